This design comes from an exercise in tuning for small area and a short achievable clock period on the open sky130 flow, not from production work.
In this exercise RTL edits were held to simulation tests only and were not proved equivalent to the original.
The runs stand in the order in which they began. Some may have run side by side, so a run need not build on the results above it, and the first need not be the original design.
The series may have gaps, and a smaller design here may also do less where the tests do not look.
No activity file was given, so power comes from the tool's default toggle rates.

### flow/design.v
`timescale 1ns / 1ps
module alu_ctr(
    input[5:0]        alu_ctr,
    output reg        sub_ctr,
    output reg        sig_ctr,
    output reg [3:0]  op_ctr
    );
always @ (*) begin
    sub_ctr <= (~alu_ctr[3] & ~alu_ctr[2] & alu_ctr[1]) | alu_ctr[3] | alu_ctr[5];
    sig_ctr <= (alu_ctr[1] & ~alu_ctr[0]) |(~alu_ctr[3]&~alu_ctr[0]);
    op_ctr[0] <= (alu_ctr[2] & alu_ctr[1] & ~alu_ctr[0]) | (alu_ctr[2] & ~alu_ctr[1] & ~alu_ctr[0])
                |(~alu_ctr[2] & alu_ctr[1]);
    op_ctr[1] <= (alu_ctr[2] & alu_ctr[1] & alu_ctr[0]) | (~alu_ctr[3] & ~alu_ctr[2] & alu_ctr[1])
                |(alu_ctr[4] & alu_ctr[3] & ~alu_ctr[1]) | (alu_ctr[4] & alu_ctr[3] & alu_ctr[1]);
    op_ctr[2] <= alu_ctr[4];
    op_ctr[3] <= alu_ctr[5];
end
endmodule
`timescale 1ns / 1ps
module alu(
    input [31:0]         regA_i,
    input [31:0]         regB_i,
    input                sub_ctr_i,
    input                sig_ctr_i,
    input [3:0]          op_ctr_i,
    output   zf, 
    output   sf, 
    output   cf,  
    output   of, 
    output reg           cout,
    output reg [31:0]    result_o
    );
reg [31:0] result;
reg [31:0] regB_ii;
always @ (*) begin
    if (sub_ctr_i) begin    
        regB_ii = ~regB_i;
    end       
    else begin
        regB_ii = regB_i;
    end
    {cout, result} = regA_i + regB_ii + sub_ctr_i;
    result_o = result;
    case(op_ctr_i)
        4'b0000: begin
            result_o = result;
        end
        4'b0011: begin
            if (sig_ctr_i) begin     
                result_o = {31'b0, (of ^ sf)};     
            end
            else begin
                if(regA_i < regB_i)
                    result_o = 32'b1;
                else
                    result_o = 32'b0;
            end
        end
        4'b1100: begin
              result_o = {31'b0, ~(of ^ sf)};     
        end
        4'b1110: begin
            if(regA_i >=  regB_i)
                result_o = 32'b1;
            else
                result_o = 32'b0;
        end  
        4'b0001: begin       
            result_o = regA_i | regB_i;
        end
        4'b0101: begin       
            result_o = regA_i & regB_i;
        end
        4'b0100: begin       
            result_o = (~regA_i & regB_i)|(regA_i & ~regB_i);
        end
        4'b0010: begin       
            result_o = regB_i;
        end
        4'b0110: begin       
            result_o = regA_i << regB_i[4:0];
        end
        4'b0111: begin       
            result_o = regA_i >> regB_i[4:0];
        end
        4'b1000: begin       
            result_o = ({32{regA_i[31]}}<<(6'd32-{1'b0,regB_i[4:0]}))|regA_i>>regB_i[4:0];
        end
    endcase
end
assign zf = (result == 32'b0 ? 1'b1 : 1'b0); 
assign sf = result[31];   
assign cf = (sub_ctr_i ? ~cout : cout);  
assign of = ((regA_i[31] == regB_ii[31]) && (regA_i[31] != result[31]) ? 1'b1 : 1'b0 ); 
endmodule
`timescale 1ns / 1ps
module alu_top(
    input[31:0] regA_i,
    input[31:0] regB_i,
    input[5:0]  alu_ctr,
    output[31:0]    res_o,
    output          zero
    );
    wire        sub_ctr;
    wire        sig_ctr;
    wire [3:0]  op_ctr;
    wire   zf; 
    wire   sf; 
    wire   cf;  
    wire   of; 
    wire    cout;
    alu_ctr alu_ctr0(
        .alu_ctr(alu_ctr), 
        .sub_ctr(sub_ctr), 
        .sig_ctr(sig_ctr), 
        .op_ctr(op_ctr)
        );
    alu alu0(
        .regA_i(regA_i), 
        .regB_i(regB_i), 
        .sub_ctr_i(sub_ctr), 
        .sig_ctr_i(sig_ctr), 
        .op_ctr_i(op_ctr), 
        .zf(zf), 
        .sf(sf), 
        .cf(cf), 
        .of(of), 
        .cout(cout), 
        .result_o(res_o)
        );
    assign zero = zf;   
endmodule
`timescale 1ns / 1ps
module id(
    input             rst_n,
    input [31:0]      inst_i,
    output reg [4:0]  reg1_addr_o,
    output reg [4:0]  reg2_addr_o,
    output reg [4:0]  wd_o,
    output reg [1:0]  branch_o,        
    output reg  jump_o,          
    output reg [2:0] memto_reg_o,    
    output reg  reg_wr_o,        
    output reg  mem_wr_o,        
    output reg  alu_asrc_o,      
    output reg muxpc_busa_o,    
    output reg [1:0]  alu_bsrc_o,    
    output reg [2:0]  ext_op_o,      
    output reg [5:0]  alu_ctr_o,      
    output reg [1:0]  mux_store_o   
    );
    wire [6:0] op  = inst_i[6:0];            
    wire [2:0] f3 = inst_i[14:12];          
    wire [6:0] f7 = inst_i[31:25];
    always @ (*) begin
        if(~rst_n) begin    
            wd_o <= 0;
            reg1_addr_o <= 0;
            reg2_addr_o <= 0;
        end
        else begin      
            wd_o <= inst_i[11:7];                     
            reg1_addr_o <= inst_i[19:15];              
            reg2_addr_o <= inst_i[24:20];              
        end
            branch_o[1]<=(op[6]& op[5] & ~op[4] & ~op[3] & ~op[2] & op[1] & op[0] & f3[2])
                          | (op[6] & op[5] & ~op[4] & ~op[3] & ~op[2] & op[1] & op[0] & f3[0]);
            branch_o[0]<=(op[6] & op[5] & ~op[4] & ~op[3] & ~op[2] & op[1] & op[0] & f3[2])
                          | (op[6] & op[5] & ~op[4] & ~op[3] & ~op[2] & op[1] & op[0] & ~f3[0]);     
            jump_o<=(op[6] & op[5] & ~op[4] & op[3] & op[2] & op[1] & op[0])
                     | (op[6] & op[5] & ~op[4] & ~op[3] & op[2] & op[1] & op[0]);             
            memto_reg_o[2]<= ~op[6] & ~op[5] & ~op[4] & ~op[3] & ~op[2] & op[1] & op[0] & f3[2];
            memto_reg_o[1]<= ~op[6] & ~op[5] & ~op[4] & ~op[3] & ~op[2] & op[1] & op[0] & ~f3[2] & ~f3[1];
            memto_reg_o[0]<= (~op[6] & ~op[5] & ~op[4] & ~op[3] & ~op[2] & op[1] & op[0] & f3[1])
                              | (~op[6] & ~op[5] & ~op[4] & ~op[3] & ~op[2] & op[1] & op[0] & f3[0]);     
            reg_wr_o<= (~op[6] & op[5] & op[4] & ~op[3] & ~op[2] & op[1] & op[0])            
                         | (~op[6] & ~op[5] & op[4] & ~op[3] & ~op[2] & op[1] & op[0])       
                         | (~op[6] & op[5] & op[4] & ~op[3] & op[2] & op[1] & op[0])         
                         | (~op[6] & ~op[5] & op[4] & ~op[3] & op[2] & op[1] & op[0])
                         | (~op[6] & ~op[5] & ~op[4] & ~op[3] & ~op[2] & op[1] & op[0])      
                         | (op[6] & op[5] & ~op[4] & op[3] & op[2] & op[1] & op[0]);         
            mem_wr_o<= ~op[6] & op[5] & ~op[4] & ~op[3] & ~op[2] & op[1] & op[0];   
            alu_asrc_o<= (op[6] & op[5] & ~op[4] & op[3] & op[2] & op[1] & op[0])
                          | (~op[6] & ~op[5] & op[4] & ~op[3] & op[2] & op[1] & op[0])
                          | (op[6] & op[5] & ~op[4] & ~op[3] & op[2] & op[1] & op[0]);   
            muxpc_busa_o<= op[6] & op[5] & ~op[4] & ~op[3] & op[2] & op[1] & op[0];
            mux_store_o[1] = ~op[6]&op[5]&~op[4]&~op[3]&~op[2]&op[1]&op[0] & f3[0];
            mux_store_o[0] = ~op[6]&op[5]&~op[4]&~op[3]&~op[2]&op[1]&op[0] & ~f3[1];
            alu_bsrc_o[1]<= (~op[6] & ~op[5] & op[4]&~op[3] & ~op[2] & op[1] & op[0])    
                           | (~op[6]&op[5]&op[4]&~op[3]&op[2]&op[1]&op[0])               
                           | (~op[6]&~op[5]&op[4]&~op[3]&op[2]&op[1]&op[0])              
                           | (~op[6]&~op[5]&~op[4]&~op[3]&~op[2]&op[1]&op[0])            
                           | (~op[6]&op[5]&~op[4]&~op[3]&~op[2]&op[1]&op[0]);            
            alu_bsrc_o[0]<= (op[6] & op[5] & ~op[4] & op[3] & op[2] & op[1] & op[0])    
                           | (op[6] & op[5] & ~op[4] & ~op[3] & op[2] & op[1] & op[0]);  
            ext_op_o[2]<= op[6] & op[5] & ~op[4] & op[3] & op[2] & op[1] & op[0];    
            ext_op_o[1]<= (op[6] & op[5] & ~op[4] & ~op[3] & ~op[2] & op[1] & op[0])         
                           | (~op[6] & op[5] & ~op[4] & ~op[3] & ~op[2] & op[1] & op[0]);    
            ext_op_o[0]<= (~op[6] & op[5] & op[4] & ~op[3] & op[2] & op[1] & op[0])          
                           | (op[6] & op[5] & ~op[4] & ~op[3] & ~op[2] & op[1] & op[0])      
                           | (~op[6] & ~op[5] & op[4] & ~op[3] & op[2] & op[1] & op[0]);
           alu_ctr_o[5]<= (~op[6] & ~op[5] & op[4] & ~op[3] & ~op[2] & op[1] & op[0] & f3[2] & ~f3[1] & f3[0] & f7[5])
                       | (~op[6] & op[5] & op[4] & ~op[3] & ~op[2] & op[1] & op[0] & f3[2] & ~f3[1] & f3[0] & f7[5])
                       | (op[6] & op[5] & ~op[4] & ~op[3] & ~op[2] & op[1] & op[0] & f3[2] & f3[0]);
           alu_ctr_o[4]<= (~op[6] & ~op[5] & op[4] & ~op[3] & ~op[2] & op[1] & op[0] & f3[2] & ~f3[1] & f3[0] & ~f7[5])
                       | (~op[6] & ~op[5] & op[4] & ~op[3] & ~op[2] & op[1] & op[0] & f3[2] & f3[1] & f3[0])
                       | (~op[6] & ~op[5] & op[4] & ~op[3] & ~op[2] & op[1] & op[0] & ~f3[2] & ~f3[1] & f3[0])
                       | (~op[6] & ~op[5] & op[4] & ~op[3] & ~op[2] & op[1] & op[0] & f3[2] & ~f3[1] & ~f3[0])
                       | (op[6] & op[5] & ~op[4] & ~op[3] & ~op[2] & op[1] & op[0] & f3[2] & f3[0])
                       | (~op[6] & op[5] & op[4] & ~op[3] & ~op[2] & op[1] & op[0] & f3[2] & ~f3[1] & f3[0] & ~f7[5])
                       | (~op[6] & op[5] & op[4] & ~op[3] & ~op[2] & op[1] & op[0] & f3[2] & f3[1] & f3[0])
                       | (~op[6] & op[5] & op[4] & ~op[3] & ~op[2] & op[1] & op[0] & ~f3[2] & ~f3[1] & f3[0])
                       | (~op[6] & op[5] & op[4] & ~op[3] & ~op[2] & op[1] & op[0] & f3[2] & ~f3[1] & ~f3[0]);
           alu_ctr_o[3]<= (~op[6] & ~op[5] & op[4] & ~op[3] & ~op[2] & op[1] & op[0] & f3[2] & ~f3[1] & f3[0] & ~f7[5])
                       | (~op[6] & ~op[5] & op[4] & ~op[3] & ~op[2] & op[1] & op[0] & ~f3[2] & ~f3[1] & f3[0])
                       | (~op[6] & op[5] & op[4] & ~op[3] & ~op[2] & op[1] & op[0] & ~f3[2] & ~f3[1] & ~f3[0] & f7[5])
                       | (~op[6] & op[5] & op[4] & ~op[3] & ~op[2] & op[1] & op[0] & f3[2] & ~f3[1] & f3[0] & ~f7[5])
                       | (~op[6] & op[5] & op[4] & ~op[3] & ~op[2] & op[1] & op[0] & ~f3[2] & ~f3[1] & f3[0])
                       | (~op[6] & op[5] & op[4] & ~op[3] & op[2] & op[1] & op[0])
                       | (op[6] & op[5] & ~op[4] & ~op[3] & ~op[2] & op[1] & op[0] & ~f3[2])
                       | (op[6] & op[5] & ~op[4] & ~op[3] & ~op[2] & op[1] & op[0] & f3[1] & f3[0]);
           alu_ctr_o[2]<= (~op[6] & ~op[5] & op[4] & ~op[3] & ~op[2] & op[1] & op[0] & f3[2] & ~f3[1] & f3[0] & ~f7[5])
                       | (~op[6] & ~op[5] & op[4] & ~op[3] & ~op[2] & op[1] & op[0] & f3[2] & f3[1])
                       | (~op[6] & op[5] & op[4] & ~op[3] & ~op[2] & op[1] & op[0] & f3[2] & ~f3[1] & f3[0] & ~f7[5])
                       | (~op[6] & op[5] & op[4] & ~op[3] & ~op[2] & op[1] & op[0] & f3[2] & f3[1])
                       | (~op[6] & op[5] & op[4] & ~op[3] & op[2] & op[1] & op[0]);
           alu_ctr_o[1]<= (~op[6] & ~op[5] & op[4] & ~op[3] & ~op[2] & op[1] & op[0] & ~f3[2] & f3[1])
                       | (~op[6] & ~op[5] & op[4] & ~op[3] & ~op[2] & op[1] & op[0] & f3[2] & f3[1] & ~f3[0])
                       | (~op[6] & op[5] & op[4] & ~op[3] & ~op[2] & op[1] & op[0] & f3[2] & f3[1] & ~f3[0])
                       | (~op[6] & op[5] & op[4] & ~op[3] & ~op[2] & op[1] & op[0] & ~f3[2] & f3[1])
                       | (op[6] & op[5] & ~op[4] & ~op[3] & ~op[2] & op[1] & op[0] & f3[2] & ~f3[0])
                       | (~op[6] & op[5] & op[4] & ~op[3] & op[2] & op[1] & op[0]);
           alu_ctr_o[0]<= (~op[6] & ~op[5] & op[4] & ~op[3] & ~op[2] & op[1] & op[0] & ~f3[2] & f3[1] & f3[0])
                       | (~op[6] & op[5] & op[4] & ~op[3] & ~op[2] & op[1] & op[0] & ~f3[2] & f3[1] & f3[0])
                       | (op[6] & op[5] & ~op[4] & ~op[3] & ~op[2] & op[1] & op[0] & f3[2] & f3[1] & ~f3[0])
                       | (~op[6] & op[5] & op[4] & ~op[3] & op[2] & op[1] & op[0]);
    end
endmodule
`timescale 1ns / 1ps
module ie(
    input [31:0]             instr,
    input [2:0]              ext_op,
    output reg [31:0]        imm
    ); 
always @ (*) begin
    case(ext_op)
        3'b000: begin  
            imm <= {{20{instr[31]}} , instr[31:20]};
        end
        3'b001: begin  
            imm <= {instr[31:12], 12'b0};
        end
        3'b010: begin  
            imm <= {{20{instr[31]}}, instr[31:25], instr[11:7]};
        end
        3'b011: begin  
            imm <= {{20{instr[31]}}, instr[7], instr[30:25], instr[11:8], 1'b0};
        end
        3'b100: begin  
            imm <= {{12{instr[31]}}, instr[19:12], instr[20], instr[30:21], 1'b0};
        end
        default: begin
            imm <= 32'b0;
        end
    endcase
end
endmodule
`timescale 1ns / 1ps
module mux_PcOrBusA(
	input [31:0]	bus_a,
	input [31:0]    pc,
	input			mux_pcBusa,
	output reg[31:0]bus_a_o
    );
	always @ (*) begin
	    if(mux_pcBusa)begin        
            bus_a_o <= bus_a;
	    end
        else begin                   
            bus_a_o <= pc;
        end
	end
endmodule
`timescale 1ns / 1ps
module mux_alu_asrc(
    input           alu_asrc,
    input [31:0]    bus_a,
    input [31:0]    pc,
    output reg[31:0]    bus_ao
    );
    always @ (*) begin
        case(alu_asrc)
            1'b0 : begin    
                bus_ao <= bus_a;
            end
            1'b1 : begin    
                bus_ao <= pc;
            end
        endcase
    end
endmodule
`timescale 1ns / 1ps
module mux_alu_bsrc(
    input [1:0]     alu_bsrc,
    input [31:0]    bus_b,
    input [31:0]    imm,
    output reg[31:0]    bus_bo
    );
    always @ (*) begin
        case(alu_bsrc)
            2'b00 : begin    
                bus_bo <= bus_b;
            end
            2'b01 : begin    
                bus_bo <= 4'h4;
            end
            2'b10 : begin    
                bus_bo <= imm;
            end
            default : begin
                bus_bo <= bus_b;
            end
        endcase
    end
endmodule
`timescale 1ns / 1ps
module mux_memto_reg(
    input [31:0]	result,
	input [31:0]	mem_data,
	input [2:0]		memto_reg,
	input [31:0]       addr,      
	output reg[31:0]	bus_w_o
    );
	always @ (*) begin
		case(memto_reg)
			3'b000: begin   
				bus_w_o <= result;
			end
			3'b001: begin   
				bus_w_o <= mem_data;
			end
			3'b010: begin   
				if(addr[1:0] == 0)
					bus_w_o <= {{24{mem_data[7]}}, mem_data[7:0]};
				else if(addr[1:0] == 1)
					bus_w_o <= {{24{mem_data[15]}}, mem_data[15:8]};
				else  if(addr[1:0] == 2)
					bus_w_o <= {{24{mem_data[23]}}, mem_data[23:16]};
				else
					bus_w_o <= {{24{mem_data[31]}}, mem_data[31:24]};
			end
			3'b011: begin   
					if(addr[1:0] == 2'b10)
						bus_w_o <= {{16{mem_data[31]}}, mem_data[31:16]};
					else
						bus_w_o <= {{16{mem_data[15]}}, mem_data[15:0]};
			end
			3'b100: begin   
				begin
				if(addr[1:0] == 0)
					bus_w_o <= {24'b0, mem_data[7:0]};
				else if(addr[1:0] == 1)
					bus_w_o <= {24'b0, mem_data[15:8]};
				else  if(addr[1:0] == 2)
					bus_w_o <= {24'b0, mem_data[23:16]};
				else
					bus_w_o <= {24'b0, mem_data[31:24]};
				end
			end
			3'b101: begin   
				if(addr[1:0] == 2'b10)
					bus_w_o <= {16'b0, mem_data[31:16]};
				else
					bus_w_o <= {16'b0, mem_data[15:0]};
			end
			default: begin
				bus_w_o <= result;
			end
		endcase
	end
endmodule
`timescale 1ns / 1ps
module mux_store(
    input [31:0]	bus_b,
	input [1:0]		mux_store,
	output reg[31:0]	bus_b_o
    );
	always @ (*) begin
		case(mux_store)
			2'b00: begin  
				bus_b_o <= bus_b;
			end
			2'b01: begin   
				bus_b_o <= {{24{bus_b[7]}}, bus_b[7:0]};
			end
			2'b11: begin   
				bus_b_o <= {{16{bus_b[15]}}, bus_b[15:0]};
			end
			default: begin
				bus_b_o <= bus_b;
			end
		endcase
	end
endmodule
`timescale 1ns / 1ps
module next_pc(
    input           ce,
    input [31:0]    pcOrbusa,
    input [31:0]    imm,
    input [1:0]     branch,
    input           result_o,  
    input           zero,
    input           jump,
    output reg[31:0]    next_pc
    );
always @ (*) begin
    if(~ce)
        next_pc <= 0;
    else begin
        if(branch == 2'b01)  
            if(zero || jump)
                next_pc <= pcOrbusa + imm;
            else
                next_pc <= pcOrbusa + 4'h4;
        else if(branch == 2'b10)  
            if(~zero || jump)
                next_pc <= pcOrbusa + imm;
            else
                next_pc <= pcOrbusa + 4'h4;
        else if(branch == 2'b11)
            if(result_o == 1)
                next_pc <= pcOrbusa + imm;
            else
                next_pc <= pcOrbusa + 4'h4;
        else                        
            if(jump)
                next_pc <= pcOrbusa + imm;
            else
                next_pc <= pcOrbusa + 4'h4;
    end 
end
endmodule
`timescale 1ns / 1ps
module pc_reg(
    input              clk,
    input              rst_n,
    input [31:0]       next_pc,
    output reg [31:0]  cur_pc,
    output reg         ce
    );
    always @ (posedge clk or negedge rst_n) begin
        if(~rst_n)
            ce <= 1'b0;
        else
            ce <= 1'b1;      
    end
    always @ (posedge clk) begin
        if(~ce)
            cur_pc <= 32'b0;
        else
            cur_pc <= next_pc;
    end    
endmodule
`timescale 1ns / 1ps
module reg_file(
    input              rst_n,
    input              clk,
    input [4:0]        rw,      
    input [31:0]       bus_w,   
    input              reg_wr,  
    input [4:0]        ra,      
    output reg [31:0] bus_a,   
    input [4:0]        rb,      
    output reg [31:0] bus_b    
);
    reg [31:0] mem_r [0:31];
always @ (posedge clk) begin      
    if(rst_n) begin
        if((rw != 5'b0) && (reg_wr))
            mem_r[rw] <= bus_w;
    end
end
always @ (*) begin                                  
    if(~rst_n)
        bus_a <= 32'b0;
    else if(ra == 5'b0)
        bus_a <= 32'b0;
    else
        bus_a <= mem_r[ra];
    end
always @ (*) begin                                  
    if(~rst_n)
        bus_b <= 32'b0;
    else if(rb == 5'b0)
        bus_b <= 32'b0;
    else
        bus_b <= mem_r[rb];
    end
endmodule
module sc_cpu(
    input             clk,
    input             rst_n,
    output [31:0]     imem_addr,
    input  [31:0]     imem_rdata,
    output [31:0]     dmem_addr,
    output            dmem_re,
    output [3:0]      dmem_wstrb,
    output [31:0]     dmem_wdata,
    input  [31:0]     dmem_rdata
);
    wire [31:0]    inst;
    wire [31:0]    cur_pc;
    wire [31:0]    next_pc;
    wire [4:0]  rw_addr;
    wire [4:0]  ra_addr;
    wire [4:0]  rb_addr;
    wire [31:0]      imm;
    wire             zero;
    wire             ce;
    wire [31:0]      bus_w;
    wire [31:0]      bus_a;
    wire [31:0]      bus_b;
    wire [31:0]      bus_b_o;
    wire [31:0]      bus_a_o;
    wire [31:0]      bus_bi;
    wire [31:0]      bus_ai;
    wire [31:0]      bus_wo;
    wire  jump;
    wire  reg_wr;
    wire  mem_wr;
    wire  alu_asrc;
    wire  muxpc_busa;
    wire [1:0] alu_bsrc;
    wire [2:0] ext_op;
    wire [5:0] alu_ctr;
    wire [1:0] mux_store_o;
    wire [1:0] branch;
    wire [2:0] mem_to_reg;
    assign imem_addr = cur_pc;
    assign inst      = ce ? imem_rdata : 32'b0;
    reg_file reg_file0(
        .rst_n(rst_n),
        .clk(clk),
        .rw(rw_addr),
        .bus_w(bus_wo),
        .reg_wr(reg_wr),
        .ra(ra_addr),
        .bus_a(bus_a),
        .rb(rb_addr),
        .bus_b(bus_b)
        );
    alu_top alu_top0(
        .regA_i(bus_ai),
        .regB_i(bus_bi),
        .alu_ctr(alu_ctr),
        .res_o(bus_w),
        .zero(zero)
        );
    ie ie0(
        .instr(inst),
        .ext_op(ext_op),
        .imm(imm)
        );
    next_pc next_pc0(
        .ce(ce),
        .pcOrbusa(bus_a_o),
        .imm(imm),
        .branch(branch),
        .result_o(bus_w[0]),
        .zero(zero),
        .jump(jump),
        .next_pc(next_pc)
        );
    pc_reg pc_reg0(
        .clk(clk),
        .rst_n(rst_n),
        .next_pc(next_pc),
        .cur_pc(cur_pc),
        .ce(ce)
        );
    mux_alu_bsrc mux_alu_bsrc0(
        .alu_bsrc(alu_bsrc),
        .bus_b(bus_b),
        .imm(imm),
        .bus_bo(bus_bi)
        );
    mux_alu_asrc mux_alu_asrc0(
        .alu_asrc(alu_asrc),
        .bus_a(bus_a),
        .pc(cur_pc),
        .bus_ao(bus_ai)
        );
    id id0(
        .rst_n(rst_n),
        .inst_i(inst),
        .reg1_addr_o(ra_addr),
        .reg2_addr_o(rb_addr),
        .wd_o(rw_addr),
        .branch_o(branch),
        .jump_o(jump),
        .memto_reg_o(mem_to_reg),
        .reg_wr_o(reg_wr),
        .mem_wr_o(mem_wr),
        .alu_asrc_o(alu_asrc),
        .muxpc_busa_o(muxpc_busa),
        .alu_bsrc_o(alu_bsrc),
        .ext_op_o(ext_op),
        .alu_ctr_o(alu_ctr),
        .mux_store_o(mux_store_o)
        );
    mux_store mux_store0(
        .bus_b(bus_b),
        .mux_store(mux_store_o),
        .bus_b_o(bus_b_o)
        );
    mux_memto_reg mux_memto_reg0(
        .result(bus_w),
        .mem_data(dmem_rdata),
        .memto_reg(mem_to_reg),
        .addr(bus_w),
        .bus_w_o(bus_wo)
        );
    mux_PcOrBusA mux_PcOrBusA0(
        .bus_a(bus_a),
        .pc(cur_pc),
        .mux_pcBusa(muxpc_busa),
        .bus_a_o(bus_a_o)
        );
    reg [3:0]  wstrb;
    reg [31:0] wdata;
    always @ (*) begin
        if (mux_store_o == 2'b11) begin
            wdata = {bus_b_o[15:0], bus_b_o[15:0]};
            wstrb = (bus_w[1:0] == 2'b10) ? 4'b1100 : 4'b0011;
        end
        else if (mux_store_o == 2'b01) begin
            wdata = {4{bus_b_o[7:0]}};
            wstrb = 4'b0001 << bus_w[1:0];
        end
        else begin
            wdata = bus_b_o;
            wstrb = 4'b1111;
        end
    end
    assign dmem_addr  = bus_w;
    assign dmem_re    = |mem_to_reg;
    assign dmem_wstrb = (mem_wr && rst_n) ? wstrb : 4'b0000;
    assign dmem_wdata = wdata;
endmodule
### flow/run.sh
#!/bin/bash
# synth_recipe.tcl (not shown) runs the flow's synth.tcl, then flattens the netlist and writes it again
# the make line also repeats each setting of config.mk as NAME=value (left out here)
make -C /OpenROAD-flow-scripts/flow DESIGN_CONFIG=/design/flow/config.mk WORK_HOME=/design/flow/orfs CLKGATE_MAP_FILE= SYNTH_SCRIPT=/design/flow/synth_recipe.tcl finish
### flow/config.mk
export PLATFORM = sky130hd
export DESIGN_NAME = sc_cpu
export DESIGN_NICKNAME = sc_cpu
export VERILOG_FILES = /design/flow/design.v
export SDC_FILE = /design/flow/constraint.sdc
export NUM_CORES = 4
export LEC_CHECK = 0
export CAP_MARGIN = 40
export CORE_MARGIN = 2
export CORE_UTILIZATION = 40
export SLEW_MARGIN = 20
### flow/constraint.sdc
create_clock -name core_clock -period 18.0 [get_ports {clk}]
set_input_delay 3.6000 -clock core_clock [delete_from_list [all_inputs] [get_ports {clk}]]
set_output_delay 3.6000 -clock core_clock [all_outputs]
set_load 0.01 [all_outputs]
==> results of run 1 <==
==> through the flow <==
step / hold slack, ps / total power [mW] / util
global placement: 686 / 4.05 / 0.431
global route: 715 / 6.56 / 0.460
detailed placement: 674 / 4.07 / 0.437
floorplan: 665 / 3.50 / -
CTS: 685 / 6.39 / 0.459
finish: 700 / 6.44 / 0.460
==> worst min path at each step <==
stage / from / end / slack [ps] / cells past startpoint
6_report: pc_reg0.cur_pc[18] / pc_reg0.cur_pc[18] / 700 / 3
5_1_grt: pc_reg0.cur_pc[18] / pc_reg0.cur_pc[18] / 710 / 3
4_1_cts: pc_reg0.cur_pc[18] / pc_reg0.cur_pc[18] / 690 / 3
3_5_place_dp: pc_reg0.cur_pc[18] / pc_reg0.cur_pc[18] / 670 / 3
3_3_place_gp: pc_reg0.cur_pc[18] / pc_reg0.cur_pc[18] / 690 / 3
2_1_floorplan: pc_reg0.cur_pc[0] / pc_reg0.cur_pc[0] / 670 / 3
==> power groups by stage <==
| stage | sequential (mW) | clock (mW) | combinational [mW] |
|---|---|---|---|
| floorplan | 2.85 | 0 | 0.652 |
| global placement | 2.85 | 0 | 1.20 |
| detailed placement | 2.85 | 0 | 1.21 |
| CTS | 2.80 | 2.37 | 1.22 |
| global route | 2.80 | 2.46 | 1.30 |
| finish | 2.80 | 2.37 | 1.28 |
==> worst max-delay path: cells and delay by family <==
kind                       cells  cell delay [ps]
and+or+nand+nor                8             1650
adders and majority gates      1              380
AOI/OAI and AO/OA             12             3500
buffers and inverters          8             2820
==> sequential cells by signal, indices dropped and copies added, names as in the netlist <==
name	flops
pc_reg0.ce	1
pc_reg0.cur_pc	32
reg_file0.mem_r	1024
==> final cells by class <==
type / instances / area (sq um) / area share
inverter: 149 / 559 / 0.00727
sequential: 1057 / 31400 / 0.408
clock buffer: 147 / 3020 / 0.0392
multi-input combinational: 4886 / 33500 / 0.436
clock inverter: 75 / 682 / 0.00886
timing repair buffer: 526 / 4930 / 0.0640
antenna: 16 / 40.0 / 0.000520
tap: 2204 / 2760 / 0.0358
==> cells by family after synthesis <==
| group | count (synthesis) |
|---|---|
| AOI/OAI and AO/OA | 2089 |
| and+or+nand+nor | 1916 |
| DFF | 1057 |
| buffers and inverters | 692 |
| muxes | 572 |
| adders and majority gates | 164 |
| xor gates and xnor gates | 112 |
| other | 2 |
==> cells in the final DEF, fill, tap and decap left out, drive strengths merged, types with 27 or more instances in the layout <==
cell type	instances
o22ai	191
clkbuf	149
nand2	555
nor3	78
clkdlybuf4s50	160
nor2b	28
o221ai	67
nor2	513
mux4	28
inv	150
and2	27
buf	363
clkinv	63
nand3	236
o31ai	48
xnor2	90
edfxtp	1024
a22oi	87
o22a	32
a21o	55
ha	162
o21ai	450
or2	92
nand4	34
a31oi	73
dfxtp	32
nand2b	49
nand4b	87
o311ai	31
a221oi	142
mux2i	369
conb	33
mux2	175
and3	110
a21oi	456
a211oi	123
o21a	30
a311oi	51
o211ai	66
==> per-layer routing <==
metal / routed length [um] / part of all wire / global-route usage / vias up
met4: 28600 / 0.082 / 0.269 / 10
li1: - / - / - / 25800
met1: 126000 / 0.36 / 0.480 / 31500
met2: 150000 / 0.43 / 0.582 / 5200
met5: 75 / 0.00021 / 0 / -
met3: 44900 / 0.13 / 0.120 / 1218
==> impl_results.md, run 1 <==
- Status: timing/DRC/antenna clean
- Synth top cells by count: edfxtp_1 (1024), nand2_1 (553), nor2_1 (512)
- Synth Area in Simple Gates: 0.139
- Crit path DAT: 12210 ps
- Fin crit period: 15810 ps
- Initial antenna violation count: 17
- Post-synth EDFFs: 1024
- I/O Pins: 167
- Max cap viols: 0
- Most common cell in the netlist: edfxtp_1
- Mux cell area share after synthesis: 0.0934
- Post-synthesis sequential area ratio: 0.466
- DP Worst Slack: 2640 ps
- Final Cycle Share: 0.878
- First-pass GRT wire length: 475 mm
- Adder-Cell Fraction of Synth Area: 0.0307
- Worst rel slew slack: 0.277
- Post-Layout Cell Count: 9060
- Clock sink count: 1057
- CP most frequent cell: nand3_1
- Synth Warn #: 13
- Core box area: 0.167 sq mm
- Clock Power Share: 0.367
- Drt total wl: 349 mm
- CTS max path bufs: 3
- Ys flop type: edfxtp_1
- Combinational power share: 0.198
- Unique masters post-synth: 125
- Reg2Reg Depth: 30
- Clock skew: 96.3 ps
- CTS resizes: 0
- Synth top area share: 0.456
- Final Setup Violations: 0
- Fillers: 15500
- Final Max Slew Viols: 0
- Reg-to-reg slack, setup: 7510 ps
- Clk latency of the worst-skew pair: 810 ps
- CP required: 14400 ps
- Internal power: 4.45 mW
- DRC: 0
- CTS root buf: clkbuf_16
- Main combinational cell family by area after synthesis: compound AO/OA/AOI/OAI gates
- DR iter-0 viols: 10400
- Hold bufs inserted after CTS: 0
- Total GRT Usage: 0.390
- Flops & latches, synth: 1057
- Worst-path fanout max: 61
- Syn Inst Count: 6604
- Sequential power share: 0.435
- Via/cell ratio: 7.04
- Setup CP Type: in2out
- Largest net degree at the start of global routing: 146
- Placer Congestion: 1.06
- Final worst slack: 2190 ps
- Slew @ Worst Pin: 1080 ps
- DIE HEIGHT: 414 um
- Startpoint types: input pin
- Setup crit end: dmem_wstrb[3]
- Leading area contributor after synthesis: edfxtp_1
- # port buffers: 166
- H-Tree Depth: 3
- Critical R2R Capture: pc_reg0.cur_pc[22]
- Switching share of power: 0.309
- # Post-CTS Setup Buffers: 0
- Vias in the first global route: 59000
- Cell Pwr Density: 83.7 mW/mm^2
- Gr ovfl total: 0
- Synthesized cell area: 0.0674 sq mm
- Clk slew on worst S/H paths: 60 ps
- Post-Synth XOR/XNOR Area: 0.0147
- Design area: 0.0770 sq mm
- Worst Hold Class: reg2reg
- Final ANT Viol Nets: 0
- Max VDD drop: 101 uV
- Starting Density: 0.403
- Layout area overhead: 14.2%
- R2R Path Start: pc_reg0.ce
- Static leakage: 27.1 nW
- Beginning of the critical path: rst_n
- Avg WL per Cell: 38.5 um
- DP HPWL: 241 mm
- Number of buffers created by CTS: 116
- Avg Cell Area, Syn: 10.2 sq um
- Via count: 63800
- Layout cells sized above 1: 0.145
- Num rows: 150
- Hold Vio Cnt, Final: 0
- Die W: 414 um
- NetSw: 1.99 mW
- Die area: 0.172 sq mm
- RSZ-0062 raised after global routing: false
- Post-synthesis async set-or-reset flop share: 0.000946
- CTS tree: built
- CP endpoint kind: output pin
- Cell total after placement: 8805
- Slowest cell on the critical path: a22oi_1
- Crit-path max cell delay: 660 ps
- Maximum operating frequency: 63.3 MHz
- Setup TNS Final: 0 ps
- Fin nets: 6966
- DRT Pass-1 Iters: 7
- Placed inst area: 0.0730 sq mm
- Area contributors post-synth: edfxtp_1 (46%), mux2i_1 (5.5%), a21oi_1 (3.4%)
- Compound-Gate Fraction of Synth Area: 0.209
==> run 2, diff against run 1 <==
==> flow/design.v (replaced) <==
`timescale 1ns / 1ps
module sc_cpu(
    input             clk,
    input             rst_n,
    output [31:0]     imem_addr,
    input  [31:0]     imem_rdata,
    output [31:0]     dmem_addr,
    output            dmem_re,
    output [3:0]      dmem_wstrb,
    output [31:0]     dmem_wdata,
    input  [31:0]     dmem_rdata
);
    reg        ce;           
    reg [31:0] pc;
    always @(posedge clk or negedge rst_n) begin
        if (~rst_n)
            ce <= 1'b0;
        else
            ce <= 1'b1;
    end
    wire [31:0] inst = imem_rdata;
    wire [4:0]  op   = inst[6:2];        
    wire [2:0]  f3   = inst[14:12];
    wire [4:0]  rd   = inst[11:7];
    wire [4:0]  rs1  = inst[19:15];
    wire [4:0]  rs2  = inst[24:20];
    wire c_hi     = op[4];
    wire c_branch = op[4] & ~op[0];
    wire c_jalr   = op[4] & op[0] & ~op[1];
    wire c_jal    = op[4] & op[1];
    wire c_mem    = ~op[4] & ~op[2];
    wire c_load   = c_mem & ~op[3];
    wire c_store  = c_mem & op[3];
    wire c_upper  = ~op[4] & op[2] & op[0];      
    wire c_lui    = c_upper & op[3];
    wire c_alu    = ~op[4] & op[2] & ~op[0];     
    wire c_rr     = op[3];                       
    wire reg_wr   = ce & ((~c_hi & ~c_store) | c_jal);
    wire [31:0] imm_i = {{20{inst[31]}}, inst[31:20]};
    wire [31:0] imm_s = {{20{inst[31]}}, inst[31:25], inst[11:7]};
    wire [31:0] imm_b = {{20{inst[31]}}, inst[7], inst[30:25], inst[11:8], 1'b0};
    wire [31:0] imm_u = {inst[31:12], 12'b0};
    wire [31:0] imm_j = {{12{inst[31]}}, inst[19:12], inst[20], inst[30:21], 1'b0};
    wire [31:0] wb;
    wire [31:0] rf_q [0:31];
    wire [32*31-1:0] rf_flat;           
    assign rf_q[0] = 32'b0;
    genvar g;
    generate
        for (g = 1; g < 32; g = g + 1) begin : rf
            reg [31:0] q;
            always @(posedge clk) begin
                if (reg_wr && rd == g)
                    q <= wb;
            end
            assign rf_q[g] = q;
            assign rf_flat[32*g-1 -: 32] = q;
        end
    endgenerate
    wire [31:0] sel_a = 32'b1 << rs1;
    wire [31:0] sel_b = 32'b1 << rs2;
    wire [31:0] rs1_v, rs2_v;
    rf_read rd_a (.sel(sel_a[31:1]), .q(rf_flat), .y(rs1_v));
    rf_read rd_b (.sel(sel_b[31:1]), .q(rf_flat), .y(rs2_v));
    integer i;
    wire [31:0] imm_ls = c_store ? imm_s : imm_i;
    wire [31:0] agu    = rs1_v + imm_ls;
    wire [31:0] alu_b   = c_rr ? rs2_v : imm_i;
    wire        do_sub  = c_branch | (f3[1] & ~f3[2]) | (f3 == 3'b000 & c_rr & inst[30]);
    wire [32:0] sum     = {1'b0, rs1_v} + {1'b0, alu_b ^ {32{do_sub}}} + {32'b0, do_sub};
    wire        ltu     = ~sum[32];
    wire        lt      = (rs1_v[31] ^ alu_b[31]) ? rs1_v[31] : ltu;
    wire        eq      = (rs1_v == rs2_v);
    wire [4:0]  shamt   = c_rr ? rs2_v[4:0] : inst[24:20];
    wire        sh_left = ~f3[2];
    reg  [31:0] sh_in, sh_out;
    always @(*) begin
        for (i = 0; i < 32; i = i + 1)
            sh_in[i] = sh_left ? rs1_v[31 - i] : rs1_v[i];
    end
    wire        sh_fill = inst[30] & rs1_v[31] & ~sh_left;
    wire [31:0] sh_1    = shamt[0] ? {{1{sh_fill}},  sh_in[31:1]}  : sh_in;
    wire [31:0] sh_2    = shamt[1] ? {{2{sh_fill}},  sh_1[31:2]}   : sh_1;
    wire [31:0] sh_4    = shamt[2] ? {{4{sh_fill}},  sh_2[31:4]}   : sh_2;
    wire [31:0] sh_8    = shamt[3] ? {{8{sh_fill}},  sh_4[31:8]}   : sh_4;
    wire [31:0] sh_r    = shamt[4] ? {{16{sh_fill}}, sh_8[31:16]}  : sh_8;
    always @(*) begin
        for (i = 0; i < 32; i = i + 1)
            sh_out[i] = sh_r[31 - i];        
    end
    reg [31:0] alu_r;
    always @(*) begin
        case (f3)
            3'b000: alu_r = sum[31:0];
            3'b001: alu_r = sh_out;
            3'b010: alu_r = {31'b0, lt};
            3'b011: alu_r = {31'b0, ltu};
            3'b100: alu_r = rs1_v ^ alu_b;
            3'b101: alu_r = sh_r;
            3'b110: alu_r = rs1_v | alu_b;
            default: alu_r = rs1_v & alu_b;
        endcase
    end
    wire [31:0] pc4     = pc + 32'd4;
    wire [31:0] imm_pc  = c_hi ? (op[1] ? imm_j : imm_b) : imm_u;
    wire [31:0] pc_imm  = pc + imm_pc;
    reg taken;
    always @(*) begin
        case (f3)
            3'b000: taken = eq;
            3'b001: taken = ~eq;
            3'b100: taken = lt;
            3'b101: taken = ~lt;
            3'b110: taken = ltu;
            3'b111: taken = ~ltu;
            default: taken = 1'b0;
        endcase
    end
    wire [31:0] next_pc = ~ce      ? 32'b0 :
                          c_jalr   ? agu :
                          (c_jal | (c_branch & taken)) ? pc_imm : pc4;
    always @(posedge clk) begin
        pc <= next_pc;
    end
    wire [1:0]  la = agu[1:0];
    wire [7:0]  ld_byte = la == 2'd0 ? dmem_rdata[7:0] :
                          la == 2'd1 ? dmem_rdata[15:8] :
                          la == 2'd2 ? dmem_rdata[23:16] : dmem_rdata[31:24];
    wire [15:0] ld_half = (la == 2'd2) ? dmem_rdata[31:16] : dmem_rdata[15:0];
    wire        ld_sx   = ~f3[2];
    reg  [31:0] ld_v;
    always @(*) begin
        if (f3[1])
            ld_v = dmem_rdata;
        else if (f3[0])
            ld_v = {{16{ld_sx & ld_half[15]}}, ld_half};
        else
            ld_v = {{24{ld_sx & ld_byte[7]}}, ld_byte};
    end
    assign wb = c_load  ? ld_v :
                c_jal   ? pc4 :
                c_upper ? (c_lui ? imm_u : pc_imm) :
                alu_r;
    wire st_word = f3[1];
    wire st_half = f3[0] & ~f3[1];
    reg [3:0] wstrb;
    always @(*) begin
        if (st_word)
            wstrb = 4'b1111;
        else if (st_half)
            wstrb = (agu[1:0] == 2'b10) ? 4'b1100 : 4'b0011;
        else
            wstrb = 4'b0001 << agu[1:0];
    end
    assign imem_addr  = pc;
    assign dmem_addr  = agu;
    assign dmem_re    = ce & c_load;
    assign dmem_wstrb = (ce & c_store) ? wstrb : 4'b0000;
    assign dmem_wdata = {st_word ? rs2_v[31:24] : st_half ? rs2_v[15:8] : rs2_v[7:0],
                         st_word ? rs2_v[23:16] : rs2_v[7:0],
                         (st_word | st_half) ? rs2_v[15:8] : rs2_v[7:0],
                         rs2_v[7:0]};
endmodule
module rf_read(
    input  [30:0]     sel,       
    input  [32*31-1:0] q,
    output [31:0]     y
);
    genvar b, k;
    generate
        for (b = 0; b < 32; b = b + 1) begin : bt
            wire [30:0] d;
            for (k = 0; k < 31; k = k + 1) begin : word
                assign d[k] = q[32*k + b];
            end
            rf_read_bit rb (.sel(sel), .d(d), .y(y[b]));
        end
    endgenerate
endmodule
module rf_read_bit(
    input  [30:0] sel,
    input  [30:0] d,
    output        y
);
    wire [10:0] n;
    genvar k;
    generate
        for (k = 0; k < 10; k = k + 1) begin : grp
            rf_aoi222 g (.s(sel[3*k+2:3*k]), .d(d[3*k+2:3*k]), .y(n[k]));
        end
    endgenerate
    assign n[10] = ~(sel[30] & d[30]);
    assign y = ~&n;
endmodule
module rf_aoi222(
    input  [2:0] s,
    input  [2:0] d,
    output       y
);
    assign y = ~((s[0] & d[0]) | (s[1] & d[1]) | (s[2] & d[2]));
endmodule
==> flow/flow/run.sh (new file) <==
#!/bin/bash
# Layout flow: the standard ORFS flow (standard.sh), with
#  * plain buffers on the ports,
#  * gate sizing not limited to cells of the same footprint,
#  * a clock tree of clkbuf_8 with larger sink clusters and no dummy loads.
set -euo pipefail
bash standard.sh \
  SETUP_SLACK_MARGIN=8 \
  MATCH_CELL_FOOTPRINT=0 \
  "BUFFER_PORTS_ARGS=-buffer_cell sky130_fd_sc_hd__buf_2" \
  "CTS_ARGS=-sink_clustering_enable -repair_clock_nets -buf_list sky130_fd_sc_hd__clkbuf_8 -sink_clustering_size 16 -sink_clustering_max_diameter 60 -dont_use_dummy_load" \
  finish > standard_flow.log 2>&1
==> flow/standard.sh (new file) <==
#!/bin/bash
# synth_recipe.tcl (not shown) runs the flow's synth.tcl, then flattens the netlist and writes it again
# the make line also repeats each setting of config.mk as NAME=value (left out here)
make -C /OpenROAD-flow-scripts/flow DESIGN_CONFIG=/design/flow/config.mk WORK_HOME=/design/flow/orfs CLKGATE_MAP_FILE= SYNTH_SCRIPT=/design/flow/synth_recipe.tcl "${@:-finish}"
--- a/flow/config.mk
+++ b/flow/config.mk
@@ -7,3 +7,3 @@
 export LEC_CHECK = 0
-export CAP_MARGIN = 40
+export CAP_MARGIN = 20
 export CORE_MARGIN = 2
@@ -11 +11,2 @@
 export SLEW_MARGIN = 20
+export SYNTH_HIERARCHICAL = 1
removed: flow/run.sh
==> run 2 against run 1 <==
  * Register-to-register slack better by 3900 ps
  * Core utilization up 2.7 points
  * Wire length fell by 26%
  * Cell area down 17%
  * Non-clock buffer count is 80 higher
  * Critical path type unchanged
==> impl_results.md, run 2 <==
- Placer Congestion: 1.03 (-3.5%)
- DRC: 0 (unchanged)
- Cells along the critical path: buf_12 > nand2b_4 > buf_12 > nor2_4 > buf_12 > a222oi_1 > nand4_1 > a2111o_1 > buf_12 > ha_4 > nand4_1 > nor4_2 > nand4_1 > a31oi_4 > buf_4 > nor2_4 > o21ai_1 > xor2_1 > buf_2
- DIE HEIGHT: 369 um (-11%)
- Max VDD drop: 60.8 uV (-40%)
- Fin crit period: 11970 ps (-3840 ps)
- Flops & latches, synth: 1025 (-3.0%)
- # port buffers: 164 (-1.2%)
- Maximum operating frequency: 83.5 MHz (+32%)
- DR iter-0 viols: 11800 (+13%)
- Max reg flops: 992 (-3.1%)
- Via/cell ratio: 7.41 (+5.3%)
- Die area: 0.136 sq mm (-21%)
- Drt total wl: 258 mm (-26%)
- Crit-path leading delay family: simple AND/OR/NAND/NOR gates
- DRT Pass-1 Iters: 14 (+7)
- Clk slew on worst S/H paths: 70 ps (about the same)
- Fillers: 11500 (-26%)
- Post-synth EDFFs: 992 (-3.1%)
- Cell Pwr Density: 94.6 mW/mm^2 (+13%)
- Critical path buffers and inverters: 6 (-2)
- Post-synthesis async set-or-reset flop share: 0.000976 (+0.0000295)
- Syn Inst Count: 4163 (-37%)
- Worst Hold Class: reg2reg
- Number of buffers created by CTS: 87 (-25%)
- Area occupied by multi-input gates: 0.0241 sq mm (-28%)
- Core box area: 0.132 sq mm (-21%)
- Die W: 369 um (-11%)
- Top reg by flops: rf.q
- Mux cell area share after synthesis: 0.0353 (-0.0582)
- Commonest non-fill, non-tap cell in the layout: edfxtp_1
- Gr ovfl total: 0 (unchanged)
- Fin nets: 4945 (-29%)
- Synth top area share: 0.560 (+0.104)
- CP most frequent cell: buf_12
- Setup TNS Final: 0 ps (unchanged)
- H-Tree Depth: 3 (unchanged)
- Clock sink count: 1025 (-3.0%)
- Layout area overhead: 20.6%
- DP HPWL: 156 mm (-35%)
- Final Setup Violations: 0 (unchanged)
- Startpoint types: input pin
- Setup CP Type: in2out
- Unique masters post-synth: 90 (-28%)
- CTS root buf: clkbuf_8
- Adder-Cell Fraction of Synth Area: 0.0383 (+0.00763)
- Area contributors post-synth: edfxtp_1 (56%), a222oi_1 (12%), ha_1 (3.7%)
- Compound-Gate Fraction of Synth Area: 0.224 (+0.0158)
- Status: timing/DRC/antenna clean
- Synth Warn #: 7 (-6)
- Crit path DAT: 8370 ps (-3840 ps)
- Final Max Slew Viols: 0 (unchanged)
- Slew @ Worst Pin: 1230 ps (+147 ps)
- Avg Cell Area, Syn: 12.8 sq um (+25%)
- Crit-path max cell delay: 750 ps (+90 ps)
- Layout cells sized above 1: 0.227 (+0.0816)
- Final ANT Viol Nets: 0 (unchanged)
- First-pass GRT wire length: 343 mm (-28%)
- Main combinational cell family by area after synthesis: compound AO/OA/AOI/OAI gates
- CTS max path bufs: 3 (unchanged)
- Avg WL per Cell: 39.9 um (+3.4%)
- Synthesized cell area: 0.0532 sq mm (-21%)
- Final Cycle Share: 0.665 (-0.213)
- Max cap viols: 0 (unchanged)
- Post-Synth XOR/XNOR Area: 0.0287 (+0.0140)
- Util after Layout: 0.487 (+0.0269)
- Worst-path fanout max: 7 (-89%)
- Starting Density: 0.404 (+0.00107)
- Area occupied by registers: 0.0305 sq mm (-3.1%)
- Clock skew: 160 ps (+63.5 ps)
- CP required: 14400 ps (about the same)
- CTS tree: built
- CP endpoint kind: output pin
- Static leakage: 22.4 nW (-17%)
- Post-synthesis sequential area ratio: 0.573 (+0.106)
- Most common cell in the netlist: edfxtp_1
- Clk latency of the worst-skew pair: 870 ps (+60 ps)
- Leading area contributor after synthesis: edfxtp_1
- Slowest cell on the critical path: nand4_1
- Via count: 48000 (-25%)
- Num rows: 133 (-11%)
- Largest regs: rf.q: 992 flops, pc: 32 flops, ce: 1 flops
- Synth Area in Simple Gates: 0.0825 (-0.0560)
- Ys flop type: edfxtp_1
- Synth top cells by count: edfxtp_1 (992), a222oi_1 (641), nand2_1 (324)
- RSZ-0062 raised after global routing: true
- I/O Pins: 167 (unchanged)
- Initial antenna violation count: 14 (-3)
- Vias in the first global route: 44000 (-25%)
- Worst rel slew slack: 0.179 (-0.0983)
- Total GRT Usage: 0.358 (-0.0310)
- Commonest cells after routing, fill and taps aside: edfxtp_1 (992), a222oi_1 (641), nand2_1 (301)
- Hold Vio Cnt, Final: 0 (unchanged)
- Largest net degree at the start of global routing: 51 (-65%)
-- run 2: layer usage --
| layer | track usage | part of all wire |
|---|---|---|
| met1 | 0.457 | 0.34 |
| met2 | 0.524 | 0.42 |
| met3 | 0.106 | 0.16 |
| met4 | 0.245 | 0.083 |
| met5 | 0 | 0.00021 |
-- run 2: cells by family after synthesis --
kind of cell               after synthesis
xor gates and xnor gates               174
DFF                                   1025
other                                    1
adders and majority gates              161
and+or+nand+nor                        937
AOI/OAI and AO/OA                     1461
buffers and inverters                  244
muxes                                  160
-- run 2: final cells by class --
cell class	instances	area share
Tap cell	1755	0.0342
Clock buffer	87	0.0187
Multi-Input combinational cell	2895	0.376
Inverter	103	0.00636
Sequential cell	1025	0.475
Antenna cell	5	0.000195
Timing Repair Buffer	606	0.0898
-- run 2: path summary, 6_finish.rpt --
| path | endpoint | slack [ps] | depth (start not counted) | start |
|---|---|---|---|---|
| max reg2reg | rf[14].q[16] | 11400 | 22 | rf[22].q[3] |
| min reg2reg | pc[0] | 500 | 2 | pc[0] |
| min | pc[0] | 500 | 2 | pc[0] |
| max | dmem_addr[25] | 6030 | 19 | imem_rdata[18] |
| max in group asynchronous | ce | 15290 | 1 | rst_n |
| min in group asynchronous | ce | 2630 | 1 | rst_n |
-- run 2: repair_timing --
item                                    in CTS  in global routing
buffers inserted                           130                 90
cloned                                      18                 14
hold buffers                                 0                  0
pin swaps                                  167                156
gates resized for setup                    352                137
endpoints found under the setup margin     979                127
-- run 2: worst register-to-register path: stages (launching register included) --
cell and delay [ps]:
edfxtp_1 390, a222oi_1 440, nand4_1 400, a2111o_1 420, buf_4 220, mux2i_2 170, buf_4 350, clkinv_1 130
buf_4 250, xnor2_1 240, ha_1 310, a211oi_1 260, a211oi_1 100, buf_4 170, and2_1 190, o2111ai_1 240
nand3b_1 120, a21oi_1 390, xor2_1 140, o221ai_1 430, o2111ai_1 310, nand2_1 140, buf_4 380
-- run 2: per-module statistics from Yosys, one instance, submodules excluded, excerpt --
| module | flops+latches | cells inside |
|---|---|---|
| rf_aoi222 | 0 | 1 |
| rf_read_bit | 0 | 4 |
| sc_cpu | 1025 | 3267 |
-- run 2: power by group --
group | switching, mW | internal [mW]
combinational | 1.39 | 0.703
clock | 0.746 | 0.430
sequential | 0.0365 | 2.77
-- run 2: per-stage QoR --
step           cell area (sq um)  power (mW)  setup WS [ps]  hold slack [ps]  std cells
6_report                   64100        6.07           6030              497       6476
5_1_grt                    64100        6.21           6170              526       6473
4_1_cts                    62500        5.89           6460              494       6367
3_5_place_dp               58300        4.61           5110              486       6132
3_3_place_gp               58300        4.60           5120              475       6132
2_1_floorplan              53900        3.85           7430              493       4163
==> run 3, diff against run 2 <==
==> flow/run.sh (new file) <==
#!/bin/bash
# synth_recipe.tcl (not shown) runs the flow's synth.tcl, then flattens the netlist and writes it again
# the make line also repeats each setting of config.mk as NAME=value (left out here)
make -C /OpenROAD-flow-scripts/flow DESIGN_CONFIG=/design/flow/config.mk WORK_HOME=/design/flow/orfs CLKGATE_MAP_FILE= SYNTH_SCRIPT=/design/flow/synth_recipe.tcl finish
--- a/flow/config.mk
+++ b/flow/config.mk
@@ -10,2 +10,6 @@
 export CORE_UTILIZATION = 40
+export CTS_BUF_LIST = sky130_fd_sc_hd__clkbuf_8
+export CTS_CLUSTER_DIAMETER = 60
+export CTS_CLUSTER_SIZE = 16
+export SETUP_SLACK_MARGIN = 5
 export SLEW_MARGIN = 20
removed: flow/flow/run.sh
removed: flow/standard.sh
==> run 3 against run 2 <==
  * Synthesized cell count unchanged
  * Largest cell class unchanged
  * Non-clock buffer count is 220 lower
  * Hold slack improved by 58 ps
  * Critical path depth up 1
  * Flip-flop and latch count unchanged
  * Area after synthesis unchanged
  * Final cell count is 2.5% lower
  * Total power is 0.34% higher
  * Core utilization is 2.5 points lower
  * Die area is the same
  * Wire length shrank 4.9%
  * Count of clock-buffer cells in the layout is the same
==> impl_results.md, run 3 <==
- Fin nets: 4724 (-4.5%)
- Avg WL per Cell: 38.9 um (-2.4%)
- Die W: 369 um (unchanged)
- Die area: 0.136 sq mm (unchanged)
- Clock sink count: 1025 (unchanged)
- Synth top cells by count: edfxtp_1 (992), a222oi_1 (641), nand2_1 (324)
- Final ANT Viol Nets: 0 (unchanged)
- Cell Pwr Density: 100 mW/mm^2 (+5.7%)
- Gr ovfl total: 0 (unchanged)
- Crit-path leading delay family: compound AO/OA/AOI/OAI gates
- Layout cells sized above 1: 0.124 (-0.103)
- Largest regs: rf.q: 992 flops, pc: 32 flops, ce: 1 flops
- Hold Path Depth: 2 (unchanged)
- Setup CP Type: in2out
- Critical path buffers and inverters: 6 (unchanged)
- Initial antenna violation count: 21 (+7)
- Number of buffers created by CTS: 86 (-1.1%)
- Commonest cells after routing, fill and taps aside: edfxtp_1 (992), a222oi_1 (641), nand2_1 (322)
- Syn Inst Count: 4163 (unchanged)
- Util after Layout: 0.462 (-0.0247)
- Slowest cell on the critical path: clkdlybuf4s50_1
- Setup TNS Final: 0 ps (unchanged)
- Placer Congestion: 1.02 (-0.89%)
- Combinational power share: 0.312 (-0.032)
- Largest net degree at the start of global routing: 49 (-3.9%)
- Drt total wl: 246 mm (-4.9%)
- Total GRT Usage: 0.346 (-0.0121)
- Max cap viols: 0 (unchanged)
- Final Max Slew Viols: 0 (unchanged)
- NetSw: 2.18 mW (+0.52%)
- Startpoint types: input pin
- Worst rel slew slack: 0.241 (+0.0615)
- Synthesized cell area: 0.0532 sq mm (unchanged)
- First-pass GRT wire length: 333 mm (-2.9%)
- Via/cell ratio: 7.34 (-0.99%)
- Worst Hold Class: reg2reg
- Slew @ Worst Pin: 1140 ps (-95.7 ps)
- DR iter-0 viols: 11800 (-0.63%)
- Max reg flops: 992 (unchanged)
- CTS root buf: clkbuf_8
- DRC: 0 (unchanged)
- Ys flop type: edfxtp_1
- Fin crit period: 13000 ps (+1030 ps)
- Final Setup Violations: 0 (unchanged)
- Top reg by flops: rf.q
- # port buffers: 164 (unchanged)
- Clock skew: 122 ps (-37.9 ps)
- Avg Cell Area, Syn: 12.8 sq um (unchanged)
- H-Tree Depth: 3 (unchanged)
- I/O Pins: 167 (unchanged)
- Internal power: 3.91 mW (+0.24%)
- DP HPWL: 160 mm (+2.3%)
- Clk slew on worst S/H paths: 90 ps (+20 ps)
- Clock Power Share: 0.227 (+0.033)
- Worst path depth: 20 (+1)
- Switching share of power: 0.358 (+0.000637)
- Flops & latches, synth: 1025 (unchanged)
- Hold Vio Cnt, Final: 0 (unchanged)
- DIE HEIGHT: 369 um (unchanged)
- Num rows: 133 (unchanged)
- Post-synth EDFFs: 992 (unchanged)
- Clk latency of the worst-skew pair: 880 ps (about the same)
- Reg2Reg Depth: 20 (-9.1%)
- CP endpoint kind: output pin
- Final Power: 6.09 mW (+0.34%)
- Synth Warn #: 7 (unchanged)
- Status: timing/DRC/antenna clean
- Commonest non-fill, non-tap cell in the layout: edfxtp_1
- DRT Pass-1 Iters: 13 (-1)
- Max VDD drop: 64.6 uV (+6.2%)
- Worst-path fanout max: 32 (+25)
- Static leakage: 20.7 nW (-7.5%)
- Cells along the critical path: clkbuf_4 > nand2b_4 > buf_4 > buf_4 > nor2_4 > buf_4 > a222oi_1 > nand4_1 > a2111o_1 > buf_4 > ha_1 > nor3_1 > nor3_1 > a22oi_1 > a31oi_4 > o2111ai_2 > nand3b_1 > a41oi_1 > xnor2_2 > clkdlybuf4s50_1
- Most common cell in the netlist: edfxtp_1
- CTS tree: built
- Core box area: 0.132 sq mm (unchanged)
- Synth top area share: 0.560 (unchanged)
- Crit-path max cell delay: 580 ps (-170 ps)
- Post-synthesis async set-or-reset flop share: 0.000976 (unchanged)
- Via count: 46300 (-3.5%)
- Final Cycle Share: 0.722 (+0.0572)
- Vias in the first global route: 42300 (-3.8%)
- Leading area contributor after synthesis: edfxtp_1
- Layout area overhead: 14.5%
- CP required: 14400 ps (about the same)
- Unique masters post-synth: 90 (unchanged)
- RSZ-0062 raised after global routing: false
- CP most frequent cell: buf_4
- CTS max path bufs: 3 (unchanged)
- Sequential power share: 0.461 (about the same)
- Area contributors post-synth: edfxtp_1 (56%), a222oi_1 (12%), ha_1 (3.7%)
- Maximum operating frequency: 76.9 MHz (-7.9%)
- Crit path DAT: 9400 ps (+1030 ps)
- Post-synthesis sequential area ratio: 0.573 (unchanged)
- Starting Density: 0.404 (unchanged)
run 3: cell counts after synthesis:
No cell type changed its count.
run 3: per-layer routing:
metal | global-route usage | wire length, um | vias up
li1 | - | - | 18700
met3 | 0.0863 | 34500 | 666
met1 | 0.454 | 87800 | 23000
met4 | 0.217 | 18700 | 22
met5 | 0.00142 | 136 | -
met2 | 0.513 | 104000 | 3925
run 3: final timing paths:
check                                 to  slack [ps]            from
max reg2reg                 rf[19].q[31]       10420     rf[19].q[2]
max in group asynchronous             ce       14950           rst_n
max                        dmem_addr[29]        5000  imem_rdata[18]
min reg2reg                        pc[0]         560           pc[0]
min in group asynchronous             ce        2950           rst_n
min                                pc[0]         560           pc[0]
run 3: stage by stage:
| step | hold slack, ps | setup slack [ps] | cells | area, sq um |
|---|---|---|---|---|
| 2_1_floorplan | 493 | 6510 | 4163 | 53200 |
| 3_3_place_gp | 517 | 3430 | 6140 | 58800 |
| 3_5_place_dp | 535 | 3440 | 6140 | 58800 |
| 4_1_cts | 550 | 4980 | 6291 | 60700 |
| 5_1_grt | 616 | 5000 | 6303 | 60800 |
| 6_report | 555 | 5000 | 6312 | 60900 |
run 3: cell type report:
class	count	area [sq um]
inverter	103	387
fill	11900	70800
clock buffer	87	1200
clock inverter	49	472
antenna	12	30.0
timing repair buffer	386	3300
sequential	1025	30500
tap	1755	2200
multi-input combinational	2895	22800
run 3: modules after synthesis, one instance, submodules excluded, a selection:
module | cell area, sq um | flip-flops and latches
sc_cpu | 45000 | 1025
rf_read_bit | 27.5 | 0
rf_aoi222 | 10.0 | 0
run 3: power groups by stage:
stage	sequential (mW)	combinational, mW	clock (mW)
after detailed placement	2.86	1.80	0
final	2.81	1.90	1.38
after floorplan	2.85	0.952	0
after CTS	2.80	1.83	1.38
after global routing	2.81	1.96	1.47
after global placement	2.86	1.80	0
run 3: what timing repair did:
action / 4_1_cts / 5_1_grt
pin swaps: 9 / 10
setup buffers: 15 / 8
setup endpoints to repair: 28 / 18
cloned: 0 / 1
hold buffers: 0 / 0
gates resized for setup: 42 / 31
run 3: cells by family after synthesis:
group	count (synthesis)	share of synthesized area
AND/OR/NAND/NOR	937	0.0825
AO/OA/AOI/OAI	1461	0.224
flip-flops	1025	0.573
other	1	0.0000705
buffers and inverters	244	0.0179
multiplexers	160	0.0353
XOR/XNOR	174	0.0287
adder cells (fa/ha/maj)	161	0.0383
run 3: tightest hold or removal path: stages, from the launching register on:
cell	delay, ps
dfxtp_1	380
nand2_1	80
a21oi_1	60
==> run 4, diff against run 3 <==
==> flow/flow/run.sh (new file) <==
#!/bin/bash
# Layout flow: the standard ORFS flow (standard.sh), with
#  * plain buffers on the ports,
#  * gate sizing not limited to cells of the same footprint,
#  * a clock tree of clkbuf_8 with larger sink clusters and no dummy loads.
set -euo pipefail
bash standard.sh \
  SETUP_SLACK_MARGIN=10 \
  MATCH_CELL_FOOTPRINT=0 \
  "BUFFER_PORTS_ARGS=-buffer_cell sky130_fd_sc_hd__buf_2" \
  "CTS_ARGS=-sink_clustering_enable -repair_clock_nets -buf_list sky130_fd_sc_hd__clkbuf_8 -sink_clustering_size 16 -sink_clustering_max_diameter 60 -dont_use_dummy_load" \
  finish > standard_flow.log 2>&1
==> flow/standard.sh (new file) <==
#!/bin/bash
# synth_recipe.tcl (not shown) runs the flow's synth.tcl, then flattens the netlist and writes it again
# the make line also repeats each setting of config.mk as NAME=value (left out here)
make -C /OpenROAD-flow-scripts/flow DESIGN_CONFIG=/design/flow/config.mk WORK_HOME=/design/flow/orfs CLKGATE_MAP_FILE= SYNTH_SCRIPT=/design/flow/synth_recipe.tcl "${@:-finish}"
--- a/flow/config.mk
+++ b/flow/config.mk
@@ -10,7 +10,4 @@
 export CORE_UTILIZATION = 40
-export CTS_BUF_LIST = sky130_fd_sc_hd__clkbuf_8
-export CTS_CLUSTER_DIAMETER = 60
-export CTS_CLUSTER_SIZE = 16
-export SETUP_SLACK_MARGIN = 5
 export SLEW_MARGIN = 20
 export SYNTH_HIERARCHICAL = 1
+export TNS_END_PERCENT = 0
removed: flow/run.sh
==> run 4 against run 3 <==
  * Sequential share of layout area shrank 0.11 points
  * Sequential power is essentially flat
  * Global-route usage is essentially flat
  * Critical path depth shrank 2
  * Clock power shrank 16%
  * Still clean
  * Core utilization grew 0.11 points
  * Final cell count grew 0.19%
  * Synthesized cell count is the same
  * Largest cell class unchanged
  * Flip-flop and latch count is the same
  * Via count grew 1.4%
==> impl_results.md, run 4 <==
- DRC: 0 (unchanged)
- Unique masters post-synth: 90 (unchanged)
- Static leakage: 21.1 nW (+1.9%)
- Leading area contributor after synthesis: edfxtp_1
- Core box area: 0.132 sq mm (unchanged)
- Syn Inst Count: 4163 (unchanged)
- Clock Power Share: 0.197 (-0.030)
- Final ANT Viol Nets: 0 (unchanged)
- Reg-to-reg slack, setup: 10670 ps (+250 ps)
- Starting Density: 0.404 (unchanged)
- Largest regs: rf.q: 992 flops, pc: 32 flops, ce: 1 flops
- Reg2Reg Depth: 19 (-5.0%)
- Final Power: 5.88 mW (-3.5%)
- Cell Pwr Density: 96.3 mW/mm^2 (-3.7%)
- Slew @ Worst Pin: 1270 ps (+132 ps)
- Cell total after placement: 6126 (-0.23%)
- Die W: 369 um (unchanged)
- M1 GR Usage: 0.450 (-0.00396)
- WHS Endpoint: pc[0]
- Synth Warn #: 7 (unchanged)
- Final Max Slew Viols: 0 (unchanged)
- Die area: 0.136 sq mm (unchanged)
- Via count: 47000 (+1.4%)
- Final worst slack: 6120 ps (+1120 ps)
- Internal power: 3.77 mW (-3.6%)
- Via/cell ratio: 7.43 (+1.2%)
- Post-synthesis sequential area ratio: 0.573 (unchanged)
- Area occupied by registers: 0.0305 sq mm (unchanged)
- R2R Path Start: rf[28].q[1]
- Total GRT Usage: 0.346 (about the same)
- Max VDD drop: 66.4 uV (+2.7%)
- Area contributors post-synth: edfxtp_1 (56%), a222oi_1 (12%), ha_1 (3.7%)
- Maximum operating frequency: 84.2 MHz (+9.4%)
- DIE HEIGHT: 369 um (unchanged)
- Layout cells sized above 1: 0.176 (+0.0517)
- CTS root buf: clkbuf_8
- Clk latency of the worst-skew pair: 840 ps (-40 ps)
- CTS max path bufs: 3 (unchanged)
- Startpoint types: input pin
- Avg WL per Cell: 38.8 um (-0.36%)
- Hold wc startpoint: pc[0]
- Combinational power share: 0.326 (+0.014)
- I/O Pins: 167 (unchanged)
- Initial antenna violation count: 16 (-24%)
- Final Setup Violations: 0 (unchanged)
- Hold_ws: 578 ps (+22.7 ps)
- Crit path DAT: 8280 ps (-1120 ps)
- Final Cycle Share: 0.660 (-0.0623)
- Design area: 0.0610 sq mm (+0.23%)
- Sequential power share: 0.477 (+0.016)
- Clock sink count: 1025 (unchanged)
- M3 GR Usage: 0.0974 (+0.0111)
- # port buffers: 164 (unchanged)
- M2 GR Usage: 0.515 (+0.00112)
- Avg Cell Area, Syn: 12.8 sq um (unchanged)
- Gr ovfl total: 0 (unchanged)
- Status: timing/DRC/antenna clean
- Cells along the critical path: buf_12 > nand3b_1 > buf_4 > nor2_4 > buf_12 > a222oi_1 > nand4_1 > a2111o_1 > buf_6 > ha_4 > nand4_1 > buf_4 > nor2_1 > o2111ai_4 > nand2_1 > a31oi_1 > xnor2_1 > buf_2
- Post-synthesis async set-or-reset flop share: 0.000976 (unchanged)
- Clock skew: 119 ps (-2.82 ps)
- Synthesized cell area: 0.0532 sq mm (unchanged)
- Most common cell in the netlist: edfxtp_1
- CTS tree: built
- Post-Layout Cell Count: 6324 (+0.19%)
- Top reg by flops: rf.q
- Switching share of power: 0.359 (+0.000626)
- Drt total wl: 245 mm (-0.17%)
- Hold Vio Cnt, Final: 0 (unchanged)
- DR iter-0 viols: 11300 (-4.2%)
- RSZ-0062 raised after global routing: true
- Critical R2R Capture: pc[29]
- Worst rel slew slack: 0.153 (-0.0875)
- Worst Hold Class: reg2reg
- H-Tree Depth: 3 (unchanged)
- CP endpoint kind: output pin
- Synth top cells by count: edfxtp_1 (992), a222oi_1 (641), nand2_1 (324)
- Worst-path fanout max: 32 (unchanged)
- Slowest cell on the critical path: nand4_1
- Placer Congestion: 1.02 (-0.19%)
- Area occupied by multi-input gates: 0.0232 sq mm (+1.6%)
- Fin crit period: 11880 ps (-1120 ps)
- Number of buffers created by CTS: 83 (-3.5%)
- Placed inst area: 0.0580 sq mm (-1.3%)
- Max reg flops: 992 (unchanged)
- Clk slew on worst S/H paths: 70 ps (-20 ps)
- DRT Pass-1 Iters: 13 (unchanged)
- NetSw: 2.11 mW (-3.3%)
- First-pass GRT wire length: 333 mm (about the same)
- Synth top area share: 0.560 (unchanged)
- Fin nets: 4792 (+1.4%)
- Commonest cells after routing, fill and taps aside: edfxtp_1 (992), a222oi_1 (641), nand2_1 (320)
- Post-synth EDFFs: 992 (unchanged)
- CP required: 14400 ps (about the same)
- Num rows: 133 (unchanged)
- Ys flop type: edfxtp_1
- Fillers: 11900 (-0.13%)
- Crit-path max cell delay: 620 ps (+40 ps)
- Vias in the first global route: 42900 (+1.2%)
- DP Worst Slack: 4820 ps (+1380 ps)
- Commonest non-fill, non-tap cell in the layout: edfxtp_1
- Util after Layout: 0.464 (+0.00106)
- Max cap viols: 0 (unchanged)
- Hold Path Depth: 2 (unchanged)
- Setup TNS Final: 0 ps (unchanged)
- Layout area overhead: 14.7%
- Hold bufs inserted after CTS: 0 (unchanged)
- DP HPWL: 154 mm (-3.7%)
- Flops & latches, synth: 1025 (unchanged)
- Busiest grt layer: met2
- Largest net degree at the start of global routing: 62 (+27%)
- Setup CP Type: in2out
-- run 4: cell types whose count changed in the layout (fill, tap and decap cells not counted), sizes merged, moves of 5 or more --
| cell | before | now |
|---|---|---|
| buf | 227 | 447 |
| bufinv | 5 | 0 |
| clkdlybuf4s50 | 154 | 0 |
| clkinv | 25 | 3 |
| diode | 12 | 6 |
| inv | 117 | 99 |
-- run 4: power groups by stage --
| stage | logic (mW) | clock network, mW | registers [mW] |
|---|---|---|---|
| 4_1_cts | 1.82 | 1.16 | 2.80 |
| 3_5_place_dp | 1.73 | 0 | 2.85 |
| 5_1_grt | 1.97 | 1.25 | 2.80 |
| 6_report | 1.92 | 1.16 | 2.80 |
| 3_3_place_gp | 1.72 | 0 | 2.85 |
| 2_1_floorplan | 0.963 | 0 | 2.85 |
-- run 4: cell type report --
| type | count | share of cell area |
|---|---|---|
| sequential | 1025 | 0.499 |
| multi-input combinational | 2894 | 0.380 |
| timing repair buffer | 458 | 0.0594 |
| tap | 1755 | 0.0360 |
| clock buffer | 83 | 0.0187 |
| inverter | 103 | 0.00640 |
| antenna | 6 | 0.000246 |
-- run 4: Yosys stat by module, one instance, submodules excluded, a selection --
module | copies in the design | cells | flops+latches
rf_aoi222 | 640 | 1 | 0
rf_read_bit | 64 | 4 | 0
sc_cpu | 1 | 3267 | 1025
-- run 4: what timing repair did --
| action | CTS | global route |
|---|---|---|
| resized for setup | 168 | 13 |
| setup endpoints to repair | 1092 | 1092 |
| gates cloned | 11 | 0 |
| pin swaps | 85 | 28 |
| buffers inserted | 78 | 19 |
-- run 4: kinds of logic (layout without fill, tap and decap cells) --
group                    Yosys count  count (layout)  share of synthesized area
other                              1               7                  0.0000705
flip-flops                      1025            1025                      0.573
AO/OA/AOI/OAI                   1461            1461                      0.224
adder cells (fa/ha/maj)          161             161                     0.0383
buffers and inverters            244             644                     0.0179
multiplexers                     160             160                     0.0353
XOR/XNOR                         174             174                     0.0287
AND/OR/NAND/NOR                  937             937                     0.0825
-- run 4: worst max path at each step --
stage,start,to,cells past startpoint
finish,imem_rdata[15],dmem_addr[24],18
global placement,imem_rdata[19],dmem_addr[29],17
global route,imem_rdata[17],dmem_addr[28],19
CTS,imem_rdata[17],dmem_addr[28],20
detailed placement,imem_rdata[19],dmem_addr[29],17
floorplan,imem_rdata[16],dmem_addr[30],17
-- run 4: metal layers --
metal  routed length [um]  part of all wire
met5                  101           0.00041
met4                17200             0.070
met3                36800              0.15
met2               104000              0.43
met1                86600              0.35
-- run 4: critical path: cells and delay by family --
| family | cells | cell delay, ps |
|---|---|---|
| compound gates | 4 | 1430 |
| simple gates | 6 | 1350 |
| buf+inv | 6 | 1050 |
| xor+xnor | 1 | 520 |
| fa+ha+maj | 1 | 270 |
==> run 5, diff against run 4 <==
--- a/flow/config.mk
+++ b/flow/config.mk
@@ -7,6 +7,6 @@
 export LEC_CHECK = 0
-export CAP_MARGIN = 20
+export CAP_MARGIN = 5
 export CORE_MARGIN = 2
 export CORE_UTILIZATION = 40
-export SLEW_MARGIN = 20
+export SLEW_MARGIN = 5
 export SYNTH_HIERARCHICAL = 1
==> run 5 against run 4 <==
  * Hold slack improved by 2.8 ps
  * Wire length is essentially flat
  * Clock power about the same
==> impl_results.md, run 5 <==
- Status: timing/DRC/antenna clean
- Largest regs: rf.q: 992 flops, pc: 32 flops, ce: 1 flops
- DR iter-0 viols: 11500 (+2.4%)
- Via count: 46800 (-0.31%)
- Commonest non-fill, non-tap cell in the layout: edfxtp_1
- Vias in the first global route: 42600 (-0.53%)
- Max cap viols: 0 (unchanged)
- Design area: 0.0609 sq mm (-0.13%)
- Synth top area share: 0.560 (unchanged)
- CTS tree: built
- Starting Density: 0.404 (unchanged)
- Avg Cell Area, Syn: 12.8 sq um (unchanged)
- Cells along the critical path: buf_12 > nand3b_1 > buf_6 > nor2_4 > buf_12 > a222oi_1 > nand4_1 > a2111o_2 > ha_4 > a21oi_4 > o21ai_2 > a221o_1 > a41oi_2 > a21oi_2 > nand3b_1 > buf_4 > o211ai_1 > buf_2
- Crit-path max cell delay: 840 ps (+220 ps)
- Largest net degree at the start of global routing: 62 (unchanged)
- DRT Pass-1 Iters: 13 (unchanged)
- Gr ovfl total: 0 (unchanged)
- Leading area contributor after synthesis: edfxtp_1
- Hold bufs inserted after CTS: 0 (unchanged)
- Die area: 0.136 sq mm (unchanged)
- Layout area overhead: 14.6%
- Synthesized cell area: 0.0532 sq mm (unchanged)
- Static leakage: 21.1 nW (-0.13%)
- Crit-path leading delay family: compound AO/OA/AOI/OAI gates
- Placer Congestion: 1.02 (unchanged)
- Final ANT Viol Nets: 0 (unchanged)
- Synth Warn #: 7 (unchanged)
- Fin nets: 4787 (-0.10%)
- Unique masters post-synth: 90 (unchanged)
- Final Max Slew Viols: 0 (unchanged)
- I/O Pins: 167 (unchanged)
- Critical path buffers and inverters: 5 (-1)
- Die W: 369 um (unchanged)
- Number of buffers created by CTS: 83 (unchanged)
- Num rows: 133 (unchanged)
- Post-synth EDFFs: 992 (unchanged)
- CP required: 14400 ps (about the same)
- Clk slew on worst S/H paths: 70 ps (about the same)
- DIE HEIGHT: 369 um (unchanged)
- DP HPWL: 154 mm (about the same)
- Max VDD drop: 66.2 uV (-0.36%)
- Most common cell in the netlist: edfxtp_1
- Initial antenna violation count: 20 (+4)
- Cell Pwr Density: 96.0 mW/mm^2 (-0.32%)
- CTS root buf: clkbuf_8
- Synth top cells by count: edfxtp_1 (992), a222oi_1 (641), nand2_1 (324)
- Flops & latches, synth: 1025 (unchanged)
- Post-synthesis async set-or-reset flop share: 0.000976 (unchanged)
- RSZ-0062 raised after global routing: true
- Commonest cells after routing, fill and taps aside: edfxtp_1 (992), a222oi_1 (641), nand2_1 (321)
- Placed inst area: 0.0580 sq mm (about the same)
- Avg WL per Cell: 38.8 um (about the same)
- Clock sink count: 1025 (unchanged)
- Fin crit period: 12070 ps (+189 ps)
- Final Cycle Share: 0.671 (+0.0105)
- Maximum operating frequency: 82.9 MHz (-1.6%)
- Startpoint types: input pin
- Setup TNS Final: 0 ps (unchanged)
- Via/cell ratio: 7.41 (-0.23%)
- Area contributors post-synth: edfxtp_1 (56%), a222oi_1 (12%), ha_1 (3.7%)
- Post-synthesis sequential area ratio: 0.573 (unchanged)
- Ys flop type: edfxtp_1
- Clock skew: 106 ps (-13.5 ps)
- CP endpoint kind: output pin
- Worst rel slew slack: 0.0749 (-0.0781)
- DRC: 0 (unchanged)
- Clk latency of the worst-skew pair: 820 ps (-20 ps)
- CTS max path bufs: 3 (unchanged)
- Max reg flops: 992 (unchanged)
- H-Tree Depth: 3 (unchanged)
- Final Power: 5.85 mW (-0.44%)
- Worst Hold Class: reg2reg
- Worst-path fanout max: 16 (-50%)
- Layout cells sized above 1: 0.172 (-0.00332)
- # port buffers: 164 (unchanged)
- Top reg by flops: rf.q
- Crit path DAT: 8470 ps (+190 ps)
- Drt total wl: 245 mm (about the same)
- Syn Inst Count: 4163 (unchanged)
- Slew @ Worst Pin: 1380 ps (+117 ps)
- Final Setup Violations: 0 (unchanged)
- Slowest cell on the critical path: a2111o_2
- First-pass GRT wire length: 332 mm (-0.28%)
- Hold_ws: 581 ps (+2.75 ps)
- Total GRT Usage: 0.345 (-0.00139)
- Setup CP Type: in2out
- Core box area: 0.132 sq mm (unchanged)
- Hold Vio Cnt, Final: 0 (unchanged)
==> run 5: power breakdown <==
group / total (mW) / internal, mW / leakage [nW] / switching [mW]
Sequential: 2.80 / 2.77 / 9.27 / 0.0349
Clock: 1.16 / 0.412 / 0.597 / 0.743
Combinational: 1.89 / 0.576 / 11.2 / 1.32
Total: 5.85 / 3.76 / 21.1 / 2.09
==> run 5: routing by layer <==
layer / track usage / share of wire / routed length [um] / up-vias
li1: - / - / - / 18800
met1: 0.453 / 0.36 / 87100 / 23200
met2: 0.512 / 0.43 / 105000 / 4096
met3: 0.0909 / 0.14 / 35300 / 749
met4: 0.201 / 0.073 / 17800 / 18
met5: 0 / 0.00047 / 115 / -
==> run 5: final cells by class <==
cell class | instances | area, sq um
multi-input combinational | 2894 | 23100
inverter | 103 | 390
timing repair buffer | 453 | 3600
tap | 1755 | 2200
clock buffer | 83 | 1140
sequential | 1025 | 30500
fill | 11900 | 70700
antenna | 6 | 15.0
==> run 5: path summary, 6_finish.rpt <==
path / start / end / slack (ps) / cells past startpoint
min reg2reg: pc[0] / pc[0] / 580 / 2
min: pc[0] / pc[0] / 580 / 2
max: imem_rdata[16] / dmem_addr[28] / 5930 / 18
min in group asynchronous: rst_n / ce / 2610 / 1
max in group asynchronous: rst_n / ce / 15310 / 1
max reg2reg: rf[25].q[2] / rf[21].q[16] / 10540 / 19
==> run 5: kinds of logic after synthesis <==
logic type / count (synthesis) / share of synthesized area
compound gates: 1461 / 0.224
xor+xnor: 174 / 0.0287
fa+ha+maj: 161 / 0.0383
buf+inv: 244 / 0.0179
flops: 1025 / 0.573
mux: 160 / 0.0353
other cells: 1 / 0.0000705
simple gates: 937 / 0.0825
==> run 5: Yosys stat by module (local to each module, per instance), a selection <==
module	times used	flip-flops and latches	cells	cell area, sq um
rf_aoi222	640	0	1	10.0
rf_read_bit	64	0	4	27.5
sc_cpu	1	1025	3267	45000
==> run 5: stage by stage <==
step | worst slack [ps] | std cells | utilization
after floorplan | 7380 | 4163 | -
after global placement | 4860 | 6126 | 0.441
after detailed placement | 4820 | 6126 | 0.441
after CTS | 6450 | 6280 | 0.460
after global routing | 5910 | 6315 | 0.463
final | 5930 | 6319 | 0.463
==> run 5: what timing repair did <==
action	4_1_cts	5_1_grt
setup endpoints to repair	1092	1092
gates cloned	9	3
resized for setup	144	10
buffers inserted	62	30
pin swaps	67	15
==> run 5: worst register-to-register path: cells and delay by family, from the launching register on <==
kind            cells  cell delay, ps
compound gates      7            2740
xor+xnor            2             490
simple gates        5            1950
flops               1             410
mux                 1             190
buf+inv             3             840
fa+ha+maj           1             380
==> run 6, diff against run 5 <==
--- a/flow/design.v
+++ b/flow/design.v
@@ -61,5 +61,7 @@
     wire [31:0] sel_b = 32'b1 << rs2;
-    wire [31:0] rs1_v, rs2_v;
-    rf_read rd_a (.sel(sel_a[31:1]), .q(rf_flat), .y(rs1_v));
-    rf_read rd_b (.sel(sel_b[31:1]), .q(rf_flat), .y(rs2_v));
+    wire [31:0] rs1_v, rs2_v, rs1_n, rs2_n;
+    rf_read rd_a (.sel(sel_a[31:1]), .q(rf_flat), .y_n(rs1_n));
+    rf_read rd_b (.sel(sel_b[31:1]), .q(rf_flat), .y_n(rs2_n));
+    assign rs1_v = ~rs1_n;
+    assign rs2_v = ~rs2_n;
     integer i;
@@ -166,3 +168,3 @@
     input  [32*31-1:0] q,
-    output [31:0]     y
+    output [31:0]     y_n        
 );
@@ -175,3 +177,3 @@
             end
-            rf_read_bit rb (.sel(sel), .d(d), .y(y[b]));
+            rf_read_bit rb (.sel(sel), .d(d), .y_n(y_n[b]));
         end
@@ -182,5 +184,6 @@
     input  [30:0] d,
-    output        y
+    output        y_n
 );
     wire [10:0] n;
+    wire [2:0]  h;
     genvar k;
@@ -192,3 +195,12 @@
     assign n[10] = ~(sel[30] & d[30]);
-    assign y = ~&n;
+    rf_nand4 c0 (.a(n[3:0]), .y(h[0]));
+    rf_nand4 c1 (.a(n[7:4]), .y(h[1]));
+    rf_nand3 c2 (.a(n[10:8]), .y(h[2]));
+    assign y_n = ~|h;
+endmodule
+module rf_nand4(input [3:0] a, output y);
+    assign y = ~&a;
+endmodule
+module rf_nand3(input [2:0] a, output y);
+    assign y = ~&a;
 endmodule
--- a/flow/config.mk
+++ b/flow/config.mk
@@ -7,6 +7,6 @@
 export LEC_CHECK = 0
-export CAP_MARGIN = 5
+export CAP_MARGIN = 20
 export CORE_MARGIN = 2
 export CORE_UTILIZATION = 40
-export SLEW_MARGIN = 5
+export SLEW_MARGIN = 20
 export SYNTH_HIERARCHICAL = 1
==> run 6 against run 5 <==
  * Worst setup slack gained 82 ps
  * Hold slack worse by 90 ps
  * Synthesized cell count rose by 2.3%
  * Die area is 0.82% higher
  * Sequential share of layout area down 0.25 points
  * Clock skew increased by 48 ps
  * Critical path type unchanged
  * Register-to-register slack worse by 210 ps
  * First-iteration DRC count is 7.5% lower
==> impl_results.md, run 6 <==
- Status: timing/DRC/antenna clean
- Synth Area in Simple Gates: 0.103 (+0.0206)
- Most common cell in the netlist: edfxtp_1
- Adder-Cell Fraction of Synth Area: 0.0379 (-0.000362)
- Initial antenna violation count: 9 (-55%)
- Avg Cell Area, Syn: 12.6 sq um (-1.4%)
- Hold wc startpoint: pc[0]
- Clock skew: 154 ps (+48.0 ps)
- Worst rel slew slack: 0.207 (+0.132)
- M1 GR Usage: 0.439 (-0.0147)
- Hold bufs inserted after CTS: 0 (unchanged)
- Crit path DAT: 8390 ps (-80 ps)
- Final Cycle Share: 0.666 (-0.00454)
- Slowest cell on the critical path: nor3_2
- Die area: 0.137 sq mm (+0.82%)
- Area occupied by multi-input gates: 0.0233 sq mm (+0.58%)
- Busiest grt layer: met2
- Clock sink count: 1025 (unchanged)
- Number of buffers created by CTS: 87 (+4.8%)
- Critical R2R Capture: rf[28].q[29]
- Post-synthesis sequential area ratio: 0.568 (-0.00472)
- Startpoint types: input pin
- Core box area: 0.133 sq mm (+1.3%)
- Setup TNS Final: 0 ps (unchanged)
- CTS root buf: clkbuf_8
- Avg WL per Cell: 37.9 um (-2.3%)
- Ys flop type: edfxtp_1
- Via count: 46800 (-0.14%)
- CP most frequent cell: nand4_1
- Critical path buffers and inverters: 5 (unchanged)
- Reg-to-reg slack, setup: 10330 ps (-210 ps)
- RSZ-0062 raised after global routing: true
- Placed inst area: 0.0584 sq mm (+0.71%)
- Starting Density: 0.402 (-0.00172)
- Via/cell ratio: 7.30 (-1.6%)
- Max reg flops: 992 (unchanged)
- Max VDD drop: 66.1 uV (about the same)
- Placer Congestion: 1.03 (+1.4%)
- Design area: 0.0612 sq mm (+0.51%)
- Vias in the first global route: 43100 (+1.0%)
- # port buffers: 164 (unchanged)
- DRT Pass-1 Iters: 13 (unchanged)
- CTS tree: built
- Setup crit end: dmem_addr[31]
- Final worst slack: 6010 ps (+81.6 ps)
- Largest regs: rf.q: 992 flops, pc: 32 flops, ce: 1 flops
- Layout area overhead: 14.2%
- Num rows: 134 (+0.75%)
- DR iter-0 viols: 10700 (-7.5%)
- Mux cell area share after synthesis: 0.0326 (-0.00272)
- First-pass GRT wire length: 329 mm (-0.92%)
- Compound-Gate Fraction of Synth Area: 0.211 (-0.0134)
- Worst-path fanout max: 16 (unchanged)
- Drt total wl: 243 mm (-0.87%)
- Area occupied by registers: 0.0305 sq mm (unchanged)
- Fin crit period: 11990 ps (-81.6 ps)
- Crit-path leading delay family: simple AND/OR/NAND/NOR gates
- Post-Layout Cell Count: 6413 (+1.5%)
- DIE HEIGHT: 370 um (+0.41%)
- Synth Warn #: 7 (unchanged)
- Synthesized cell area: 0.0536 sq mm (+0.83%)
- Maximum operating frequency: 83.4 MHz (+0.68%)
- Unique masters post-synth: 86 (-4.4%)
- Fillers: 12100 (+2.0%)
- M3 GR Usage: 0.0945 (+0.00364)
- Leading area contributor after synthesis: edfxtp_1
- Gr ovfl total: 0 (unchanged)
- Post-synthesis async set-or-reset flop share: 0.000976 (unchanged)
- M2 GR Usage: 0.503 (-0.00938)
- Area contributors post-synth: edfxtp_1 (56%), a222oi_1 (12%), ha_1 (3.7%)
- I/O Pins: 167 (unchanged)
- Top reg by flops: rf.q
- Cell Pwr Density: 94.2 mW/mm^2 (-1.8%)
- Fin nets: 4868 (+1.7%)
- Final ANT Viol Nets: 0 (unchanged)
- Static leakage: 20.7 nW (-1.8%)
- Reg2Reg Depth: 21 (+2)
- Beginning of the critical path: imem_rdata[17]
- Setup CP Type: in2out
- R2R Path Start: rf[1].q[2]
- Post-Synth XOR/XNOR Area: 0.0276 (-0.00105)
- Flops & latches, synth: 1025 (unchanged)
- Worst path depth: 16 (-2)
- Crit-path max cell delay: 740 ps (-100 ps)
- Synth top cells by count: edfxtp_1 (992), a222oi_1 (642), nand2_1 (290)
- Layout cells sized above 1: 0.176 (+0.00364)
- Die W: 370 um (+0.41%)
- Largest net degree at the start of global routing: 56 (-9.7%)
- Worst Hold Class: reg2reg
- Final Max Slew Viols: 0 (unchanged)
- CTS max path bufs: 3 (unchanged)
- Final Setup Violations: 0 (unchanged)
- Cells along the critical path: buf_8 > or3b_4 > nor2_4 > buf_4 > clkbuf_16 > a222oi_1 > nand4_1 > nor3_2 > inv_1 > ha_1 > nand4_1 > or3_1 > a21oi_1 > o22ai_1 > xnor2_2 > buf_2
- DRC: 0 (unchanged)
- Clk slew on worst S/H paths: 60 ps (about the same)
- DP HPWL: 155 mm (+0.92%)
- Main combinational cell family by area after synthesis: compound AO/OA/AOI/OAI gates
- CP required: 14400 ps (about the same)
- Synth top area share: 0.556 (-0.00462)
- DP Worst Slack: 4390 ps (-431 ps)
- Commonest cells after routing, fill and taps aside: edfxtp_1 (992), a222oi_1 (642), nand2_1 (287)
- Slew @ Worst Pin: 1180 ps (-200 ps)
- Total GRT Usage: 0.339 (-0.00531)
- Post-synth EDFFs: 992 (unchanged)
- H-Tree Depth: 3 (unchanged)
- Max cap viols: 0 (unchanged)
- Hold Vio Cnt, Final: 0 (unchanged)
- Syn Inst Count: 4259 (+2.3%)
- Clk latency of the worst-skew pair: 850 ps (+30 ps)
- Cell total after placement: 6239 (+1.8%)
- Commonest non-fill, non-tap cell in the layout: edfxtp_1
- CP endpoint kind: output pin
==> run 6: area by class of cell <==
| class | count | share of cell area |
|---|---|---|
| well taps | 1768 | 0.0361 |
| inverters | 128 | 0.00795 |
| repair buffers | 438 | 0.0590 |
| diodes | 5 | 0.000204 |
| multi-input cells | 2962 | 0.380 |
| clock buffers | 87 | 0.0196 |
| flip-flops and latches | 1025 | 0.497 |
==> run 6: worst min path at each step <==
| stage | to | slack [ps] | depth (start not counted) |
|---|---|---|---|
| floorplan | pc[0] | 490 | 2 |
| global placement | pc[0] | 470 | 2 |
| detailed placement | pc[0] | 480 | 2 |
| CTS | pc[0] | 490 | 2 |
| global route | pc[0] | 540 | 2 |
| finish | pc[0] | 490 | 2 |
==> run 6: worst min-delay path: stages, from the launching register on <==
cell and delay [ps]:
dfxtp_1 330, nand2_1 60, a21oi_1 50
==> run 6: logic make-up (layout without fill, tap and decap cells) <==
| group | after synthesis | after routing |
|---|---|---|
| xor+xnor | 169 | 169 |
| buf+inv | 272 | 653 |
| simple gates | 1094 | 1094 |
| fa+ha+maj | 161 | 161 |
| mux | 142 | 142 |
| other cells | 1 | 6 |
| flops | 1025 | 1025 |
| compound gates | 1395 | 1395 |
==> run 6: through the flow <==
stage	power, mW	hold slack [ps]	util
4_1_cts	5.69	488	0.455
3_3_place_gp	4.50	472	0.438
5_1_grt	5.93	538	0.459
2_1_floorplan	3.79	489	-
6_report	5.77	491	0.459
3_5_place_dp	4.52	480	0.438
==> run 6: modules after synthesis (local to each module, per instance), excerpt <==
module	cells inside	flops+latches	cell area, sq um
rf_nand4	1	0	6.26
rf_nand3	1	0	5.00
rf_read_bit	2	0	13.8
rf_aoi222	1	0	10.0
sc_cpu	3299	1025	45200
==> run 6: timing repair <==
| item | in CTS | in global routing |
|---|---|---|
| resized for setup | 101 | 65 |
| endpoints found under the hold margin | 0 | 0 |
| cloned | 7 | 6 |
| setup buffers | 46 | 23 |
| endpoints found under the setup margin | 1092 | 1092 |
| pin swaps | 35 | 62 |
==> run 6: report_power, final <==
group / switching, mW / internal (mW) / total, mW / leakage (nW)
sequential: 0.0388 / 2.76 / 2.80 / 9.28
clock: 0.750 / 0.430 / 1.18 / 0.626
combinational: 1.24 / 0.554 / 1.79 / 10.8
total: 2.03 / 3.74 / 5.77 / 20.7
==> run 6: routing by layer <==
metal / wire (um) / vias up
met5: 41 / -
met1: 86400 / 23000
li1: - / 19000
met4: 18600 / 6
met3: 35400 / 680
met2: 102000 / 4047
==> run 7, diff against run 6 <==
--- a/flow/design.v
+++ b/flow/design.v
@@ -61,7 +61,5 @@
     wire [31:0] sel_b = 32'b1 << rs2;
-    wire [31:0] rs1_v, rs2_v, rs1_n, rs2_n;
-    rf_read rd_a (.sel(sel_a[31:1]), .q(rf_flat), .y_n(rs1_n));
-    rf_read rd_b (.sel(sel_b[31:1]), .q(rf_flat), .y_n(rs2_n));
-    assign rs1_v = ~rs1_n;
-    assign rs2_v = ~rs2_n;
+    wire [31:0] rs1_v, rs2_v;
+    rf_read rd_a (.sel(sel_a[31:1]), .q(rf_flat), .y(rs1_v));
+    rf_read rd_b (.sel(sel_b[31:1]), .q(rf_flat), .y(rs2_v));
     integer i;
@@ -168,3 +166,3 @@
     input  [32*31-1:0] q,
-    output [31:0]     y_n        
+    output [31:0]     y
 );
@@ -177,3 +175,3 @@
             end
-            rf_read_bit rb (.sel(sel), .d(d), .y_n(y_n[b]));
+            rf_read_bit rb (.sel(sel), .d(d), .y(y[b]));
         end
@@ -184,6 +182,5 @@
     input  [30:0] d,
-    output        y_n
+    output        y
 );
     wire [10:0] n;
-    wire [2:0]  h;
     genvar k;
@@ -195,12 +192,3 @@
     assign n[10] = ~(sel[30] & d[30]);
-    rf_nand4 c0 (.a(n[3:0]), .y(h[0]));
-    rf_nand4 c1 (.a(n[7:4]), .y(h[1]));
-    rf_nand3 c2 (.a(n[10:8]), .y(h[2]));
-    assign y_n = ~|h;
-endmodule
-module rf_nand4(input [3:0] a, output y);
-    assign y = ~&a;
-endmodule
-module rf_nand3(input [2:0] a, output y);
-    assign y = ~&a;
+    assign y = ~&n;
 endmodule
--- a/flow/config.mk
+++ b/flow/config.mk
@@ -9,3 +9,3 @@
 export CORE_MARGIN = 2
-export CORE_UTILIZATION = 40
+export CORE_UTILIZATION = 46
 export SLEW_MARGIN = 20
==> run 7 against run 6 <==
  * Still clean on timing, DRC and antenna
  * Total power grew 2.0%
  * First-iteration DRC count rose by 1.5%
  * Sequential power hardly changed
  * Via count decreased by 0.68%
  * Maximum frequency increased by 3.0%
  * Critical path depth grew 2
  * Area after synthesis decreased by 0.82%
  * Final cell count is 5.6% lower
  * Non-clock buffer count fell by 12
  * Synthesized cell count down 2.3%
==> impl_results.md, run 7 <==
- CTS root buf: clkbuf_8
- Startpoint types: input pin
- Starting Density: 0.464 (+0.0622)
- CP required: 14400 ps (about the same)
- CP endpoint kind: output pin
- DR iter-0 viols: 10800 (+1.5%)
- Mux cell area share after synthesis: 0.0353 (+0.00272)
- Avg WL per Cell: 39.9 um (+5.5%)
- DP HPWL: 154 mm (-0.92%)
- Final Setup Violations: 0 (unchanged)
- Post-synth EDFFs: 992 (unchanged)
- Setup CP Type: in2out
- Fin nets: 4765 (-2.1%)
- Leading area contributor after synthesis: edfxtp_1
- Commonest non-fill, non-tap cell in the layout: edfxtp_1
- Via count: 46500 (-0.68%)
- Synth Warn #: 7 (unchanged)
- Hold bufs inserted after CTS: 0 (unchanged)
- Design area: 0.0606 sq mm (-1.0%)
- DIE HEIGHT: 344 um (-7.1%)
- First-pass GRT wire length: 327 mm (-0.57%)
- Synth top area share: 0.560 (+0.00462)
- Crit-path max cell delay: 650 ps (-90 ps)
- Status: timing/DRC/antenna clean
- Clk slew on worst S/H paths: 60 ps (about the same)
- Worst rel slew slack: 0.170 (-0.0376)
- # port buffers: 164 (unchanged)
- Synthesized cell area: 0.0532 sq mm (-0.82%)
- Clock sink count: 1025 (unchanged)
- Synth top cells by count: edfxtp_1 (992), a222oi_1 (641), nand2_1 (324)
- Number of buffers created by CTS: 88 (+1.1%)
- Flops & latches, synth: 1025 (unchanged)
- Cells along the critical path: buf_12 > or3b_4 > nor2_4 > buf_12 > a222oi_1 > nand4_1 > a2111o_2 > ha_4 > nand4_1 > buf_6 > nor3_4 > a22oi_2 > a31oi_4 > o2111ai_4 > nand3b_1 > a41oi_2 > xnor2_2 > buf_2
- Core box area: 0.115 sq mm (-14%)
- Largest net degree at the start of global routing: 60 (+7.1%)
- Syn Inst Count: 4163 (-2.3%)
- Fin crit period: 11640 ps (-350 ps)
- Total GRT Usage: 0.394 (+0.0546)
- Via/cell ratio: 7.67 (+5.2%)
- Largest regs: rf.q: 992 flops, pc: 32 flops, ce: 1 flops
- Post-synthesis sequential area ratio: 0.573 (+0.00472)
- RSZ-0062 raised after global routing: true
- Die W: 344 um (-7.1%)
- Num rows: 124 (-7.5%)
- I/O Pins: 167 (unchanged)
- Slew @ Worst Pin: 1240 ps (+57.0 ps)
- Vias in the first global route: 42400 (-1.6%)
- Area contributors post-synth: edfxtp_1 (56%), a222oi_1 (12%), ha_1 (3.7%)
- Ys flop type: edfxtp_1
- H-Tree Depth: 3 (unchanged)
- Crit-path leading delay family: compound AO/OA/AOI/OAI gates
- Compound-Gate Fraction of Synth Area: 0.224 (+0.0134)
- Main combinational cell family by area after synthesis: compound AO/OA/AOI/OAI gates
- Max cap viols: 0 (unchanged)
- Gr ovfl total: 0 (unchanged)
- Worst Hold Class: reg2reg
- Die area: 0.118 sq mm (-14%)
- Adder-Cell Fraction of Synth Area: 0.0383 (+0.000362)
- Avg Cell Area, Syn: 12.8 sq um (+1.5%)
- Unique masters post-synth: 90 (+4.7%)
- Max reg flops: 992 (unchanged)
- Drt total wl: 242 mm (-0.39%)
- Crit path DAT: 8040 ps (-350 ps)
- Placer Congestion: 1.06 (+3.2%)
- Cell Pwr Density: 97.1 mW/mm^2 (+3.1%)
- Most common cell in the netlist: edfxtp_1
- Slowest cell on the critical path: a2111o_2
- Clock skew: 95.8 ps (-57.8 ps)
- CTS max path bufs: 3 (unchanged)
- Commonest cells after routing, fill and taps aside: edfxtp_1 (992), a222oi_1 (641), nand2_1 (321)
- Max VDD drop: 74.1 uV (+12%)
- Synth Area in Simple Gates: 0.0825 (-0.0206)
- Final Max Slew Viols: 0 (unchanged)
- Worst-path fanout max: 32 (+16)
- Top reg by flops: rf.q
- Setup TNS Final: 0 ps (unchanged)
- DRT Pass-1 Iters: 13 (unchanged)
- Critical path buffers and inverters: 4 (-1)
- Initial antenna violation count: 6 (-3)
- Placed inst area: 0.0576 sq mm (-1.3%)
- CTS tree: built
- Hold Vio Cnt, Final: 0 (unchanged)
- Final Cycle Share: 0.647 (-0.0194)
- Maximum operating frequency: 85.9 MHz (+3.0%)
- Post-synthesis async set-or-reset flop share: 0.000976 (unchanged)
- Post-Synth XOR/XNOR Area: 0.0287 (+0.00105)
- Clk latency of the worst-skew pair: 790 ps (-60 ps)
- Layout area overhead: 14.0%
- DRC: 0 (unchanged)
- Static leakage: 21.0 nW (+1.4%)
- Layout cells sized above 1: 0.173 (-0.00258)
- Final ANT Viol Nets: 0 (unchanged)
run 7: changes by cell type after synthesis, moves of 9 or more:
cell      previous run  this run
nand2_1            290       324
a2111o_1             2        64
xnor2_1             94        76
or3_1               18         9
inv_1              127        99
nor3_1              36        27
nor2_1             260       237
a21oi_1            181       230
xor2_1              75        98
mux2i_1             99       119
nor3_2              65         0
nand3_1            147        77
o21ai_0            197       177
a22oi_1             19        10
run 7: power breakdown:
group / internal (mW) / switching, mW / leakage (nW)
clock network: 0.436 / 0.732 / 0.633
registers: 2.77 / 0.0358 / 9.27
logic: 0.588 / 1.33 / 11.1
total: 3.79 / 2.10 / 21.0
run 7: cell type report:
class	instances	area, sq um
flip-flops and latches	1025	30500
multi-input cells	2894	23300
inverters	103	390
clock buffers	88	1210
fillers	9875	53900
repair buffers	426	3350
well taps	1512	1890
diodes	9	22.5
run 7: cells by family after synthesis:
family,after synthesis
AO/OA/AOI/OAI,1461
XOR/XNOR,174
adder cells (fa/ha/maj),161
buffers and inverters,244
flip-flops,1025
multiplexers,160
other,1
AND/OR/NAND/NOR,937
run 7: final timing paths:
| check | startpoint | end | slack (ps) | depth (start not counted) |
|---|---|---|---|---|
| setup / recovery | imem_rdata[16] | dmem_addr[29] | 6360 | 18 |
| hold / removal | pc[0] | pc[0] | 540 | 2 |
| setup reg to reg | rf[25].q[2] | pc[14] | 10510 | 19 |
| hold reg to reg | pc[0] | pc[0] | 540 | 2 |
| max in group asynchronous | rst_n | ce | 15290 | 1 |
| min in group asynchronous | rst_n | ce | 2630 | 1 |
run 7: per-module statistics from Yosys (local to each module, per instance), excerpt:
module       times used  flip-flops and latches  cell area (sq um)
rf_read_bit          64                       0               27.5
sc_cpu                1                    1025              45000
rf_aoi222           640                       0               10.0
run 7: timing repair:
item | CTS | global route
gates resized for setup | 168 | 40
gates cloned | 5 | 2
hold endpoints to repair | 0 | 0
setup buffers | 67 | 13
pin swaps | 96 | 65
endpoints found under the setup margin | 1092 | 1092
run 7: routing by layer:
metal,GRT usage,vias up,wire [um]
li1,-,18800,-
met1,0.521,22800,85800
met2,0.579,4150,102000
met3,0.0990,737,34700
met4,0.253,2,19100
met5,0,-,14
run 7: tightest hold or removal path, delay by kind of cell (launching register included):
| kind | cells | cell delay [ps] |
|---|---|---|
| simple gates | 1 | 80 |
| flops | 1 | 360 |
| compound gates | 1 | 60 |
run 7: through the flow:
stage / hold slack [ps] / total power [mW] / setup slack [ps] / utilization / cells
final: 542 / 5.89 / 6360 / 0.529 / 6057
after global routing: 568 / 6.03 / 6340 / 0.529 / 6050
after CTS: 534 / 5.78 / 6530 / 0.526 / 6031
after detailed placement: 523 / 4.58 / 4770 / 0.503 / 5871
after global placement: 520 / 4.57 / 4750 / 0.503 / 5871
after floorplan: 493 / 3.82 / 7380 / - / 4163
==> run 8, diff against run 7 <==
--- a/flow/config.mk
+++ b/flow/config.mk
@@ -9,3 +9,3 @@
 export CORE_MARGIN = 2
-export CORE_UTILIZATION = 46
+export CORE_UTILIZATION = 52
 export SLEW_MARGIN = 20
==> run 8 against run 7 <==
  * Area after synthesis unchanged
  * Total power down 0.27%
  * Worst setup slack got worse by 93 ps
  * First-iteration DRC count grew 7.5%
  * Core utilization grew 6.3 points
  * Via count grew 0.95%
  * Cell area down 0.79%
  * Maximum frequency decreased by 0.79%
  * Non-clock buffer count down 14
==> impl_results.md, run 8 <==
- Total GRT Usage: 0.451 (+0.0571)
- CP endpoint kind: output pin
- Combinational power share: 0.324 (-0.002)
- NetSw: 2.09 mW (-0.32%)
- Cell Pwr Density: 97.7 mW/mm^2 (+0.53%)
- Post-synthesis sequential area ratio: 0.573 (unchanged)
- Avg WL per Cell: 41.3 um (+3.3%)
- Switching share of power: 0.356 (about the same)
- Synth top area share: 0.560 (unchanged)
- Via/cell ratio: 7.96 (+3.7%)
- Status: timing/DRC/antenna clean
- Crit path DAT: 8130 ps (+90 ps)
- Setup CP Type: in2out
- Clk latency of the worst-skew pair: 790 ps (about the same)
- Maximum operating frequency: 85.2 MHz (-0.79%)
- Avg Cell Area, Syn: 12.8 sq um (unchanged)
- Hold Vio Cnt, Final: 0 (unchanged)
- H-Tree Depth: 3 (unchanged)
- Post-synthesis async set-or-reset flop share: 0.000976 (unchanged)
- Sequential power share: 0.477 (about the same)
- Most common cell in the netlist: edfxtp_1
- Static leakage: 20.8 nW (-0.67%)
- Leading area contributor after synthesis: edfxtp_1
- Commonest non-fill, non-tap cell in the layout: edfxtp_1
- Via count: 46900 (+0.95%)
- Internal power: 3.78 mW (-0.24%)
- Fin nets: 4750 (-0.31%)
- Initial antenna violation count: 13 (+7)
- CTS tree: built
- Max VDD drop: 78.9 uV (+6.5%)
- Clock sink count: 1025 (unchanged)
- Gr ovfl total: 0 (unchanged)
- Final Cycle Share: 0.652 (+0.00514)
- Worst rel slew slack: 0.122 (-0.0480)
- Fin crit period: 11730 ps (+92.6 ps)
- Synthesized cell area: 0.0532 sq mm (unchanged)
- DRT Pass-1 Iters: 13 (unchanged)
- Slew @ Worst Pin: 1320 ps (+75.9 ps)
- Drt total wl: 243 mm (+0.56%)
- DP HPWL: 157 mm (+2.1%)
- CP required: 14400 ps (about the same)
- Worst Hold Class: reg2reg
- Layout cells sized above 1: 0.169 (-0.00451)
- Clk slew on worst S/H paths: 60 ps (about the same)
- Synth Warn #: 7 (unchanged)
- CTS max path bufs: 3 (unchanged)
- Final ANT Viol Nets: 0 (unchanged)
- Syn Inst Count: 4163 (unchanged)
- Core box area: 0.102 sq mm (-11%)
- Die area: 0.105 sq mm (-11%)
- Commonest cells after routing, fill and taps aside: edfxtp_1 (992), a222oi_1 (641), nand2_1 (319)
- Clock skew: 99.0 ps (+3.23 ps)
- Worst-path fanout max: 16 (-50%)
- I/O Pins: 167 (unchanged)
- Ys flop type: edfxtp_1
- Placer Congestion: 1.05 (-0.95%)
- DRC: 0 (unchanged)
- DR iter-0 viols: 11600 (+7.5%)
- Num rows: 117 (-5.6%)
- Layout area overhead: 13.1%
- Largest regs: rf.q: 992 flops, pc: 32 flops, ce: 1 flops
- Max cap viols: 0 (unchanged)
- Number of buffers created by CTS: 87 (-1.1%)
- Area contributors post-synth: edfxtp_1 (56%), a222oi_1 (12%), ha_1 (3.7%)
- Die W: 324 um (-5.9%)
- Post-synth EDFFs: 992 (unchanged)
- Final Max Slew Viols: 0 (unchanged)
- # port buffers: 164 (unchanged)
- DIE HEIGHT: 324 um (-5.9%)
- Util after Layout: 0.592 (+0.0625)
- Max reg flops: 992 (unchanged)
- Flops & latches, synth: 1025 (unchanged)
- Top reg by flops: rf.q
- Final Setup Violations: 0 (unchanged)
- CTS root buf: clkbuf_8
- Largest net degree at the start of global routing: 54 (-10%)
- Startpoint types: input pin
- First-pass GRT wire length: 330 mm (+0.99%)
- Starting Density: 0.523 (+0.0590)
- Setup TNS Final: 0 ps (unchanged)
- RSZ-0062 raised after global routing: true
- Unique masters post-synth: 90 (unchanged)
- Vias in the first global route: 43200 (+1.9%)
- Clock Power Share: 0.199 (about the same)
- Synth top cells by count: edfxtp_1 (992), a222oi_1 (641), nand2_1 (324)
-- run 8: logic make-up after synthesis --
family / Yosys count / share of synthesized area
AOI/OAI and AO/OA: 1461 / 0.224
xor gates and xnor gates: 174 / 0.0287
adders and majority gates: 161 / 0.0383
buffers and inverters: 244 / 0.0179
DFF: 1025 / 0.573
muxes: 160 / 0.0353
other: 1 / 0.0000705
and+or+nand+nor: 937 / 0.0825
-- run 8: per-layer routing --
metal  global-route usage  share of wire  up-vias  wire [um]
li1                     -              -    18800          -
met1                0.570           0.34    23000      83400
met2                0.666           0.43     4275     104000
met3                0.147           0.15      910      36400
met4                0.292          0.081        6      19800
met5                    0        0.00023        -         55
-- run 8: path summary, 6_finish.rpt --
kind | from | end | slack (ps) | cells after the start
setup / recovery | imem_rdata[18] | dmem_addr[31] | 6270 | 21
hold / removal | pc[0] | pc[0] | 530 | 2
setup reg to reg | rf[1].q[1] | rf[30].q[31] | 10600 | 20
hold reg to reg | pc[0] | pc[0] | 530 | 2
max in group asynchronous | rst_n | ce | 15240 | 1
min in group asynchronous | rst_n | ce | 2670 | 1
-- run 8: repair_timing --
| action | in CTS | in global routing |
|---|---|---|
| buffers inserted | 43 | 18 |
| pin swaps | 69 | 57 |
| endpoints found under the setup margin | 1092 | 1092 |
| hold buffers | 0 | 0 |
| hold endpoints to repair | 0 | 0 |
| resized for setup | 145 | 40 |
| cloned | 0 | 3 |
-- run 8: final cells by class --
class	count	area [sq um]
diodes	6	15.0
repair buffers	412	3110
flip-flops and latches	1025	30500
fillers	8375	41500
inverters	103	389
multi-input cells	2894	23300
clock buffers	87	1200
well taps	1368	1710
-- run 8: per-module statistics from Yosys, one instance, submodules excluded, excerpt --
| module | cells | copies in the design | flops+latches |
|---|---|---|---|
| sc_cpu | 3267 | 1 | 1025 |
| rf_read_bit | 4 | 64 | 0 |
| rf_aoi222 | 1 | 640 | 0 |
-- run 8: worst max-delay path, stage by stage --
cell and delay [ps]:
buf_12 130, nand2b_4 200, buf_12 120, nor2_4 70, buf_12 180, a222oi_1 380, nand4_1 380, a2111o_1 530
buf_8 150, ha_4 290, nand4_1 240, buf_4 220, nor3_2 120, a22oi_2 100, a31oi_4 230, o2111ai_2 180
buf_4 170, a31oi_1 190, o22ai_1 150, xnor2_2 260, buf_2 190
-- run 8: stage by stage --
stage               cells  hold WS, ps  total power [mW]  cell area, sq um  worst slack, ps
floorplan            4163          493              3.82             53500             7380
global placement     5737          496              4.55             57500             5040
detailed placement   5737          510              4.56             57500             4990
CTS                  5867          518              5.75             59700             6610
global route         5892          544              6.01             60100             6250
finish               5895          534              5.87             60100             6270
-- run 8: power by group through the flow --
stage | logic (mW) | registers (mW) | clock network (mW)
global placement | 1.70 | 2.85 | 0
finish | 1.90 | 2.80 | 1.17
detailed placement | 1.71 | 2.86 | 0
floorplan | 0.963 | 2.85 | 0
global route | 1.95 | 2.80 | 1.26
CTS | 1.77 | 2.80 | 1.17
==> run 9, diff against run 8 <==
--- a/flow/design.v
+++ b/flow/design.v
@@ -68,3 +68,3 @@
     wire [31:0] alu_b   = c_rr ? rs2_v : imm_i;
-    wire        do_sub  = c_branch | (f3[1] & ~f3[2]) | (f3 == 3'b000 & c_rr & inst[30]);
+    wire        do_sub  = (f3[1] & ~f3[2]) | (f3 == 3'b000 & c_rr & inst[30]);
     wire [32:0] sum     = {1'b0, rs1_v} + {1'b0, alu_b ^ {32{do_sub}}} + {32'b0, do_sub};
@@ -72,2 +72,5 @@
     wire        lt      = (rs1_v[31] ^ alu_b[31]) ? rs1_v[31] : ltu;
+    wire [32:0] bdiff   = {1'b0, rs1_v} - {1'b0, rs2_v};
+    wire        b_ltu   = bdiff[32];
+    wire        b_lt    = (rs1_v[31] ^ rs2_v[31]) ? rs1_v[31] : b_ltu;
     wire        eq      = (rs1_v == rs2_v);
@@ -111,6 +114,6 @@
             3'b001: taken = ~eq;
-            3'b100: taken = lt;
-            3'b101: taken = ~lt;
-            3'b110: taken = ltu;
-            3'b111: taken = ~ltu;
+            3'b100: taken = b_lt;
+            3'b101: taken = ~b_lt;
+            3'b110: taken = b_ltu;
+            3'b111: taken = ~b_ltu;
             default: taken = 1'b0;
--- a/flow/config.mk
+++ b/flow/config.mk
@@ -9,3 +9,3 @@
 export CORE_MARGIN = 2
-export CORE_UTILIZATION = 52
+export CORE_UTILIZATION = 46
 export SLEW_MARGIN = 20
==> run 9 against run 8 <==
  * Still clean
  * Final cell count rose by 3.5%
  * Via count rose by 1.3%
  * Synthesized cell count rose by 0.41%
  * Critical path type unchanged
  * Critical endpoint is now dmem_addr[22]
==> impl_results.md, run 9 <==
- Die W: 345 um (+6.4%)
- WHS Endpoint: pc[0]
- Most common cell in the netlist: edfxtp_1
- Top reg by flops: rf.q
- Slew @ Worst Pin: 1220 ps (-102 ps)
- Final Max Slew Viols: 0 (unchanged)
- Worst Hold Class: reg2reg
- Reg2Reg Depth: 16 (-20%)
- Vias in the first global route: 43500 (+0.63%)
- Synth top area share: 0.558 (-0.00202)
- Core box area: 0.115 sq mm (+13%)
- Worst-path fanout max: 15 (-1)
- Syn Inst Count: 4180 (+0.41%)
- Final Power: 5.78 mW (-1.7%)
- Synth Warn #: 7 (unchanged)
- Via/cell ratio: 7.78 (-2.2%)
- Avg Cell Area, Syn: 12.8 sq um (about the same)
- Max VDD drop: 57.0 uV (-28%)
- Hold wc startpoint: pc[0]
- Synth top cells by count: edfxtp_1 (992), a222oi_1 (643), nand2_1 (295)
- Leading area contributor after synthesis: edfxtp_1
- CP endpoint kind: output pin
- Hold_ws: 468 ps (-65.5 ps)
- Area occupied by registers: 0.0305 sq mm (unchanged)
- DRT Pass-1 Iters: 12 (-1)
- Ys flop type: edfxtp_1
- Critical path buffers and inverters: 5 (-2)
- Post-synthesis async set-or-reset flop share: 0.000976 (unchanged)
- CTS max path bufs: 3 (unchanged)
- Total GRT Usage: 0.402 (-0.0493)
- Max reg flops: 992 (unchanged)
- DP HPWL: 152 mm (-2.9%)
- Clock skew: 109 ps (+9.71 ps)
- First-pass GRT wire length: 333 mm (+0.79%)
- Max cap viols: 0 (unchanged)
- Final Setup Violations: 0 (unchanged)
- Post-synth EDFFs: 992 (unchanged)
- RSZ-0062 raised after global routing: true
- H-Tree Depth: 3 (unchanged)
- Crit-path leading delay family: compound AO/OA/AOI/OAI gates
- Critical R2R Capture: rf[7].q[20]
- Largest regs: rf.q: 992 flops, pc: 32 flops, ce: 1 flops
- Static leakage: 21.1 nW (+1.4%)
- Reg-to-reg slack, setup: 11400 ps (+800 ps)
- Fin nets: 4842 (+1.9%)
- Final Cycle Share: 0.649 (-0.00295)
- # port buffers: 164 (unchanged)
- Number of buffers created by CTS: 87 (unchanged)
- CTS root buf: clkbuf_8
- Area occupied by multi-input gates: 0.0232 sq mm (-0.29%)
- Clk slew on worst S/H paths: 40 ps (-20 ps)
- Starting Density: 0.465 (-0.0579)
- Startpoint types: input pin
- Area contributors post-synth: edfxtp_1 (56%), a222oi_1 (12%), ha_1 (4.5%)
- Unique masters post-synth: 91 (+1.1%)
- Die area: 0.119 sq mm (+13%)
- Status: timing/DRC/antenna clean
- Avg WL per Cell: 41.0 um (-0.56%)
- Flops & latches, synth: 1025 (unchanged)
- Setup CP Type: in2out
- Clock sink count: 1025 (unchanged)
- Clk latency of the worst-skew pair: 810 ps (+20 ps)
- Post-synthesis sequential area ratio: 0.571 (-0.00207)
- Hold Vio Cnt, Final: 0 (unchanged)
- I/O Pins: 167 (unchanged)
- Largest net degree at the start of global routing: 66 (+22%)
- Commonest non-fill, non-tap cell in the layout: edfxtp_1
- R2R Path Start: rf[16].q[6]
- Setup TNS Final: 0 ps (unchanged)
- Fin crit period: 11680 ps (-53.1 ps)
- Maximum operating frequency: 85.6 MHz (+0.46%)
- Layout cells sized above 1: 0.171 (+0.00216)
- Slowest cell on the critical path: a2111o_2
- Via count: 47500 (+1.3%)
- Final ANT Viol Nets: 0 (unchanged)
- Worst rel slew slack: 0.183 (+0.0616)
- Crit-path max cell delay: 650 ps (+120 ps)
- CP required: 14400 ps (about the same)
- Util after Layout: 0.533 (-0.0591)
- DIE HEIGHT: 345 um (+6.4%)
- CTS tree: built
- Drt total wl: 250 mm (+3.0%)
- Cell Pwr Density: 94.5 mW/mm^2 (-3.2%)
- Design area: 0.0611 sq mm (+1.6%)
- Fillers: 9765 (+17%)
- Cells along the critical path: buf_12 > nand2b_4 > nor2_4 > buf_12 > buf_4 > a222oi_1 > nand4_1 > a2111o_2 > ha_4 > and4_1 > o211ai_1 > a21oi_2 > buf_4 > o21ai_0 > a21boi_0 > xnor2_1 > buf_2
- Num rows: 124 (+6.0%)
- Layout area overhead: 14.5%
- Placed inst area: 0.0578 sq mm (+0.47%)
- Hold bufs inserted after CTS: 0 (unchanged)
- Crit path DAT: 8080 ps (-50 ps)
- Hold Path Depth: 2 (unchanged)
- Synthesized cell area: 0.0534 sq mm (+0.36%)
- Initial antenna violation count: 7 (-6)
- Commonest cells after routing, fill and taps aside: edfxtp_1 (992), a222oi_1 (643), nand2_1 (293)
- Gr ovfl total: 0 (unchanged)
- DR iter-0 viols: 11500 (-1.5%)
- Placer Congestion: 1.04 (-1.1%)
- DRC: 0 (unchanged)
==> run 9: power by group <==
part | switching, mW | leakage (nW) | internal [mW] | total, mW
clock network | 0.743 | 0.626 | 0.430 | 1.17
registers | 0.0284 | 9.27 | 2.76 | 2.79
logic | 1.25 | 11.2 | 0.565 | 1.81
total | 2.02 | 21.1 | 3.75 | 5.78
==> run 9: layer usage <==
layer | vias up | global-route usage | share of wire | wire [um]
li1 | 18900 | - | - | -
met1 | 23300 | 0.512 | 0.34 | 84800
met2 | 4416 | 0.591 | 0.42 | 105000
met3 | 907 | 0.106 | 0.15 | 37800
met4 | 0 | 0.296 | 0.089 | 22400
met5 | - | 0 | 0 | 0
==> run 9: kinds of logic (layout without fill, tap and decap cells) <==
logic type      Yosys count  count (layout)  synth area share
fa+ha+maj               193             193            0.0457
flops                  1025            1025             0.571
mux                     118             118            0.0295
buf+inv                 272             673            0.0202
other cells               1              11         0.0000703
xor+xnor                133             133            0.0218
compound gates         1477            1477             0.228
simple gates            961             961            0.0841
==> run 9: area by class of cell <==
class | instances | area share
well taps | 1512 | 0.0310
flip-flops and latches | 1025 | 0.498
inverters | 142 | 0.00883
multi-input cells | 2883 | 0.380
diodes | 10 | 0.000410
clock buffers | 87 | 0.0196
repair buffers | 444 | 0.0621
==> run 9: worst max path at each step <==
stage               slack, ps      startpoint            end  cells after the start
detailed placement       5040  imem_rdata[18]  dmem_addr[26]                     18
global placement         5070  imem_rdata[18]  dmem_addr[26]                     18
floorplan                7270  imem_rdata[17]  dmem_addr[30]                     15
finish                   6320  imem_rdata[18]  dmem_addr[22]                     17
global route             6300  imem_rdata[17]  dmem_addr[31]                     19
CTS                      6390  imem_rdata[19]  dmem_addr[30]                     20
==> run 9: tightest hold or removal path: stages (launching register included) <==
cell     delay (ps)
dfxtp_1         310
nand2_1          50
a21oi_1          50
==> run 9: repair_timing <==
action | 4_1_cts | 5_1_grt
gates resized for setup | 128 | 87
pin swaps | 55 | 90
setup buffers | 48 | 45
gates cloned | 5 | 9
endpoints found under the setup margin | 1092 | 1092
==> run 9: stage by stage <==
step | cells | setup WS (ps)
4_1_cts | 6039 | 6390
6_report | 6103 | 6320
3_5_place_dp | 5899 | 5040
5_1_grt | 6094 | 6300
2_1_floorplan | 4180 | 7270
3_3_place_gp | 5898 | 5070
==> run 9: per-module statistics from Yosys, one instance, submodules excluded, excerpt <==
| module | cell area (sq um) | times used |
|---|---|---|
| rf_read_bit | 27.5 | 64 |
| rf_aoi222 | 10.0 | 640 |
| sc_cpu | 45200 | 1 |

## what the ideal ports hide
The results above use ideal ports. As a check the final layouts listed here were re-extracted and re-timed, cells and wires unchanged.
Step 1, drivers: a clkbuf_16 drives clk and a buf_2 each remaining input, both assumed.
Step 2 adds t to the input delays and takes it off the output delays; t is the mean of the earliest and latest rising clock arrival at the registers after step 1. Input paths then give back, and output paths get back, about the clock's delay inside the block.
Three values: no drivers, after step 1, after step 2; two values: the first two.
run	t, ns	setup WS [ns]	clock arrival spread, ns	cell pins on the clock port's net
run 1	0.849	2.192 / 2.145 / 2.145	0.096 / 0.097	1
run 2	0.861	6.028 / 5.894 / 5.894	0.160 / 0.160	1
run 3	0.900	4.999 / 4.968 / 4.719	0.122 / 0.122	1
run 4	0.851	6.119 / 5.972 / 5.557	0.119 / 0.119	1
run 5	0.838	5.930 / 5.854 / 5.438	0.105 / 0.105	1
run 6	0.846	6.012 / 5.874 / 5.442	0.154 / 0.154	1
run 7	0.812	6.362 / 6.146 / 5.547	0.096 / 0.096	1
run 8	0.819	6.269 / 6.200 / 5.570	0.099 / 0.099	1
run 9	0.826	6.322 / 6.114 / 6.114	0.109 / 0.109	1
After both steps every run listed still meets setup and hold. For run 7, which loses most, drivers alone change the setup slack by -0.216 ns; drivers and shift together by -0.815 ns.
